This is an optimization exercise on Yosys and OpenROAD, whose aim is a short achievable clock period and few clock cycles, not a production implementation.
Function was checked by simulation only, so behaviour that the tests miss may differ from the original.
Runs are listed by start time; runs that overlapped did not see each other's results, and the first one shown may already differ from the original design.
Some runs may be left out. An edit can pass the tests and still lose a function that they never use.
No activity file was given, so power comes from the tool's default toggle rates.

<file path="flow/run.sh">
#!/bin/bash
# synth_recipe.tcl (not shown) runs the flow's synth.tcl, then flattens the netlist and writes it again
# the make line also repeats each setting of config.mk as NAME=value (left out here)
make -C /OpenROAD-flow-scripts/flow DESIGN_CONFIG=/design/flow/config.mk WORK_HOME=/design/flow/orfs CLKGATE_MAP_FILE= SYNTH_SCRIPT=/design/flow/synth_recipe.tcl finish
</file>
<file path="flow/design.v">
module register (
    a,
    b,
    clk,
    en,
    reset
);
  parameter n = 5;
  output reg [n-1:0] b;
  input wire [n-1:0] a;
  input wire clk;
  input wire en;
  input wire reset;
  always @(posedge clk, posedge reset) begin
    if (reset) b <= 0;
    else if (en == 1'b1) begin
      b <= a;
    end
  end
endmodule
module registerfile(c10,readselect1,readselect2,writeselect,inp,outp1,outp2,dbg_select,dbg_outp,clk,reset);
	input wire c10,clk,reset;input wire[1:0]readselect1,readselect2,writeselect;
	input wire [7:0]inp;
	output wire [7:0]outp1,outp2;
	input wire [1:0] dbg_select;
	output wire [7:0] dbg_outp;
	reg [7:0] c [0:3];
	integer i;
	always @(posedge clk , posedge reset) begin
		if (reset) begin
			for(i=0 ; i<4 ; i=i+1) begin
				c[i] <= 8'd0;
			end
		end
		else begin
			if (c10==1'b1)
				c[writeselect] <= inp;
		end
	end
	assign outp1 = c[readselect1];
	assign outp2 = c[readselect2];
	assign dbg_outp = c[dbg_select];
endmodule
module flag_calculator (
    output wire negative,
    output wire zero,
    input wire [7:0] ALU_RESULT
);
  assign negative = ALU_RESULT[7];
  assign zero = ~|ALU_RESULT;
endmodule
module full_adder (
    output wire s,
    output wire cout,
    input  wire a,
    input  wire b,
    input  wire c
);
  assign s = a ^ b ^ c;
  assign cout = (a & b) | (b & c) | (a & c);
endmodule
module adder_sub (
    output wire [7:0] result,
    output wire carry,
    output wire overflow,
    input wire [7:0] X,
    input wire [7:0] Y,
    input wire sub
);
  wire [8:0] carrys;
  assign carrys[0] = sub;
  full_adder FA0 (
      .s(result[0]),
      .cout(carrys[1]),
      .a(X[0]),
      .b(Y[0] ^ sub),
      .c(carrys[0])
  );
  full_adder FA1 (
      .s(result[1]),
      .cout(carrys[2]),
      .a(X[1]),
      .b(Y[1] ^ sub),
      .c(carrys[1])
  );
  full_adder FA2 (
      .s(result[2]),
      .cout(carrys[3]),
      .a(X[2]),
      .b(Y[2] ^ sub),
      .c(carrys[2])
  );
  full_adder FA3 (
      .s(result[3]),
      .cout(carrys[4]),
      .a(X[3]),
      .b(Y[3] ^ sub),
      .c(carrys[3])
  );
  full_adder FA4 (
      .s(result[4]),
      .cout(carrys[5]),
      .a(X[4]),
      .b(Y[4] ^ sub),
      .c(carrys[4])
  );
  full_adder FA5 (
      .s(result[5]),
      .cout(carrys[6]),
      .a(X[5]),
      .b(Y[5] ^ sub),
      .c(carrys[5])
  );
  full_adder FA6 (
      .s(result[6]),
      .cout(carrys[7]),
      .a(X[6]),
      .b(Y[6] ^ sub),
      .c(carrys[6])
  );
  full_adder FA7 (
      .s(result[7]),
      .cout(carrys[8]),
      .a(X[7]),
      .b(Y[7] ^ sub),
      .c(carrys[7])
  );
  assign carry = carrys[8];
  assign overflow = carrys[7] ^ carrys[8];
endmodule
module shifter (
    output reg [7:0] result,
    output reg shiftout,
    input wire [7:0] X,
    input wire R
);
  always @(*) begin
    if (R == 1'b0) begin
      result   <= X << 1;
      shiftout <= X[7];
    end else begin
      result   <= X >> 1;
      shiftout <= X[0];
    end
  end
endmodule
module ALU (
    output reg [7:0] ALU_RESULT,
    output reg [3:0] ALU_FLAGS,
    input wire [7:0] X,
    input wire [7:0] Y,
    input wire ALU_SELECT1,
    input wire ALU_SELECT0
);
  wire [7:0] s1, s2;
  wire s3, s4, s5;
  shifter SH (
      .result(s1),
      .shiftout(s3),
      .X(X),
      .R(ALU_SELECT0)
  );
  adder_sub AS (
      .result(s2),
      .carry(s4),
      .overflow(s5),
      .X(X),
      .Y(Y),
      .sub(ALU_SELECT0)
  );
  wire flag_negative, flag_zero;
  flag_calculator FC (
      .negative(flag_negative),
      .zero(flag_zero),
      .ALU_RESULT(ALU_RESULT)
  );
  always @(*) begin
    ALU_RESULT = 8'b0;
    ALU_FLAGS  = 4'b0000;
    case (ALU_SELECT1)
      1'b0: begin
        ALU_RESULT   = s1;   
        ALU_FLAGS[3] = s3;   
        ALU_FLAGS[2] = 1'b0;   
      end
      1'b1: begin
        ALU_RESULT   = s2;   
        ALU_FLAGS[3] = s4;   
        ALU_FLAGS[2] = s5;   
      end
    endcase
    ALU_FLAGS[1] = flag_negative;
    ALU_FLAGS[0] = flag_zero;
  end
endmodule
module opCodeDecoder(
   Y,
   Inp,
   En
);
	output wire [26:0]Y;
   input wire [7:0] Inp;
   wire [15:0]I;
   input wire En;
   reg [26:0]reg_Y;
	assign I[15:0] = {Inp,8'b00000000} ;
   assign Y = reg_Y;
   always @(I or En)
	begin
      reg_Y = 23'b0;  
      if (En == 1'b1)
		begin
			reg_Y[23] = I[11];
			reg_Y[24] = I[10];
			reg_Y[25] = I[9];
			reg_Y[26] = I[8];
         case (I[15:12])
            4'b0000: reg_Y[0] = 1'b1;
				4'b0001: begin
               case (I[9:8])
						2'b00: reg_Y[1] = 1'b1;
                  2'b01: reg_Y[2] = 1'b1;
                  2'b10: reg_Y[3] = 1'b1;
                  2'b11: reg_Y[4] = 1'b1;
               endcase
            end
            4'b0010: reg_Y[5] = 1'b1;
            4'b0011: reg_Y[6] = 1'b1;
            4'b0100: reg_Y[7] = 1'b1;
            4'b0101: reg_Y[8] = 1'b1;
            4'b0110: reg_Y[9] = 1'b1;
            4'b0111: reg_Y[10] = 1'b1;
            4'b1000: reg_Y[11] = 1'b1;
            4'b1001: reg_Y[12] = 1'b1;
            4'b1010: reg_Y[13] = 1'b1;
            4'b1011: reg_Y[14] = 1'b1;
				4'b1100: begin
               case (I[9:8])
                  2'b00: reg_Y[15] = 1'b1;
                  2'b01: reg_Y[16] = 1'b1;
                  default: ;
               endcase
            end
            4'b1101: reg_Y[17] = 1'b1;
            4'b1110: reg_Y[18] = 1'b1;
            4'b1111: begin
               case (I[9:8])
                  2'b00: reg_Y[19] = 1'b1;
                  2'b01: reg_Y[20] = 1'b1;
                  2'b10: reg_Y[21] = 1'b1;
                  2'b11: reg_Y[22] = 1'b1;
               endcase
            end
            default: ;
         endcase
      end
   end
endmodule
module control(
	output reg c1,    
	output reg c2,    
	output reg c3,    
	output reg c4,    
	output reg c5,    
	output reg c6,    
	output reg c7,    
	output reg c8,   
	output reg c9,    
	output reg c10,   
	output reg c11,   
	output reg c12,   
	output reg c13,   
	output reg c14,   
	output reg c15,   
	output reg c16,   
	output reg c17,   
	output reg c18,   
	input wire [26:0]inp,  
	input wire [3:0]flags  
);
	localparam NOOP = 23'b00000000000000000000001;
	localparam INPUTC = 23'b00000000000000000000010;
	localparam INPUTCF = 23'b00000000000000000000100;
	localparam INPUTD = 23'b00000000000000000001000;
	localparam INPUTDF = 23'b00000000000000000010000;
	localparam MOVE = 23'b00000000000000000100000;
	localparam LOADI_LOADP = 23'b00000000000000001000000;
	localparam ADD = 23'b00000000000000010000000;
	localparam ADDI = 23'b00000000000000100000000;
	localparam SUB = 23'b00000000000001000000000;
	localparam SUBI = 23'b00000000000010000000000;
	localparam LOAD = 23'b00000000000100000000000;
	localparam LOADF = 23'b00000000001000000000000;
	localparam STORE = 23'b00000000010000000000000;
	localparam STOREF = 23'b00000000100000000000000;
	localparam SHIFTL = 23'b00000001000000000000000;
	localparam SHIFTR = 23'b00000010000000000000000;
	localparam CMP = 23'b00000100000000000000000;
	localparam JUMP = 23'b00001000000000000000000;
	localparam BRE_BRZ = 23'b00010000000000000000000;
	localparam BRNE_BRNZ = 23'b00100000000000000000000;
	localparam BRG = 23'b01000000000000000000000;
	localparam BRGE = 23'b10000000000000000000000;
	reg B1, B2, B3, B4;
	always@(inp, flags)
	begin
		{c1, c2, c3, c4, c5, c6, c7, c8, c9, c10, c11, c12, c13, c14, c15, c16, c17, c18} = 18'b0;
		B1 = flags[0];
		B2 = ~flags[0];
		B3 = (~flags[0])&(flags[1] ~^ flags[2]);
		B4 = flags[1] ~^ flags[2];
		case(inp[22:0])
			NOOP : c3 = 1'b1;
			INPUTC : begin
				c1 = 1'b1;
				c3 = 1'b1;
				c15 = 1'b1;
			end
			INPUTCF : begin
				c1 = 1'b1;
				c3 = 1'b1;
				c4 = inp[23];
				c5 = inp[24];
				c11 = 1'b1;
				c12 = 1'b1;
			end
			INPUTD : begin
				c3 = 1'b1;
				c15 = 1'b1;
				c16 = 1'b1;
				c17 = 1'b1;
			end
			INPUTDF : begin
				c3 = 1'b1;
				c4 = inp[23];
				c5 = inp[24];
				c11 = 1'b1;
				c12 = 1'b1;
				c16 = 1'b1;
				c17 = 1'b1;
			end
			MOVE : begin
				c3 = 1'b1;
				c4 = inp[25];
				c5 = inp[26];
				c8 = inp[23];
				c9 = inp[24];
				c10 = 1'b1;
				c11 = 1'b1;
				c12 = 1'b1;
			end
			LOADI_LOADP : begin
				c3 = 1'b1;
				c8 = inp[23];
				c9 = inp[24];
				c10 = 1'b1;
				c15 = 1'b1;
			end
			ADD : begin
				c3 = 1'b1;
				c4 = inp[23];
				c5 = inp[24];
				c6 = inp[25];
				c7 = inp[26];
				c8 = inp[23];
				c9 = inp[24];
				c10 = 1'b1;
				c12 = 1'b1;
				c14 = 1'b1;
			end
			ADDI : begin
				c3 = 1'b1;
				c4 = inp[23];
				c5 = inp[24];
				c8 = inp[23];
				c9 = inp[24];
				c10 = 1'b1;
				c11 = 1'b1;
				c12 = 1'b1;
				c14 = 1'b1;
			end
			SUB : begin
				c3 = 1'b1;
				c4 = inp[23];
				c5 = inp[24];
				c6 = inp[25];
				c7 = inp[26];
				c8 = inp[23];
				c9 = inp[24];
				c10 = 1'b1;
				c12 = 1'b1;
				c13 = 1'b1;
				c14 = 1'b1;
			end
			SUBI : begin
				c3 = 1'b1;
				c4 = inp[23];
				c5 = inp[24];
				c8 = inp[23];
				c9 = inp[24];
				c10 = 1'b1;
				c11 = 1'b1;
				c12 = 1'b1;
				c13 = 1'b1;
				c14 = 1'b1;
			end
			LOAD : begin
				c3 = 1'b1;
				c8 = inp[23];
				c9 = inp[24];
				c10 = 1'b1;
				c15 = 1'b1;
				c18 = 1'b1;
			end
			LOADF : begin
				c3 = 1'b1;
				c4 = inp[25];
				c5 = inp[26];
				c8 = inp[23];
				c9 = inp[24];
				c10 = 1'b1;
				c11 = 1'b1;
				c12 = 1'b1;
				c18 = 1'b1;
			end
			STORE : begin
				c3 = 1'b1;
				c6 = inp[23];
				c7 = inp[24];
				c15 = 1'b1;
				c17 = 1'b1;
			end
			STOREF : begin
				c3 = 1'b1;
				c4 = inp[25];
				c5 = inp[26];
				c6 = inp[23];
				c7 = inp[24];
				c11 = 1'b1;
				c12 = 1'b1;
				c17 = 1'b1;
			end
			SHIFTL : begin
				c3 = 1'b1;
				c4 = inp[23];
				c5 = inp[24];
				c8 = inp[23];
				c9 = inp[24];
				c10 = 1'b1;
				c14 = 1'b1;
			end
			SHIFTR : begin
				c3 = 1'b1;
				c4 = inp[23];
				c5 = inp[24];
				c8 = inp[23];
				c9 = inp[24];
				c10 = 1'b1;
				c13 = 1'b1;
				c14 = 1'b1;
			end
			CMP : begin
				c3 = 1'b1;
				c4 = inp[23];
				c5 = inp[24];
				c6 = inp[25];
				c7 = inp[26];
				c12 = 1'b1;
				c13 = 1'b1;
				c14 = 1'b1;
			end
			JUMP : begin
				c2 = 1'b1;
				c3 = 1'b1;
			end
			BRE_BRZ : begin
				c2 = B1;
				c3 = 1'b1;
			end
			BRNE_BRNZ : begin
				c2 = B2;
				c3 = 1'b1;
			end
			BRG : begin
				c2 = B3;
				c3 = 1'b1;
			end
			BRGE : begin
				c2 = B4;
				c3 = 1'b1;
			end
			default : begin
				c1 = 1'b0;
				c2 = 1'b0;
				c3 = 1'b0;
				c4 = 1'b0;
				c5 = 1'b0;
				c6 = 1'b0;
				c7 = 1'b0;
				c8 = 1'b0;
				c9 = 1'b0;
				c10 = 1'b0;
				c11 = 1'b0;
				c12 = 1'b0;
				c13 = 1'b0;
				c14 = 1'b0;
				c15 = 1'b0;
				c16 = 1'b0;
				c17 = 1'b0;
				c18 = 1'b0;
			end
		endcase
	end
endmodule
module PC_updatelogic(currentaddress,offset,outp0,outp1);
	input wire [5:0] currentaddress,offset;
	output wire [5:0] outp0,outp1;
	assign outp0 = currentaddress + 5'b00001 ;
	assign outp1 = currentaddress + 5'b00001 + offset;
endmodule
module codememory_sort(c1,readselect,writeselect,inp,outp,clk,reset,ld_we,ld_addr,ld_data);
	input wire c1,clk,reset;input wire[5:0]readselect,writeselect;
	input wire [15:0]inp;
	output wire [15:0]outp;
	input wire ld_we;
	input wire [5:0] ld_addr;
	input wire [15:0] ld_data;
	reg [15:0] c [0:63];
	always @(posedge clk) begin
		if (reset) begin
			if (ld_we == 1'b1)
				c[ld_addr] <= ld_data;
		end
		else begin
			if(c1==1'b1)
				c[writeselect] <= inp;
		end
	end
	assign outp = c[readselect];
endmodule
module datamemory_sort(c17,readselect,writeselect,inp,outp,clk,reset,ld_we,ld_addr,ld_data,dbg_addr,dbg_outp);
	input wire c17,clk,reset;input wire[3:0]readselect,writeselect;
	input wire [7:0]inp;
	output wire [7:0]outp;
	input wire ld_we;
	input wire [3:0] ld_addr;
	input wire [7:0] ld_data;
	input wire [3:0] dbg_addr;
	output wire [7:0] dbg_outp;
	reg [7:0] c_o [0:15];
	always @(posedge clk) begin
		if (reset) begin
			if (ld_we == 1'b1)
				c_o[ld_addr] <= ld_data;
		end
		else begin
			if (c17==1'b1)
				c_o[writeselect] <= inp;
		end
	end
	assign outp = c_o[readselect];
	assign dbg_outp = c_o[dbg_addr];
endmodule
module CPU (
    input wire clk,
    input wire [15:0] switches,
    input wire reset,
    input wire ld_we,
    input wire ld_code,
    input wire [5:0] ld_addr,
    input wire [15:0] ld_data,
    input wire [4:0] rd_addr,
    output wire [7:0] rd_data,
    output wire halted
);
  wire [7:0] datamem_outp;
  wire [7:0] datamem_dbg;
  wire c1, c2, c3, c4, c5, c6, c7, c8, c9, c10, c11, c12, c13, c14, c15, c16, c17, c18;
  wire [15:0] instruction;
  wire [ 5:0] cm_writeselect;
  wire [ 5:0] pc;
  codememory_sort cm (
      .c1(c1),
      .readselect(pc),
      .writeselect(cm_writeselect),
      .inp(switches),
      .outp(instruction),
      .clk(clk),
      .reset(reset),
      .ld_we(ld_we & ld_code),
      .ld_addr(ld_addr),
      .ld_data(ld_data)
  );
  wire [26:0] control_in;
  opCodeDecoder op (
      .Y (control_in),
      .Inp (instruction[15:8]),
      .En(1'b1)
  );
  wire [3:0] ALU_flags;
  control ctrl (
      .inp(control_in),
      .flags(ALU_flags),
      .c1(c1),
      .c2(c2),
      .c3(c3),
      .c4(c4),
      .c5(c5),
      .c6(c6),
      .c7(c7),
      .c8(c8),
      .c9(c9),
      .c10(c10),
      .c11(c11),
      .c12(c12),
      .c13(c13),
      .c14(c14),
      .c15(c15),
      .c16(c16),
      .c17(c17),
      .c18(c18)
  );
  wire [7:0] regfile_inp;
  wire [7:0] regfile_outp1, regfile_outp2, regfile_dbg;
  registerfile rf (
      .c10(c10),
      .readselect1({c4, c5}),
      .readselect2({c6, c7}),
      .writeselect({c8, c9}),
      .inp(regfile_inp),
      .outp1(regfile_outp1),
      .outp2(regfile_outp2),
      .dbg_select(rd_addr[1:0]),
      .dbg_outp(regfile_dbg),
      .clk(clk),
      .reset(reset)
  );
  wire [7:0] ALU_outp;
  wire [3:0] ALU_f;
  ALU alu (
      .X(regfile_outp1),
      .Y((c11) ? instruction[7:0] : regfile_outp2),
      .ALU_SELECT1(c12),
      .ALU_SELECT0(c13),
      .ALU_RESULT(ALU_outp),
      .ALU_FLAGS(ALU_f)
  );
  register fr (
      .a(ALU_f),
      .b(ALU_flags),
      .clk(clk),
      .en(c14),
      .reset(reset)
  );
  defparam fr.n=4;
  wire [7:0] ALU_res_MUX;
  assign ALU_res_MUX = (c15) ? instruction[7:0] : ALU_outp;
  assign cm_writeselect = ALU_res_MUX[5:0];
  assign regfile_inp = (c18) ? datamem_outp : ALU_res_MUX;
  datamemory_sort dm (
      .c17(c17),
      .readselect(ALU_res_MUX[3:0]),
      .writeselect(ALU_res_MUX[3:0]),
      .inp((c16) ? switches[7:0] : regfile_outp2),
      .outp(datamem_outp),
      .clk(clk),
      .reset(reset),
      .ld_we(ld_we & ~ld_code),
      .ld_addr(ld_addr[3:0]),
      .ld_data(ld_data[7:0]),
      .dbg_addr(rd_addr[3:0]),
      .dbg_outp(datamem_dbg)
  );
  wire [5:0] pc_out1, pc_out2;
  PC_updatelogic pcu (
      .currentaddress(pc),
      .offset(instruction[5:0]),
      .outp0(pc_out1),
      .outp1(pc_out2)
  );
  register pcr (
      .a((c2) ? pc_out2 : pc_out1),
      .b(pc),
      .clk(clk),
      .en(c3),
      .reset(reset)
  );
  defparam pcr.n=6;
  assign halted = c2 & (instruction[5:0] == 6'b111111);
  assign rd_data = (rd_addr[4] == 1'b0) ? datamem_dbg :
                   (rd_addr[3:2] == 2'b00) ? regfile_dbg :
                   (rd_addr[3:0] == 4'b0100) ? {4'b0000, ALU_flags} : 8'b00000000;
endmodule
</file>
<file path="flow/constraint.sdc">
create_clock -name core_clock -period 9.0 [get_ports {clk}]
set_input_delay 1.8000 -clock core_clock [delete_from_list [all_inputs] [get_ports {clk}]]
set_output_delay 1.8000 -clock core_clock [all_outputs]
set_load 0.01 [all_outputs]
</file>
<file path="flow/config.mk">
export PLATFORM = sky130hd
export DESIGN_NAME = CPU
export DESIGN_NICKNAME = CPU
export VERILOG_FILES = /design/flow/design.v
export SDC_FILE = /design/flow/constraint.sdc
export NUM_CORES = 4
export LEC_CHECK = 0
export CAP_MARGIN = 20
export CORE_MARGIN = 2
export CORE_UTILIZATION = 40
export PLACE_DENSITY = 0.6
export SLEW_MARGIN = 20
</file>
==> results of run 1 <==
-- how the worst min path moves through the flow --
stage,start,end,slack (ps),depth (start not counted)
4_1_cts,rf.c[3][3]$_DFFE_PP0P_,rf.c[3][3]$_DFFE_PP0P_,560,1
2_1_floorplan,rf.c[3][7]$_DFFE_PP0P_,rf.c[3][7]$_DFFE_PP0P_,490,1
3_3_place_gp,rf.c[3][5]$_DFFE_PP0P_,rf.c[3][5]$_DFFE_PP0P_,530,1
5_1_grt,rf.c[3][3]$_DFFE_PP0P_,rf.c[3][3]$_DFFE_PP0P_,580,1
3_5_place_dp,rf.c[3][3]$_DFFE_PP0P_,rf.c[3][3]$_DFFE_PP0P_,540,1
6_report,rf.c[1][5]$_DFFE_PP0P_,rf.c[1][5]$_DFFE_PP0P_,560,1
-- cell usage after synthesis, types with 4 or more instances --
cell type     n  area share [%]
edfxtp_1   1152              69
mux4_2      348              16
nor2_1      163             1.2
mux2i_1     106             2.1
nand2_1     105            0.79
mux2_2       67             1.5
a21oi_1      55            0.55
o21ai_0      51            0.51
a22oi_1      44            0.66
clkbuf_1     44            0.33
dfrtp_1      42             2.1
buf_2        38            0.38
nand3_1      27            0.27
buf_4        20            0.30
inv_1        19            0.14
nor3_1       17            0.17
buf_1        16            0.12
xnor2_1      15            0.26
a31oi_1      13            0.16
buf_6        13            0.29
nor2b_1      13            0.16
and2_1       11            0.14
o22ai_1      10            0.12
fa_1          8            0.32
a221oi_1      7            0.12
nand2b_1      7           0.087
o211ai_1      7            0.10
a211o_1       6            0.10
a21o_1        6           0.090
ha_1          6            0.15
a221oi_2      5            0.15
and3_1        5           0.062
nand4_1       5           0.062
o2111ai_1     5           0.087
o21a_1        5           0.075
a211oi_1      4           0.060
nor4_1        4           0.050
o211a_1       4           0.080
-- logic make-up after synthesis --
| family | after synthesis | synth area share, % |
|---|---|---|
| XOR/XNOR | 18 | 0.3148 |
| AND/OR/NAND/NOR | 379 | 3.371 |
| adder cells (fa/ha/maj) | 14 | 0.4697 |
| flip-flops | 1194 | 71.18 |
| buffers and inverters | 154 | 1.619 |
| multiplexers | 526 | 19.41 |
| AO/OA/AOI/OAI | 261 | 3.636 |
-- repair_timing --
item,in CTS,in global routing
gates resized for setup,0,0
endpoints found under the setup margin,0,93
hold endpoints to repair,0,0
setup buffers,0,1
-- placed cells by master, fill, tap and decap left out, drive strengths merged, types with 8 or more instances in the layout --
cell and instances:
a21oi 56, a221oi 12, a22oi 44, a31oi 14
and2 11, buf 215, bufinv 14, clkbuf 137
clkdlybuf4s50 53, clkinv 57, clkinvlp 8, dfrtp 42
edfxtp 1152, fa 8, inv 28, mux2 71
mux2i 107, mux4 348, nand2 106, nand3 27
nor2 164, nor2b 13, nor3 17, o211ai 9
o21ai 54, o22ai 10, xnor2 15
-- through the flow --
step | setup WS [ps] | cell area, sq um | util, %
after floorplan | 1219 | 50080 | -
after global placement | 384.8 | 53770 | 43.38
after detailed placement | 355.2 | 53770 | 43.38
after CTS | 352.1 | 57710 | 46.55
after global routing | 17.05 | 57730 | 46.58
final | 417.4 | 57740 | 46.58
-- layer usage --
| layer | vias to the layer above | GRT usage, % |
|---|---|---|
| li1 | 11090 | - |
| met1 | 14180 | 30.28 |
| met2 | 1232 | 33.58 |
| met3 | 217 | 3.710 |
| met4 | 0 | 6.820 |
| met5 | - | 0 |
-- cell type report --
type	count	area [sq um]	area share [%]
Sequential cell	1194	35660	61.75
Multi-Input combinational cell	1198	13700	23.73
Clock buffer	137	3067	5.311
Timing Repair Buffer	268	2317	4.013
Tap cell	1637	2048	3.547
Clock inverter	86	865.8	1.499
Inverter	21	78.83	0.1365
Antenna cell	3	7.507	0.01300
-- worst register-to-register path, stage by stage, from the launching register on --
cell and delay [ps]:
dfrtp_4 600, buf_12 250, buf_4 410, mux4_2 580, mux4_2 550, o21ai_0 520
o21a_1 360, o22a_1 230, buf_4 230, a211oi_1 110, nor3b_1 270, a21oi_1 150
fa_1 440, inv_1 100, fa_1 170, inv_1 60, fa_1 450, fa_1 420
inv_1 80, fa_1 380, nand2_1 70, o221a_2 210, a21oi_1 90, mux2_2 290
nor2_1 240, nand2_1 310, nor2_1 390, buf_4 310
-- flip-flops by register name (all words and copies together), names as in the netlist --
register and flops:
rf.c 32, fr.b 4, cm.c 1024, pcr.b 6, dm.c_o 128
==> summary.txt, run 1 <==
cts hold-fix bufs=0; routability cong.=0.9647; initial antenna violation count=3; Pre-Repair DR Iteration Count=7; detailed-route DRC error count=0; first-pass GRT wire length=195700 microns; vias in the first global route=26950; Max Slew Vio Count=0; status=no timing/DRC/antenna violations; setup_tns=0 ps; Rel. slew slack=20.42%; Clock Skews=29.77 ps; CP required=9410 ps; Via-to-Cell Ratio=5.881; GRT overflow=0; clock buffer depth=3; WS Path Type=reg -> reg; # IOs=56; Most common cell on crit path=fa_1; Final Instance Count excl. Fillers=4544; slowest CP cell=dfrtp_4; gr usage total=21.30%; CTS tree=built; Period minus WS final=8583 ps; Setup Viol. Count Final=0; R2R cell count=27; Worst R2R End=cm.c[28][6]$_DFFE_PP_; Critical Path Sink=cm.c[28][6]$_DFFE_PP_; period utilization=95.36%; DRT antenna net count=0; Yosys warnings=10; # fillers=10300; met2 WL post-DR=64150 microns; synth unique cells=83; layout cells sized above 1=29.65%; Synth Cell Area=50080 sq um; total CTS buffers=120; CP Depth=27; Least-Margin Pin Slew=1177 ps; port bufs=55; Crit Path Max Fanout=21; achievable frequency=116.5 MHz; die area=128000 sq um; Syn Nets=2607; Arr. time, crit path=8990 ps; hold_ws=564.7 ps; DRT iter0 DRCs=3109; Die X=357.8 microns; Worst setup EP type=flop; Met1 Wirelength=56620 microns; number of synthesized flops with an enable pin=1152; main flop type after synthesis=edfxtp_1; critical path's largest stage delay=600 ps; clock sinks=1194; clock transition at the registers of the reported paths=60 ps; startpoint types=flop; H-tree depth=3; async set-or-reset flop fraction in the synthesized netlist=3.518%; buffers and inverters on the worst path=7; sequential area share after synthesis=71.18%; final WL=136600 microns; max_cap viols=0; flops & latches, synth=1194; nets=2864; Core Region=124000 sq um; Initial Util=40.40%; R2R Path Start=pcr.b[0]$_DFFE_PP0P_; Hold Violations, Final=0; largest net degree at the start of global routing=65; area grow syn2layout=15.31%; HPWL after DPL=89210 microns; synthesized instance count=2546; Clk Latency, worst-skew pair=720 ps; Vias=26720; CTS root buf=clkbuf_16; DR WL met3=11010 microns; num rows=129; Placed Cells=4317; WL/cell=30.05 microns; Synth Area per Inst=19.67 sq um; chip height=357.8 microns; RSZ-0062 raised after global routing=no; internal reg-to-reg setup slack=420 ps; crit path from=pcr.b[0]$_DFFE_PP0P_; Hold Crit Class=reg -> reg; DR top layer=met4; critical path's top delay family=adder cells
Testbench counts, summed over its fixed seeds: cycles 37,776.
Power of run 1 is not shown: default switching activity piles up to over one toggle a cycle in this logic, so the estimate is an artifact.
==> run 2, diff against run 1 <==
==> flow/design.v (replaced) <==
module i281_form (
    input  wire [15:0] c0,   
    input  wire [15:0] c1,   
    input  wire [ 5:0] a1,   
    output wire [62:0] b
);
  wire [5:0] a2 = a1 + 6'd1;
  wire [5:0] a3 = a1 + 6'd2;
  wire [3:0] op0 = c0[15:12];
  wire [3:0] op1 = c1[15:12];
  wire ctl0 = &c0[15:13];
  wire ctl1 = &c1[15:13];
  wire cw0 = (op0 == 4'h1) & ~c0[9];
  wire cw1 = (op1 == 4'h1) & ~c1[9];
  wire wreg0 = ((op0 >= 4'h2) & (op0 <= 4'h9)) | (op0 == 4'hC);
  wire base1_used = (op1 == 4'h9) | (op1 == 4'hB) | ((op1 == 4'h1) & (c1[9:8] == 2'b11));
  wire [1:0] base1 = (op1 == 4'h1) ? c1[11:10] : c1[9:8];
  wire dwr0 = (op0 == 4'hA) | (op0 == 4'hB) | ((op0 == 4'h1) & c0[9]);
  wire drd1 = (op1 == 4'h8) | (op1 == 4'h9);
  wire pair = ~cw1 & ~(wreg0 & base1_used & (c0[11:10] == base1)) & ~(dwr0 & drd1);
  reg v0, v1, hb, bj, bhalt;
  reg [1:0] by;
  reg [5:0] ft, ft1, tg, tg1;
  always @(*) begin
    v0 = 1'b1;
    v1 = 1'b0;
    hb = 1'b0;
    bj = 1'b0;
    by = 2'b00;
    bhalt = 1'b0;
    ft = a1;
    ft1 = a2;
    tg = a2 + c1[5:0];
    tg1 = a3 + c1[5:0];
    if (ctl0) begin
      v0 = 1'b0;
      hb = 1'b1;
      bj = ~c0[12];
      by = c0[9:8];
      bhalt = &c0[5:0];
      tg = a1 + c0[5:0];
      tg1 = a2 + c0[5:0];
    end else if (cw0) begin
    end else if (ctl1) begin
      hb = 1'b1;
      bj = ~c1[12];
      by = c1[9:8];
      bhalt = &c1[5:0];
      ft = a2;
      ft1 = a3;
    end else if (pair) begin
      v1 = 1'b1;
      ft = a2;
      ft1 = a3;
    end
  end
  assign b = {v0, v1, hb, bj, by, bhalt, c0, c1, ft, ft1, tg, tg1};
endmodule
module i281_slot (
    input  wire        v,
    input  wire [15:0] w,
    input  wire [ 7:0] rx,      
    input  wire [ 7:0] ry,      
    input  wire [ 7:0] base,    
    input  wire [ 7:0] mrd,     
    input  wire [ 7:0] sw,
    output wire [ 3:0] daddr,
    output wire        dwe,
    output wire [ 7:0] ddata,
    output wire        cwe,
    output wire [ 5:0] caddr,
    output wire        wen,
    output wire [ 7:0] wdata,
    output wire        sets,
    output wire [ 3:0] flags
);
  wire [3:0] op = w[15:12];
  wire [7:0] imm = w[7:0];
  wire is_sub = (op == 4'h6) | (op == 4'h7) | (op == 4'hD);
  wire [7:0] A = (op == 4'h2) ? ry : rx;
  wire [7:0] B = ((op == 4'h4) | (op == 4'h6) | (op == 4'hD)) ? ry : imm;
  wire [7:0] Bx = B ^ {8{is_sub}};
  wire [7:0] lo = {1'b0, A[6:0]} + {1'b0, Bx[6:0]} + {7'd0, is_sub};
  wire [8:0] sum = {1'b0, A} + {1'b0, Bx} + {8'd0, is_sub};
  wire is_sh = (op == 4'hC);
  wire [7:0] shr = w[8] ? {1'b0, rx[7:1]} : {rx[6:0], 1'b0};
  wire shc = w[8] ? rx[0] : rx[7];
  wire [7:0] res = is_sh ? shr : sum[7:0];
  assign flags = {is_sh ? shc : sum[8], is_sh ? 1'b0 : (lo[7] ^ sum[8]), res[7], ~|res};
  assign sets = v & ((op == 4'h4) | (op == 4'h5) | (op == 4'h6) | (op == 4'h7) | is_sh | (op == 4'hD));
  assign wen = v & (((op >= 4'h2) & (op <= 4'h9)) | is_sh);
  assign wdata = ((op == 4'h8) | (op == 4'h9)) ? mrd : (op == 4'h3) ? imm : res;
  wire dimm = (op == 4'h8) | (op == 4'hA) | ((op == 4'h1) & ~w[8]);
  assign daddr = dimm ? imm[3:0] : (base[3:0] + imm[3:0]);
  assign dwe = v & ((op == 4'hA) | (op == 4'hB) | ((op == 4'h1) & w[9]));
  assign ddata = (op == 4'h1) ? sw[7:0] : rx;
  assign cwe = v & (op == 4'h1) & ~w[9];
  assign caddr = w[8] ? (base[5:0] + imm[5:0]) : imm[5:0];
endmodule
module CPU (
    input wire clk,
    input wire [15:0] switches,
    input wire reset,
    input wire ld_we,
    input wire ld_code,
    input wire [5:0] ld_addr,
    input wire [15:0] ld_data,
    input wire [4:0] rd_addr,
    output wire [7:0] rd_data,
    output wire halted
);
  reg [1023:0] cm;   
  reg [127:0] dm;   
  reg [7:0] R0, R1, R2, R3;
  reg [3:0] FL;   
  reg halt_r;
  reg [62:0] ir;   
  wire run = ~halt_r;
  wire v0 = ir[62], v1 = ir[61], hb = ir[60], bj = ir[59];
  wire [1:0] by = ir[58:57];
  wire bhalt = ir[56];
  wire [15:0] w0 = ir[55:40], w1 = ir[39:24];
  wire [5:0] ft = ir[23:18], ft1 = ir[17:12], tg = ir[11:6], tg1 = ir[5:0];
  function [7:0] rsel(input [1:0] s, input [7:0] a, input [7:0] b, input [7:0] c, input [7:0] d);
    rsel = s[1] ? (s[0] ? d : c) : (s[0] ? b : a);
  endfunction
  wire [7:0] rx0 = rsel(w0[11:10], R0, R1, R2, R3);
  wire [7:0] ry0 = rsel(w0[9:8], R0, R1, R2, R3);
  wire [3:0] daddr0, daddr1;
  wire dwe0, dwe1, cwe0, cwe1, wen0, wen1, sets0, sets1;
  wire [7:0] ddata0, ddata1, wdata0, wdata1;
  wire [5:0] caddr0, caddr1;
  wire [3:0] flags0, flags1;
  wire [7:0] mrd0 = dm[8*daddr0+:8];
  wire [7:0] mrd1 = dm[8*daddr1+:8];
  i281_slot s0 (
      .v(v0),
      .w(w0),
      .rx(rx0),
      .ry(ry0),
      .base((w0[15:12] == 4'h1) ? rx0 : ry0),
      .mrd(mrd0),
      .sw(switches),
      .daddr(daddr0),
      .dwe(dwe0),
      .ddata(ddata0),
      .cwe(cwe0),
      .caddr(caddr0),
      .wen(wen0),
      .wdata(wdata0),
      .sets(sets0),
      .flags(flags0)
  );
  wire [1:0] wr0 = w0[11:10];
  wire [7:0] F0 = (wen0 & (wr0 == 2'd0)) ? wdata0 : R0;
  wire [7:0] F1 = (wen0 & (wr0 == 2'd1)) ? wdata0 : R1;
  wire [7:0] F2 = (wen0 & (wr0 == 2'd2)) ? wdata0 : R2;
  wire [7:0] F3 = (wen0 & (wr0 == 2'd3)) ? wdata0 : R3;
  wire [7:0] rx1 = rsel(w1[11:10], F0, F1, F2, F3);
  wire [7:0] ry1 = rsel(w1[9:8], F0, F1, F2, F3);
  wire [7:0] base1 = rsel((w1[15:12] == 4'h1) ? w1[11:10] : w1[9:8], R0, R1, R2, R3);
  i281_slot s1 (
      .v(v1),
      .w(w1),
      .rx(rx1),
      .ry(ry1),
      .base(base1),
      .mrd(mrd1),
      .sw(switches),
      .daddr(daddr1),
      .dwe(dwe1),
      .ddata(ddata1),
      .cwe(cwe1),
      .caddr(caddr1),
      .wen(wen1),
      .wdata(wdata1),
      .sets(sets1),
      .flags(flags1)
  );
  wire [3:0] flags_br = sets0 ? flags0 : FL;
  wire [3:0] flags_end = sets1 ? flags1 : flags_br;
  function cond(input j, input [1:0] y, input [3:0] f);
    cond = j | (y == 2'd0 ? f[0] : y == 2'd1 ? ~f[0] : y == 2'd2 ? (~f[0] & (f[1] == f[2])) : (f[1] == f[2]));
  endfunction
  wire taken = hb & cond(bj, by, flags_br);
  wire [62:0] bft, btg;
  i281_form fft (
      .c0(cm[16*ft+:16]),
      .c1(cm[16*ft1+:16]),
      .a1(ft1),
      .b (bft)
  );
  i281_form ftg (
      .c0(cm[16*tg+:16]),
      .c1(cm[16*tg1+:16]),
      .a1(tg1),
      .b (btg)
  );
  wire [62:0] bnext = taken ? btg : bft;
  wire nhalt = ~bnext[62] & bnext[60] & bnext[56] & cond(bnext[59], bnext[58:57], flags_end);
  wire [62:0] bempty = {3'b000, 4'b0000, 32'd0, ft, ft1, 12'd0};
  always @(posedge clk or posedge reset) begin
    if (reset) begin
      ir <= {39'd0, 6'd0, 6'd1, 12'd0};
      halt_r <= 1'b0;
    end else if (run) begin
      ir <= cwe0 ? bempty : bnext;
      halt_r <= (taken & bhalt) | (~cwe0 & nhalt);
    end
  end
  always @(posedge clk or posedge reset) begin
    if (reset) begin
      R0 <= 8'd0;
      R1 <= 8'd0;
      R2 <= 8'd0;
      R3 <= 8'd0;
      FL <= 4'd0;
    end else if (run) begin
      if (wen1 & (w1[11:10] == 2'd0)) R0 <= wdata1;
      else if (wen0 & (wr0 == 2'd0)) R0 <= wdata0;
      if (wen1 & (w1[11:10] == 2'd1)) R1 <= wdata1;
      else if (wen0 & (wr0 == 2'd1)) R1 <= wdata0;
      if (wen1 & (w1[11:10] == 2'd2)) R2 <= wdata1;
      else if (wen0 & (wr0 == 2'd2)) R2 <= wdata0;
      if (wen1 & (w1[11:10] == 2'd3)) R3 <= wdata1;
      else if (wen0 & (wr0 == 2'd3)) R3 <= wdata0;
      FL <= flags_end;
    end
  end
  integer k;
  always @(posedge clk) begin
    for (k = 0; k < 16; k = k + 1) begin
      if (reset) begin
        if (ld_we & ~ld_code & (ld_addr[3:0] == k)) dm[8*k+:8] <= ld_data[7:0];
      end else if (run) begin
        if (dwe1 & (daddr1 == k)) dm[8*k+:8] <= ddata1;
        else if (dwe0 & (daddr0 == k)) dm[8*k+:8] <= ddata0;
      end
    end
  end
  always @(posedge clk) begin
    for (k = 0; k < 64; k = k + 1) begin
      if (reset) begin
        if (ld_we & ld_code & (ld_addr == k)) cm[16*k+:16] <= ld_data;
      end else if (run) begin
        if (cwe0 & (caddr0 == k)) cm[16*k+:16] <= switches;
      end
    end
  end
  assign halted = halt_r;
  wire [7:0] rsel_dbg = rsel(rd_addr[1:0], R0, R1, R2, R3);
  assign rd_data = (rd_addr[4] == 1'b0) ? dm[8*rd_addr[3:0]+:8] :
                   (rd_addr[3:2] == 2'b00) ? rsel_dbg :
                   (rd_addr[3:0] == 4'b0100) ? {4'b0000, FL} : 8'b00000000;
endmodule
==> summary.txt, run 2 <==
Yosys top cell area share=39.81% (-29 points); Core Region=216500 sq um (+75%); gr usage total=30.56% (+9.3 points); clock buffer depth=3 (unchanged); Setup Viol. Count Final=0 (unchanged); RSZ-0062 raised after global routing=no; R2R cell count=29 (+7.4%); flops & latches, synth=1252 (+4.9%); synth unique cells=106 (+28%); Worst Hold End=ir[56]$_DFFE_PP0N_; CTS tree=built; critical path's largest stage delay=680 ps (+80 ps); DRT antenna net count=0 (unchanged); Arr. time, crit path=9150 ps (+160 ps); synth top area cells=edfxtp_1 40%, mux4_2 31%, mux2i_1 4.2%; nets=6165 (+120%); Top Registers=cm (1024), dm (128), ir (62); num rows=171 (+33%); period utilization=93.16% (-2.2 points); # fillers=19000 (+84%); achievable frequency=119.3 MHz (+2.4%); startpoint types=flop; CP required=9760 ps (+350 ps); Initial Util=40.14% (-0.26 points); final WL=344500 microns (+150%); Synth area leader=edfxtp_1; Least-Margin Pin Slew=1166 ps (-11.29 ps); vias in the first global route=62320 (+130%); routability cong.=0.9665 (+0.19%); async set-or-reset flop fraction in the synthesized netlist=7.987% (+4.5 points); cts hold-fix bufs=0 (unchanged); H-tree depth=4 (+1); Post-CTS Setup Inserts=0 (unchanged); R2R Path Start=ir[52]$_DFFE_PP0N_; most common cell after layout, fill and taps aside=mux4_2; GRT overflow=0 (unchanged); main flop type after synthesis=edfxtp_1; synthesized instance count=6181 (+140%); max_cap viols=0 (unchanged); port bufs=55 (unchanged); WL/cell=38.21 microns (+27%); crit path from=ir[52]$_DFFE_PP0N_; Synth Cell Area=86900 sq um (+74%); hold_ws=491.6 ps (-73.06 ps); setup_tns=0 ps (unchanged); most frequent cell after synthesis=mux4_2; Resized Gates After CTS=0 (unchanged); max reg flops=1024 (unchanged); Clock Skews=71.77 ps (+42.01 ps); Pre-Repair DR Iteration Count=7 (unchanged); Top reg by flops=cm; # IOs=56 (unchanged); Hold Startpoint=ir[56]$_DFFE_PP0N_; total CTS buffers=150 (+25%); largest net degree at the start of global routing=121 (+86%); Worst R2R End=halt_r$_DFF_PP0_; first-pass GRT wire length=482000 microns (+150%); commonest cells in the netlist=1180 x mux4_2, 1152 x edfxtp_1, 473 x o21ai_0, 378 x clkbuf_1, 370 x nand2_1; WS Path Type=reg -> reg; detailed-route DRC error count=0 (unchanged); Hold Violations, Final=0 (unchanged); DRT iter0 DRCs=10090 (+220%); Rel. slew slack=21.29% (+0.87 points); highest-count cells in the layout ignoring fill and taps=1180 x mux4_2, 1152 x edfxtp_1, 464 x o21ai_0, 370 x nand2_1, 363 x mux2i_1; Period minus WS final=8385 ps (-198.0 ps); Crit Path Max Fanout=15 (-29%); status=no timing/DRC/antenna violations; Die X=470.1 microns (+31%); Hold Crit Class=reg -> reg; Via-to-Cell Ratio=7.224 (+23%); Syn Nets=6308 (+140%); die area=221000 sq um (+73%); Hold Path Stages=2 (+1); internal reg-to-reg setup slack=620 ps (+200 ps); initial antenna violation count=14 (+11); CTS root buf=clkbuf_16; Synth Area per Inst=14.06 sq um (-29%); Yosys warnings=4 (-6); clock sinks=1252 (+4.9%); chip height=470.1 microns (+31%); Clk Latency, worst-skew pair=860 ps (+140 ps); layout cells sized above 1=31.20% (+1.6 points); Worst setup EP type=flop; clock transition at the registers of the reported paths=70 ps (about the same); slowest CP cell=fa_1; Max Slew Vio Count=0 (unchanged); sequential area share after synthesis=42.69% (-28 points); Vias=65140 (+140%); HPWL after DPL=216800 microns (+140%); number of synthesized flops with an enable pin=1152 (unchanged); area grow syn2layout=10.74%
-- run 2: area by class of cell --
cell class                 instances  area [sq um]  share of cell area [%]
clock inverter                    83         899.6                  0.9348
tap                             2854          3571                   3.711
sequential                      1252         37180                   38.63
inverter                          68         257.7                  0.2678
multi-input combinational       4260         47690                   49.55
clock buffer                     188          3926                   4.080
timing repair buffer             306          2704                   2.810
antenna                            6         15.01                 0.01560
-- run 2: worst max-delay path by stage --
stage	slack, ps	end
after CTS	770	halt_r$_DFF_PP0_
final	620	halt_r$_DFF_PP0_
after global routing	20	halt_r$_DFF_PP0_
after detailed placement	750	halt_r$_DFF_PP0_
after global placement	790	halt_r$_DFF_PP0_
after floorplan	810	halt_r$_DFF_PP0_
-- run 2: layer usage --
metal | vias up | share of wire (%) | track usage (%)
li1 | 25520 | - | -
met1 | 33520 | 36 | 39.78
met2 | 5098 | 44 | 45.16
met3 | 989 | 14 | 11.23
met4 | 14 | 5.7 | 14.76
met5 | - | 0.032 | 0
-- run 2: metrics by stage --
step / worst slack, ps / cells / util [%] / area, sq um
after floorplan: 814.2 / 6181 / - / 86900
after global placement: 792.9 / 8737 / 42.17 / 91310
after detailed placement: 753.7 / 8739 / 42.18 / 91330
after CTS: 767.4 / 9010 / 44.41 / 96150
after global routing: 18.67 / 9012 / 44.44 / 96220
final: 615.3 / 9017 / 44.45 / 96240
-- run 2: logic make-up (layout without fill, tap and decap cells) --
| group | Yosys count | in the layout | share of synthesized area (%) |
|---|---|---|---|
| adders and majority gates | 80 | 80 | 1.255 |
| AOI/OAI and AO/OA | 1443 | 1443 | 10.42 |
| and+or+nand+nor | 978 | 978 | 5.209 |
| xor gates and xnor gates | 110 | 110 | 1.109 |
| muxes | 1649 | 1649 | 36.13 |
| DFF | 1252 | 1252 | 42.69 |
| other | 0 | 6 | 0 |
| buffers and inverters | 669 | 645 | 3.188 |
-- run 2: critical path: cells and delay by family, from the launching register on --
family / cells / cell delay [ps]
mux: 2 / 910
compound gates: 13 / 2700
fa+ha+maj: 2 / 1120
xor+xnor: 3 / 480
flops: 1 / 640
buf+inv: 1 / 290
simple gates: 8 / 2220
Testbench counts for the RTL of run 2, summed over its fixed seeds: cycles 19,464.
Power of run 2 is not shown: the default activity estimate is doubtful for this run.
==> run 3, diff against run 2 <==
--- a/flow/design.v
+++ b/flow/design.v
@@ -200,12 +200,19 @@
   wire nhalt = ~bnext[62] & bnext[60] & bnext[56] & cond(bnext[59], bnext[58:57], flags_end);
   wire [62:0] bempty = {3'b000, 4'b0000, 32'd0, ft, ft1, 12'd0};
+  wire [62:0] b0;
+  i281_form f0 (
+      .c0(cm[15:0]),
+      .c1(cm[31:16]),
+      .a1(6'd1),
+      .b (b0)
+  );
+  wire ld01 = ld_we & ld_code & (ld_addr[5:1] == 5'd0);
+  always @(posedge clk) begin
+    if (reset) ir <= ld01 ? {39'd0, 6'd0, 6'd1, 12'd0} : b0;
+    else if (run) ir <= cwe0 ? bempty : bnext;
+  end
   always @(posedge clk or posedge reset) begin
-    if (reset) begin
-      ir <= {39'd0, 6'd0, 6'd1, 12'd0};
-      halt_r <= 1'b0;
-    end else if (run) begin
-      ir <= cwe0 ? bempty : bnext;
-      halt_r <= (taken & bhalt) | (~cwe0 & nhalt);
-    end
+    if (reset) halt_r <= 1'b0;
+    else if (run) halt_r <= (taken & bhalt) | (~cwe0 & nhalt);
   end
   always @(posedge clk or posedge reset) begin
--- a/flow/config.mk
+++ b/flow/config.mk
@@ -6,7 +6,10 @@
 export NUM_CORES = 4
 export LEC_CHECK = 0
+export ABC_CLOCK_PERIOD_IN_PS = 5000
 export CAP_MARGIN = 20
 export CORE_MARGIN = 2
-export CORE_UTILIZATION = 40
-export PLACE_DENSITY = 0.6
+export CORE_UTILIZATION = 35
+export PLACE_DENSITY = 0.55
+export SETUP_SLACK_MARGIN = 3.8
 export SLEW_MARGIN = 20
+export TNS_END_PERCENT = 100
==> summary.txt, run 3 <==
status=no timing/DRC/antenna violations; Clock Skews=76.08 ps (+4.305 ps); commonest cells in the netlist=1215 x edfxtp_1, 1179 x mux4_2, 483 x o21ai_0, 389 x nand2_1, 350 x mux2i_1; synth top area cells=edfxtp_1 42%, mux4_2 30%, mux2i_1 4.0%; clock sinks=1252 (unchanged); Final Instance Count excl. Fillers=9770 (+8.4%); most frequent cell after synthesis=edfxtp_1; Storage cell area=37420 sq um (+0.65%); Hold Crit Class=reg -> reg; clock buffer depth=3 (unchanged); Worst setup EP type=flop; clock transition at the registers of the reported paths=70 ps (about the same); met2 WL post-DR=160500 microns (+6.0%); Yosys top cell area share=41.55% (+1.7 points); CP required=9680 ps (-80 ps); Synth area leader=edfxtp_1; Via-to-Cell Ratio=6.925 (-4.1%); synth unique cells=111 (+4.7%); vias in the first global route=64630 (+3.7%); synthesized instance count=6195 (+0.23%); GRT overflow=0 (unchanged); first-pass GRT wire length=509600 microns (+5.7%); num rows=183 (+7.0%); detailed-route DRC error count=0 (unchanged); async set-or-reset flop fraction in the synthesized netlist=2.955% (-5.0 points); # IOs=56 (unchanged); RSZ-0062 raised after global routing=yes; WS Path Type=reg -> reg; Core Region=249100 sq um (+15%); Hold Path Stages=2 (unchanged); gr usage total=28.07% (-2.5 points); DRT antenna net count=0 (unchanged); most common cell after layout, fill and taps aside=edfxtp_1; Synth Area per Inst=14.17 sq um (+0.82%); Synth Cell Area=87810 sq um (+1.0%); Vias=67660 (+3.9%); sequential area share after synthesis=42.60% (-0.084 points); Max Slew Vio Count=0 (unchanged); main flop type after synthesis=edfxtp_1; Clk Latency, worst-skew pair=870 ps (about the same); startpoint types=flop; achievable frequency=152.1 MHz (+27%); DRT iter0 DRCs=10480 (+3.8%); Initial Util=35.25% (-4.9 points); number of synthesized flops with an enable pin=1215 (+5.5%); highest-count cells in the layout ignoring fill and taps=1215 x edfxtp_1, 1179 x mux4_2, 364 x nand2_1, 361 x buf_4, 349 x o21ai_0; # fillers=22670 (+19%); flops & latches, synth=1252 (unchanged); DR WL met3=51750 microns (+4.9%); CTS root buf=clkbuf_16; largest net degree at the start of global routing=101 (-17%); Arr. time, crit path=7260 ps (-1890 ps); max reg flops=1024 (unchanged); HPWL after DPL=231300 microns (+6.7%); period utilization=73.07% (-20 points); port bufs=55 (unchanged); total CTS buffers=145 (-3.3%); R2R cell count=29 (unchanged); Most common cell on crit path=buf_6; slowest CP cell=mux4_2; final WL=368800 microns (+7.1%); Yosys warnings=4 (unchanged); Top reg by flops=cm; Rel. slew slack=10.79% (-11 points); Pre-Repair DR Iteration Count=8 (+1); Die X=504.9 microns (+7.4%); Top Registers=cm (1024), dm (128), ir (63); CTS tree=built; layout cells sized above 1=38.64% (+7.4 points); initial antenna violation count=13 (-1); routability cong.=0.9718 (+0.55%); Crit Path Max Fanout=8 (-7); DR top layer=met5; Setup Viol. Count Final=0 (unchanged); H-tree depth=4 (unchanged); nets=6463 (+4.8%); Period minus WS final=6576 ps (-1808 ps); multi-input gate area in the final layout=50290 sq um (+5.5%); WL/cell=37.75 microns (-1.2%); area grow syn2layout=17.05%; Hold Violations, Final=0 (unchanged); Placed Cells=9232 (+5.6%); max_cap viols=0 (unchanged); Least-Margin Pin Slew=1324 ps (+158.4 ps); critical path's largest stage delay=610 ps (-70 ps); cts hold-fix bufs=0 (unchanged); chip height=504.9 microns (+7.4%); Met1 Wirelength=136400 microns (+10%); die area=254900 sq um (+15%); setup_tns=0 ps (unchanged); Syn Nets=6329 (+0.33%)
[run 3: cell types whose count changed in the layout (fill, tap and decap cells not counted), moves of 28 or more]
| cell | previous run | this run |
|---|---|---|
| o21ai_1 | 12 | 103 |
| buf_4 | 229 | 361 |
| edfxtp_1 | 1152 | 1215 |
| buf_6 | 0 | 59 |
| o21ai_0 | 464 | 349 |
| o21ai_2 | 2 | 51 |
| a22oi_1 | 70 | 125 |
| buf_12 | 22 | 59 |
| o22ai_1 | 63 | 111 |
| mux2i_1 | 363 | 320 |
| dfrtp_1 | 75 | 33 |
| nor2_1 | 210 | 182 |
| a21oi_1 | 344 | 111 |
[run 3: worst paths after layout]
path | slack, ps | from | end
min | 620 | R0[2]$_DFFE_PP0N_ | R0[2]$_DFFE_PP0N_
max in group asynchronous | 6880 | reset | R3[0]$_DFFE_PP0N_
min in group asynchronous | 1620 | reset | FL[1]$_DFFE_PP0N_
min reg2reg | 620 | R0[2]$_DFFE_PP0N_ | R0[2]$_DFFE_PP0N_
max reg2reg | 2420 | ir[50]$_DFFE_PP_ | R0[7]$_DFFE_PP0N_
max | 2420 | ir[50]$_DFFE_PP_ | R0[7]$_DFFE_PP0N_
[run 3: repair_timing]
action / 4_1_cts / 5_1_grt
pin swaps: 95 / 98
gates resized for setup: 459 / 264
cloned: 19 / 12
buffers inserted: 174 / 74
endpoints found under the setup margin: 1212 / 483
[run 3: cells by family (layout without fill, tap and decap cells)]
kind of cell / after synthesis / after routing / share of synthesized area [%]
other cells: 0 / 4 / 0
flops: 1252 / 1252 / 42.60
mux: 1645 / 1647 / 35.72
fa+ha+maj: 87 / 87 / 1.342
buf+inv: 676 / 908 / 3.286
compound gates: 1401 / 1401 / 10.46
simple gates: 1012 / 1019 / 5.368
xor+xnor: 122 / 122 / 1.217
[run 3: per-stage QoR]
step	hold slack, ps	cell area (sq um)	utilization, %	worst slack [ps]
2_1_floorplan	460.9	88050	-	2463
3_3_place_gp	566.6	92660	37.20	1321
6_report	622.7	102800	41.26	2424
4_1_cts	604.4	101000	40.55	2563
5_1_grt	633.9	102800	41.26	2247
3_5_place_dp	591.5	92690	37.21	1208
[run 3: routing by layer]
| layer | track usage (%) | vias to the layer above |
|---|---|---|
| met5 | 0 | - |
| met4 | 12.41 | 6 |
| met3 | 9.663 | 1062 |
| met2 | 41.33 | 5197 |
| met1 | 37.42 | 35100 |
| li1 | - | 26300 |
[run 3: final cells by class]
| class | count | share of cell area (%) |
|---|---|---|
| clock inverters | 69 | 0.7644 |
| flip-flops and latches | 1252 | 36.40 |
| multi-input cells | 4276 | 48.92 |
| inverters | 85 | 0.3141 |
| repair buffers | 569 | 5.816 |
| diodes | 4 | 0.009738 |
| well taps | 3330 | 4.054 |
| clock buffers | 185 | 3.716 |
[run 3: critical path, delay by kind of cell, from the launching register on]
family          cells  cell delay (ps)
mux                 5             1870
flops               1              420
simple gates        4              780
fa+ha+maj           3              890
buf+inv             7              880
compound gates     10             1580
Testbench counts for the RTL of run 3, summed over its fixed seeds: cycles 19,368.
Power of run 3 is not shown: the default activity estimate is doubtful for this run.
==> run 4, diff against run 3 <==
==> flow/design.v (replaced) <==
module i281_dec (
    input  wire [15:0] c,
    output wire        ctl,     
    output wire        cw,      
    output wire        plain,   
    output wire        wreg,    
    output wire        rdx,     
    output wire        rdy,     
    output wire        bu,      
    output wire [1:0]  bs,      
    output wire        drd,     
    output wire        dwr,     
    output wire        sets     
);
  wire [3:0] op = c[15:12];
  assign ctl = &c[15:13];
  assign cw = (op == 4'h1) & ~c[9];
  assign plain = ~ctl & ~cw;
  assign wreg = ((op >= 4'h2) & (op <= 4'h9)) | (op == 4'hC);
  assign rdx = (op >= 4'h4) & (op <= 4'hD) & (op != 4'h8) & (op != 4'h9);
  assign rdy = (op == 4'h2) | (op == 4'h4) | (op == 4'h6) | (op == 4'hD);
  assign bu = (op == 4'h9) | (op == 4'hB) | ((op == 4'h1) & (c[9:8] == 2'b11));
  assign bs = (op == 4'h1) ? c[11:10] : c[9:8];
  assign drd = (op == 4'h8) | (op == 4'h9);
  assign dwr = (op == 4'hA) | (op == 4'hB) | ((op == 4'h1) & c[9]);
  assign sets = ((op >= 4'h4) & (op <= 4'h7)) | (op == 4'hC) | (op == 4'hD);
endmodule
module i281_form (
    input  wire [ 95:0] cwin,   
    input  wire [  5:0] a,
    output wire [ 37:0] b
);
  wire [15:0] c0 = cwin[15:0];
  wire ctl0, cw0, plain0, wreg0, rdx0, rdy0, bu0, drd0, dwr0, sets0;
  wire [1:0] bs0;
  i281_dec d0 (c0, ctl0, cw0, plain0, wreg0, rdx0, rdy0, bu0, bs0, drd0, dwr0, sets0);
  wire isj0 = ctl0 & ~c0[12];   
  wire bc0 = ctl0 & c0[12];   
  wire simple0 = (c0[15:12] == 4'h8) | (c0[15:12] == 4'h3);   
  wire [15:0] c1 = cwin[31:16];
  wire ctl1, cw1, plain1, wreg1, rdx1, rdy1, bu1, drd1, dwr1, sets1;
  wire [1:0] bs1;
  i281_dec d1 (c1, ctl1, cw1, plain1, wreg1, rdx1, rdy1, bu1, bs1, drd1, dwr1, sets1);
  wire isj1 = ctl1 & ~c1[12];   
  wire bc1 = ctl1 & c1[12];   
  wire simple1 = (c1[15:12] == 4'h8) | (c1[15:12] == 4'h3);   
  wire [15:0] c2 = cwin[47:32];
  wire ctl2, cw2, plain2, wreg2, rdx2, rdy2, bu2, drd2, dwr2, sets2;
  wire [1:0] bs2;
  i281_dec d2 (c2, ctl2, cw2, plain2, wreg2, rdx2, rdy2, bu2, bs2, drd2, dwr2, sets2);
  wire isj2 = ctl2 & ~c2[12];   
  wire bc2 = ctl2 & c2[12];   
  wire simple2 = (c2[15:12] == 4'h8) | (c2[15:12] == 4'h3);   
  wire [15:0] c3 = cwin[63:48];
  wire ctl3, cw3, plain3, wreg3, rdx3, rdy3, bu3, drd3, dwr3, sets3;
  wire [1:0] bs3;
  i281_dec d3 (c3, ctl3, cw3, plain3, wreg3, rdx3, rdy3, bu3, bs3, drd3, dwr3, sets3);
  wire isj3 = ctl3 & ~c3[12];   
  wire bc3 = ctl3 & c3[12];   
  wire simple3 = (c3[15:12] == 4'h8) | (c3[15:12] == 4'h3);   
  wire [15:0] c4 = cwin[79:64];
  wire ctl4, cw4, plain4, wreg4, rdx4, rdy4, bu4, drd4, dwr4, sets4;
  wire [1:0] bs4;
  i281_dec d4 (c4, ctl4, cw4, plain4, wreg4, rdx4, rdy4, bu4, bs4, drd4, dwr4, sets4);
  wire isj4 = ctl4 & ~c4[12];   
  wire bc4 = ctl4 & c4[12];   
  wire simple4 = (c4[15:12] == 4'h8) | (c4[15:12] == 4'h3);   
  wire [15:0] c5 = cwin[95:80];
  wire ctl5, cw5, plain5, wreg5, rdx5, rdy5, bu5, drd5, dwr5, sets5;
  wire [1:0] bs5;
  i281_dec d5 (c5, ctl5, cw5, plain5, wreg5, rdx5, rdy5, bu5, bs5, drd5, dwr5, sets5);
  wire isj5 = ctl5 & ~c5[12];   
  wire bc5 = ctl5 & c5[12];   
  wire simple5 = (c5[15:12] == 4'h8) | (c5[15:12] == 4'h3);   
  wire raw01 = wreg0 & ((rdx1 & (c1[11:10] == c0[11:10])) | (rdy1 & (c1[9:8] == c0[11:10])));
  wire d1_01 = (wreg0 & bu1 & (bs1 == c0[11:10])) | (dwr0 & drd1);
  wire d2_01 = raw01 | d1_01;
  wire raw02 = wreg0 & ((rdx2 & (c2[11:10] == c0[11:10])) | (rdy2 & (c2[9:8] == c0[11:10])));
  wire d1_02 = (wreg0 & bu2 & (bs2 == c0[11:10])) | (dwr0 & drd2);
  wire d2_02 = raw02 | d1_02;
  wire raw03 = wreg0 & ((rdx3 & (c3[11:10] == c0[11:10])) | (rdy3 & (c3[9:8] == c0[11:10])));
  wire d1_03 = (wreg0 & bu3 & (bs3 == c0[11:10])) | (dwr0 & drd3);
  wire d2_03 = raw03 | d1_03;
  wire raw04 = wreg0 & ((rdx4 & (c4[11:10] == c0[11:10])) | (rdy4 & (c4[9:8] == c0[11:10])));
  wire d1_04 = (wreg0 & bu4 & (bs4 == c0[11:10])) | (dwr0 & drd4);
  wire d2_04 = raw04 | d1_04;
  wire raw05 = wreg0 & ((rdx5 & (c5[11:10] == c0[11:10])) | (rdy5 & (c5[9:8] == c0[11:10])));
  wire d1_05 = (wreg0 & bu5 & (bs5 == c0[11:10])) | (dwr0 & drd5);
  wire d2_05 = raw05 | d1_05;
  wire raw12 = wreg1 & ((rdx2 & (c2[11:10] == c1[11:10])) | (rdy2 & (c2[9:8] == c1[11:10])));
  wire d1_12 = (wreg1 & bu2 & (bs2 == c1[11:10])) | (dwr1 & drd2);
  wire d2_12 = raw12 | d1_12;
  wire raw13 = wreg1 & ((rdx3 & (c3[11:10] == c1[11:10])) | (rdy3 & (c3[9:8] == c1[11:10])));
  wire d1_13 = (wreg1 & bu3 & (bs3 == c1[11:10])) | (dwr1 & drd3);
  wire d2_13 = raw13 | d1_13;
  wire raw14 = wreg1 & ((rdx4 & (c4[11:10] == c1[11:10])) | (rdy4 & (c4[9:8] == c1[11:10])));
  wire d1_14 = (wreg1 & bu4 & (bs4 == c1[11:10])) | (dwr1 & drd4);
  wire d2_14 = raw14 | d1_14;
  wire raw15 = wreg1 & ((rdx5 & (c5[11:10] == c1[11:10])) | (rdy5 & (c5[9:8] == c1[11:10])));
  wire d1_15 = (wreg1 & bu5 & (bs5 == c1[11:10])) | (dwr1 & drd5);
  wire d2_15 = raw15 | d1_15;
  wire raw23 = wreg2 & ((rdx3 & (c3[11:10] == c2[11:10])) | (rdy3 & (c3[9:8] == c2[11:10])));
  wire d1_23 = (wreg2 & bu3 & (bs3 == c2[11:10])) | (dwr2 & drd3);
  wire d2_23 = raw23 | d1_23;
  wire raw24 = wreg2 & ((rdx4 & (c4[11:10] == c2[11:10])) | (rdy4 & (c4[9:8] == c2[11:10])));
  wire d1_24 = (wreg2 & bu4 & (bs4 == c2[11:10])) | (dwr2 & drd4);
  wire d2_24 = raw24 | d1_24;
  wire raw25 = wreg2 & ((rdx5 & (c5[11:10] == c2[11:10])) | (rdy5 & (c5[9:8] == c2[11:10])));
  wire d1_25 = (wreg2 & bu5 & (bs5 == c2[11:10])) | (dwr2 & drd5);
  wire d2_25 = raw25 | d1_25;
  wire raw34 = wreg3 & ((rdx4 & (c4[11:10] == c3[11:10])) | (rdy4 & (c4[9:8] == c3[11:10])));
  wire d1_34 = (wreg3 & bu4 & (bs4 == c3[11:10])) | (dwr3 & drd4);
  wire d2_34 = raw34 | d1_34;
  wire raw35 = wreg3 & ((rdx5 & (c5[11:10] == c3[11:10])) | (rdy5 & (c5[9:8] == c3[11:10])));
  wire d1_35 = (wreg3 & bu5 & (bs5 == c3[11:10])) | (dwr3 & drd5);
  wire d2_35 = raw35 | d1_35;
  wire raw45 = wreg4 & ((rdx5 & (c5[11:10] == c4[11:10])) | (rdy5 & (c5[9:8] == c4[11:10])));
  wire d1_45 = (wreg4 & bu5 & (bs5 == c4[11:10])) | (dwr4 & drd5);
  wire d2_45 = raw45 | d1_45;
  wire hs0 = bc0 & 1'b1;
  wire hs1 = bc1 & ~bc0;
  wire hs2 = bc2 & ~bc0 & ~bc1;
  wire hs3 = bc3 & ~bc0 & ~bc1 & ~bc2;
  wire hs4 = bc4 & ~bc0 & ~bc1 & ~bc2 & ~bc3;
  wire hs5 = ~bc0 & ~bc1 & ~bc2 & ~bc3 & ~bc4;
  wire pnone0 = 1'b1;
  wire fok0 = pnone0;
  wire [3:0] pxy0 = 4'd0;
  wire g0_0 = bc0 & fok0;
  wire g0_1 = plain1 & 1'b1;
  wire g0_2 = plain2 & ~d1_12 & ~(raw12 & (1'b1 | ~simple1));
  wire g0_3 = plain3 & ~d2_13 & ~d2_23;
  wire g0_4 = plain4 & ~d2_14 & ~d2_24 & ~d2_34;
  wire g0_5 = 1'b0;
  wire in0_0 = 1'b1;
  wire in0_1 = in0_0 & g0_0;
  wire in0_2 = in0_1 & g0_1;
  wire in0_3 = in0_2 & g0_2;
  wire in0_4 = in0_3 & g0_3;
  wire in0_5 = in0_4 & g0_4;
  wire in0_6 = in0_5 & g0_5;
  wire nw0_1 = (in0_0 & isj0) | (in0_1 & ~g0_1 & ~isj1);
  wire nw0_2 = (in0_1 & isj1) | (in0_2 & ~g0_2 & ~isj2);
  wire nw0_3 = (in0_2 & isj2) | (in0_3 & ~g0_3 & ~isj3);
  wire nw0_4 = (in0_3 & isj3) | (in0_4 & ~g0_4 & ~isj4);
  wire nw0_5 = (in0_4 & isj4) | (in0_5 & ~g0_5 & ~isj5);
  wire nw0_6 = (in0_5 & isj5) | in0_6;
  wire jend0 = (in0_0 & isj0) | (in0_1 & isj1) | (in0_2 & isj2) | (in0_3 & isj3) | (in0_4 & isj4) | (in0_5 & isj5);
  wire prov1_0 = sets0;
  wire pnone1 = ~sets0;
  wire fok1 = pnone1 | (prov1_0 & (c0[15:12] == 4'hD));
  wire [3:0] pxy1 = ({4{prov1_0}} & c0[11:8]);
  wire g1_0 = plain0 & 1'b1;
  wire g1_1 = bc1 & fok1;
  wire g1_2 = plain2 & ~d1_02 & ~(raw02 & (1'b0 | ~simple0));
  wire g1_3 = plain3 & ~d2_03 & ~d2_23;
  wire g1_4 = plain4 & ~d2_04 & ~d2_24 & ~d2_34;
  wire g1_5 = 1'b0;
  wire in1_0 = 1'b1;
  wire in1_1 = in1_0 & g1_0;
  wire in1_2 = in1_1 & g1_1;
  wire in1_3 = in1_2 & g1_2;
  wire in1_4 = in1_3 & g1_3;
  wire in1_5 = in1_4 & g1_4;
  wire in1_6 = in1_5 & g1_5;
  wire nw1_1 = (in1_0 & isj0) | (in1_1 & ~g1_1 & ~isj1);
  wire nw1_2 = (in1_1 & isj1) | (in1_2 & ~g1_2 & ~isj2);
  wire nw1_3 = (in1_2 & isj2) | (in1_3 & ~g1_3 & ~isj3);
  wire nw1_4 = (in1_3 & isj3) | (in1_4 & ~g1_4 & ~isj4);
  wire nw1_5 = (in1_4 & isj4) | (in1_5 & ~g1_5 & ~isj5);
  wire nw1_6 = (in1_5 & isj5) | in1_6;
  wire jend1 = (in1_0 & isj0) | (in1_1 & isj1) | (in1_2 & isj2) | (in1_3 & isj3) | (in1_4 & isj4) | (in1_5 & isj5);
  wire prov2_0 = sets0 & ~sets1;
  wire prov2_1 = sets1;
  wire pnone2 = ~sets0 & ~sets1;
  wire fok2 = pnone2 | (prov2_0 & (c0[15:12] == 4'hD)) | (prov2_1 & (c1[15:12] == 4'hD) & ~raw01);
  wire [3:0] pxy2 = ({4{prov2_0}} & c0[11:8]) | ({4{prov2_1}} & c1[11:8]);
  wire g2_0 = plain0 & 1'b1;
  wire g2_1 = plain1 & ~d1_01 & ~(raw01 & (1'b0 | ~simple0));
  wire g2_2 = bc2 & fok2;
  wire g2_3 = plain3 & ~d2_03 & ~d2_13;
  wire g2_4 = plain4 & ~d2_04 & ~d2_14 & ~d2_34;
  wire g2_5 = 1'b0;
  wire in2_0 = 1'b1;
  wire in2_1 = in2_0 & g2_0;
  wire in2_2 = in2_1 & g2_1;
  wire in2_3 = in2_2 & g2_2;
  wire in2_4 = in2_3 & g2_3;
  wire in2_5 = in2_4 & g2_4;
  wire in2_6 = in2_5 & g2_5;
  wire nw2_1 = (in2_0 & isj0) | (in2_1 & ~g2_1 & ~isj1);
  wire nw2_2 = (in2_1 & isj1) | (in2_2 & ~g2_2 & ~isj2);
  wire nw2_3 = (in2_2 & isj2) | (in2_3 & ~g2_3 & ~isj3);
  wire nw2_4 = (in2_3 & isj3) | (in2_4 & ~g2_4 & ~isj4);
  wire nw2_5 = (in2_4 & isj4) | (in2_5 & ~g2_5 & ~isj5);
  wire nw2_6 = (in2_5 & isj5) | in2_6;
  wire jend2 = (in2_0 & isj0) | (in2_1 & isj1) | (in2_2 & isj2) | (in2_3 & isj3) | (in2_4 & isj4) | (in2_5 & isj5);
  wire prov3_0 = sets0 & ~sets1 & ~sets2;
  wire prov3_1 = sets1 & ~sets2;
  wire prov3_2 = sets2;
  wire pnone3 = ~sets0 & ~sets1 & ~sets2;
  wire fok3 = pnone3 | (prov3_0 & (c0[15:12] == 4'hD)) | (prov3_1 & (c1[15:12] == 4'hD) & ~raw01) | (prov3_2 & (c2[15:12] == 4'hD));
  wire [3:0] pxy3 = ({4{prov3_0}} & c0[11:8]) | ({4{prov3_1}} & c1[11:8]) | ({4{prov3_2}} & c2[11:8]);
  wire g3_0 = plain0 & 1'b1;
  wire g3_1 = plain1 & ~d1_01 & ~(raw01 & (1'b0 | ~simple0));
  wire g3_2 = plain2 & ~d2_02 & ~d2_12;
  wire g3_3 = bc3 & fok3;
  wire g3_4 = plain4 & ~d2_04 & ~d2_14 & ~d2_24;
  wire g3_5 = 1'b0;
  wire in3_0 = 1'b1;
  wire in3_1 = in3_0 & g3_0;
  wire in3_2 = in3_1 & g3_1;
  wire in3_3 = in3_2 & g3_2;
  wire in3_4 = in3_3 & g3_3;
  wire in3_5 = in3_4 & g3_4;
  wire in3_6 = in3_5 & g3_5;
  wire nw3_1 = (in3_0 & isj0) | (in3_1 & ~g3_1 & ~isj1);
  wire nw3_2 = (in3_1 & isj1) | (in3_2 & ~g3_2 & ~isj2);
  wire nw3_3 = (in3_2 & isj2) | (in3_3 & ~g3_3 & ~isj3);
  wire nw3_4 = (in3_3 & isj3) | (in3_4 & ~g3_4 & ~isj4);
  wire nw3_5 = (in3_4 & isj4) | (in3_5 & ~g3_5 & ~isj5);
  wire nw3_6 = (in3_5 & isj5) | in3_6;
  wire jend3 = (in3_0 & isj0) | (in3_1 & isj1) | (in3_2 & isj2) | (in3_3 & isj3) | (in3_4 & isj4) | (in3_5 & isj5);
  wire prov4_0 = sets0 & ~sets1 & ~sets2 & ~sets3;
  wire prov4_1 = sets1 & ~sets2 & ~sets3;
  wire prov4_2 = sets2 & ~sets3;
  wire prov4_3 = sets3;
  wire pnone4 = ~sets0 & ~sets1 & ~sets2 & ~sets3;
  wire fok4 = pnone4 | (prov4_0 & (c0[15:12] == 4'hD)) | (prov4_1 & (c1[15:12] == 4'hD) & ~raw01) | (prov4_2 & (c2[15:12] == 4'hD)) | (prov4_3 & (c3[15:12] == 4'hD));
  wire [3:0] pxy4 = ({4{prov4_0}} & c0[11:8]) | ({4{prov4_1}} & c1[11:8]) | ({4{prov4_2}} & c2[11:8]) | ({4{prov4_3}} & c3[11:8]);
  wire g4_0 = plain0 & 1'b1;
  wire g4_1 = plain1 & ~d1_01 & ~(raw01 & (1'b0 | ~simple0));
  wire g4_2 = plain2 & ~d2_02 & ~d2_12;
  wire g4_3 = plain3 & ~d2_03 & ~d2_13 & ~d2_23;
  wire g4_4 = bc4 & fok4;
  wire g4_5 = 1'b0;
  wire in4_0 = 1'b1;
  wire in4_1 = in4_0 & g4_0;
  wire in4_2 = in4_1 & g4_1;
  wire in4_3 = in4_2 & g4_2;
  wire in4_4 = in4_3 & g4_3;
  wire in4_5 = in4_4 & g4_4;
  wire in4_6 = in4_5 & g4_5;
  wire nw4_1 = (in4_0 & isj0) | (in4_1 & ~g4_1 & ~isj1);
  wire nw4_2 = (in4_1 & isj1) | (in4_2 & ~g4_2 & ~isj2);
  wire nw4_3 = (in4_2 & isj2) | (in4_3 & ~g4_3 & ~isj3);
  wire nw4_4 = (in4_3 & isj3) | (in4_4 & ~g4_4 & ~isj4);
  wire nw4_5 = (in4_4 & isj4) | (in4_5 & ~g4_5 & ~isj5);
  wire nw4_6 = (in4_5 & isj5) | in4_6;
  wire jend4 = (in4_0 & isj0) | (in4_1 & isj1) | (in4_2 & isj2) | (in4_3 & isj3) | (in4_4 & isj4) | (in4_5 & isj5);
  wire g5_0 = plain0 & 1'b1;
  wire g5_1 = plain1 & ~d1_01 & ~(raw01 & (1'b0 | ~simple0));
  wire g5_2 = plain2 & ~d2_02 & ~d2_12;
  wire g5_3 = plain3 & ~d2_03 & ~d2_13 & ~d2_23;
  wire g5_4 = 1'b0;
  wire g5_5 = 1'b0;
  wire in5_0 = 1'b1;
  wire in5_1 = in5_0 & g5_0;
  wire in5_2 = in5_1 & g5_1;
  wire in5_3 = in5_2 & g5_2;
  wire in5_4 = in5_3 & g5_3;
  wire in5_5 = in5_4 & g5_4;
  wire in5_6 = in5_5 & g5_5;
  wire nw5_1 = (in5_0 & isj0) | (in5_1 & ~g5_1 & ~isj1);
  wire nw5_2 = (in5_1 & isj1) | (in5_2 & ~g5_2 & ~isj2);
  wire nw5_3 = (in5_2 & isj2) | (in5_3 & ~g5_3 & ~isj3);
  wire nw5_4 = (in5_3 & isj3) | (in5_4 & ~g5_4 & ~isj4);
  wire nw5_5 = (in5_4 & isj4) | (in5_5 & ~g5_5 & ~isj5);
  wire nw5_6 = (in5_5 & isj5) | in5_6;
  wire jend5 = (in5_0 & isj0) | (in5_1 & isj1) | (in5_2 & isj2) | (in5_3 & isj3) | (in5_4 & isj4) | (in5_5 & isj5);
  wire nw_1 = (hs0 & nw0_1) | (hs1 & nw1_1) | (hs2 & nw2_1) | (hs3 & nw3_1) | (hs4 & nw4_1) | (hs5 & nw5_1);
  wire nw_2 = (hs0 & nw0_2) | (hs1 & nw1_2) | (hs2 & nw2_2) | (hs3 & nw3_2) | (hs4 & nw4_2) | (hs5 & nw5_2);
  wire nw_3 = (hs0 & nw0_3) | (hs1 & nw1_3) | (hs2 & nw2_3) | (hs3 & nw3_3) | (hs4 & nw4_3) | (hs5 & nw5_3);
  wire nw_4 = (hs0 & nw0_4) | (hs1 & nw1_4) | (hs2 & nw2_4) | (hs3 & nw3_4) | (hs4 & nw4_4) | (hs5 & nw5_4);
  wire nw_5 = (hs0 & nw0_5) | (hs1 & nw1_5) | (hs2 & nw2_5) | (hs3 & nw3_5) | (hs4 & nw4_5) | (hs5 & nw5_5);
  wire nw_6 = (hs0 & nw0_6) | (hs1 & nw1_6) | (hs2 & nw2_6) | (hs3 & nw3_6) | (hs4 & nw4_6) | (hs5 & nw5_6);
  wire jp_0 = isj0 & ((hs0 & in0_0) | (hs1 & in1_0) | (hs2 & in2_0) | (hs3 & in3_0) | (hs4 & in4_0) | (hs5 & in5_0));
  wire jp_1 = isj1 & ((hs0 & in0_1) | (hs1 & in1_1) | (hs2 & in2_1) | (hs3 & in3_1) | (hs4 & in4_1) | (hs5 & in5_1));
  wire jp_2 = isj2 & ((hs0 & in0_2) | (hs1 & in1_2) | (hs2 & in2_2) | (hs3 & in3_2) | (hs4 & in4_2) | (hs5 & in5_2));
  wire jp_3 = isj3 & ((hs0 & in0_3) | (hs1 & in1_3) | (hs2 & in2_3) | (hs3 & in3_3) | (hs4 & in4_3) | (hs5 & in5_3));
  wire jp_4 = isj4 & ((hs0 & in0_4) | (hs1 & in1_4) | (hs2 & in2_4) | (hs3 & in3_4) | (hs4 & in4_4) | (hs5 & in5_4));
  wire jp_5 = isj5 & ((hs0 & in0_5) | (hs1 & in1_5) | (hs2 & in2_5) | (hs3 & in3_5) | (hs4 & in4_5) | (hs5 & in5_5));
  wire jend = (hs0 & jend0) | (hs1 & jend1) | (hs2 & jend2) | (hs3 & jend3) | (hs4 & jend4) | (hs5 & jend5);
  wire in_0 = (hs0 & in0_0) | (hs1 & in1_0) | (hs2 & in2_0) | (hs3 & in3_0) | (hs4 & in4_0) | (hs5 & in5_0);
  wire in_1 = (hs0 & in0_1) | (hs1 & in1_1) | (hs2 & in2_1) | (hs3 & in3_1) | (hs4 & in4_1) | (hs5 & in5_1);
  wire in_2 = (hs0 & in0_2) | (hs1 & in1_2) | (hs2 & in2_2) | (hs3 & in3_2) | (hs4 & in4_2) | (hs5 & in5_2);
  wire in_3 = (hs0 & in0_3) | (hs1 & in1_3) | (hs2 & in2_3) | (hs3 & in3_3) | (hs4 & in4_3) | (hs5 & in5_3);
  wire in_4 = (hs0 & in0_4) | (hs1 & in1_4) | (hs2 & in2_4) | (hs3 & in3_4) | (hs4 & in4_4) | (hs5 & in5_4);
  wire in_5 = (hs0 & in0_5) | (hs1 & in1_5) | (hs2 & in2_5) | (hs3 & in3_5) | (hs4 & in4_5) | (hs5 & in5_5);
  wire in_6 = (hs0 & in0_6) | (hs1 & in1_6) | (hs2 & in2_6) | (hs3 & in3_6) | (hs4 & in4_6) | (hs5 & in5_6);
  wire hb = (hs0 & in0_1) | (hs1 & in1_2) | (hs2 & in2_3) | (hs3 & in3_4) | (hs4 & in4_5);
  wire [15:0] cb = ({16{hs0}} & c0) | ({16{hs1}} & c1) | ({16{hs2}} & c2) | ({16{hs3}} & c3) | ({16{hs4}} & c4);
  wire fcmp = (hs0 & ~pnone0) | (hs1 & ~pnone1) | (hs2 & ~pnone2) | (hs3 & ~pnone3) | (hs4 & ~pnone4);
  wire [3:0] pxy = ({4{hs0}} & pxy0) | ({4{hs1}} & pxy1) | ({4{hs2}} & pxy2) | ({4{hs3}} & pxy3) | ({4{hs4}} & pxy4);
  wire tin = hb & ((hs0 & nw_2 & (c0[5:0] < 6'd1)) | (hs0 & nw_3 & (c0[5:0] < 6'd2)) | (hs0 & nw_4 & (c0[5:0] < 6'd3)) | (hs0 & nw_5 & (c0[5:0] < 6'd4)) | (hs0 & nw_6 & (c0[5:0] < 6'd5)) | (hs1 & nw_3 & (c1[5:0] < 6'd1)) | (hs1 & nw_4 & (c1[5:0] < 6'd2)) | (hs1 & nw_5 & (c1[5:0] < 6'd3)) | (hs1 & nw_6 & (c1[5:0] < 6'd4)) | (hs2 & nw_4 & (c2[5:0] < 6'd1)) | (hs2 & nw_5 & (c2[5:0] < 6'd2)) | (hs2 & nw_6 & (c2[5:0] < 6'd3)) | (hs3 & nw_5 & (c3[5:0] < 6'd1)) | (hs3 & nw_6 & (c3[5:0] < 6'd2)) | (hs4 & nw_6 & (c4[5:0] < 6'd1)));
  wire pre0 = hs1 | hs2 | hs3 | hs4 | hs5;
  wire [15:0] w0 = pre0 ? c0 : c1;
  wire v0 = cw0 | (pre0 ? in_1 : in_2);
  wire s0 = ~cw0 & hb & ((hs0 & (~tin | (c0[5:0] > 6'd0))));
  wire pre1 = hs2 | hs3 | hs4 | hs5;
  wire [15:0] w1 = pre1 ? c1 : c2;
  wire v1 = ~cw0 & (pre1 ? in_2 : in_3);
  wire s1 = ~cw0 & hb & ((hs0 & (~tin | (c0[5:0] > 6'd1))) | (hs1 & (~tin | (c1[5:0] > 6'd0))));
  wire pre2 = hs3 | hs4 | hs5;
  wire [15:0] w2 = pre2 ? c2 : c3;
  wire v2 = ~cw0 & (pre2 ? in_3 : in_4);
  wire s2 = ~cw0 & hb & ((hs0 & (~tin | (c0[5:0] > 6'd2))) | (hs1 & (~tin | (c1[5:0] > 6'd1))) | (hs2 & (~tin | (c2[5:0] > 6'd0))));
  wire pre3 = hs4 | hs5;
  wire [15:0] w3 = pre3 ? c3 : c4;
  wire v3 = ~cw0 & (pre3 ? in_4 : in_5);
  wire s3 = ~cw0 & hb & ((hs0 & (~tin | (c0[5:0] > 6'd3))) | (hs1 & (~tin | (c1[5:0] > 6'd2))) | (hs2 & (~tin | (c2[5:0] > 6'd1))) | (hs3 & (~tin | (c3[5:0] > 6'd0))));
  wire [5:0] an1 = a + 6'd1;
  wire [5:0] an2 = a + 6'd2;
  wire [5:0] an3 = a + 6'd3;
  wire [5:0] an4 = a + 6'd4;
  wire [5:0] an5 = a + 6'd5;
  wire [5:0] an6 = a + 6'd6;
  wire [5:0] tp0 = an1 + c0[5:0];
  wire [5:0] tp1 = an2 + c1[5:0];
  wire [5:0] tp2 = an3 + c2[5:0];
  wire [5:0] tp3 = an4 + c3[5:0];
  wire [5:0] tp4 = an5 + c4[5:0];
  wire [5:0] tp5 = an6 + c5[5:0];
  wire [5:0] ft = cw0 ? an1 : jend ? (({6{jp_0}} & tp0) | ({6{jp_1}} & tp1) | ({6{jp_2}} & tp2) | ({6{jp_3}} & tp3) | ({6{jp_4}} & tp4) | ({6{jp_5}} & tp5)) : (({6{nw_1}} & an1) | ({6{nw_2}} & an2) | ({6{nw_3}} & an3) | ({6{nw_4}} & an4) | ({6{nw_5}} & an5) | ({6{nw_6}} & an6));
  wire [5:0] tg = ({6{hs0}} & tp0) | ({6{hs1}} & tp1) | ({6{hs2}} & tp2) | ({6{hs3}} & tp3) | ({6{hs4}} & tp4);
  assign b = {
    v0, s0, pre0, v1, s1, pre1, v2, s2, pre2, v3, s3, pre3,
    hb & ~cw0, cb[9:8], &cb[5:0], tin & ~cw0, fcmp, pxy,
    ctl0 & (&c0[5:0]), isj0, c0[9:8],
    ft, tg
  };
endmodule
module i281_slot (
    input  wire        v,
    input  wire [15:0] w,
    input  wire [ 7:0] rx,      
    input  wire [ 7:0] ry,      
    input  wire [ 7:0] base,    
    input  wire [ 7:0] mrd,     
    input  wire [ 7:0] sw,
    output wire [ 3:0] daddr,
    output wire        dwe,
    output wire [ 7:0] ddata,
    output wire        cwe,
    output wire [ 5:0] caddr,
    output wire        wen,
    output wire [ 7:0] wdata,
    output wire        sets,
    output wire [ 3:0] flags
);
  wire [3:0] op = w[15:12];
  wire [7:0] imm = w[7:0];
  wire is_sub = (op == 4'h6) | (op == 4'h7) | (op == 4'hD);
  wire [7:0] A = (op == 4'h2) ? ry : rx;
  wire [7:0] B = ((op == 4'h4) | (op == 4'h6) | (op == 4'hD)) ? ry : imm;
  wire [7:0] Bx = B ^ {8{is_sub}};
  wire [7:0] pp = A ^ Bx;
  wire [7:0] g0 = {A[7:1] & Bx[7:1], (A[0] & Bx[0]) | (pp[0] & is_sub)};
  wire [7:0] g1 = g0 | ({pp[7:1], 1'b0} & {g0[6:0], 1'b0});
  wire [7:0] p1 = pp & {pp[6:0], 1'b0};
  wire [7:0] g2 = g1 | ({p1[7:2], 2'b0} & {g1[5:0], 2'b0});
  wire [7:0] p2 = p1 & {p1[5:0], 2'b0};
  wire [7:0] g3 = g2 | ({p2[7:4], 4'b0} & {g2[3:0], 4'b0});
  wire [8:0] cy = {g3, is_sub};   
  wire [7:0] sum = pp ^ cy[7:0];
  wire zadd = ~|(pp ^ {A[6:0] | Bx[6:0], is_sub});
  wire is_sh = (op == 4'hC);
  wire [7:0] shr = w[8] ? {1'b0, rx[7:1]} : {rx[6:0], 1'b0};
  wire shc = w[8] ? rx[0] : rx[7];
  wire [7:0] res = is_sh ? shr : sum;
  assign flags = {is_sh ? shc : cy[8], is_sh ? 1'b0 : (cy[7] ^ cy[8]), res[7], is_sh ? ~|shr : zadd};
  assign sets = v & ((op == 4'h4) | (op == 4'h5) | (op == 4'h6) | (op == 4'h7) | is_sh | (op == 4'hD));
  assign wen = v & (((op >= 4'h2) & (op <= 4'h9)) | is_sh);
  assign wdata = ((op == 4'h8) | (op == 4'h9)) ? mrd : (op == 4'h3) ? imm : res;
  wire dimm = (op == 4'h8) | (op == 4'hA) | ((op == 4'h1) & ~w[8]);
  assign daddr = dimm ? imm[3:0] : (base[3:0] + imm[3:0]);
  assign dwe = v & ((op == 4'hA) | (op == 4'hB) | ((op == 4'h1) & w[9]));
  assign ddata = (op == 4'h1) ? sw[7:0] : rx;
  assign cwe = v & (op == 4'h1) & ~w[9];
  assign caddr = w[8] ? (base[5:0] + imm[5:0]) : imm[5:0];
endmodule
module CPU (
    input wire clk,
    input wire [15:0] switches,
    input wire reset,
    input wire ld_we,
    input wire ld_code,
    input wire [5:0] ld_addr,
    input wire [15:0] ld_data,
    input wire [4:0] rd_addr,
    output wire [7:0] rd_data,
    output wire halted
);
  reg [1023:0] cm;   
  reg [2431:0] bt;   
  reg [127:0] dm;   
  reg [7:0] R0, R1, R2, R3;
  reg [3:0] FL;   
  reg halt_r;
  reg [3:0] iv, is;   
  reg [15:0] w0, w1, w2, w3;
  reg hb, bhalt, tin, fcmp;
  reg [1:0] by;
  reg [3:0] pxy;
  reg [29:0] ftv, tgv;   
  wire run = ~halt_r;
  wire v0 = iv[0], v1 = iv[1], v2 = iv[2], v3 = iv[3];
  wire s0 = is[0], s1 = is[1], s2 = is[2], s3 = is[3];
  function [7:0] rsel(input [1:0] s, input [7:0] a, input [7:0] b, input [7:0] c, input [7:0] d);
    rsel = s[1] ? (s[0] ? d : c) : (s[0] ? b : a);
  endfunction
  wire [3:0] daddr0, daddr1, daddr2, daddr3, daddr1n;
  wire dwe0, dwe1, dwe2, dwe3, cwe0, cwe1, cwe2, cwe3;
  wire wen0, wen1, wen2, wen3, sets0, sets1, sets2, sets3;
  wire [7:0] ddata0, ddata1, ddata2, ddata3, wdata0, wdata1, wdata2, wdata3;
  wire [5:0] caddr0, caddr1, caddr2, caddr3;
  wire [3:0] flags0, flags1, flags2, flags3, flags1n;
  wire [7:0] mrd0 = dm[8*daddr0+:8];
  wire [7:0] mrd1 = dm[8*daddr1+:8];
  wire [7:0] mrd2 = dm[8*daddr2+:8];
  wire [7:0] mrd3 = dm[8*daddr3+:8];
  wire [7:0] rx0 = rsel(w0[11:10], R0, R1, R2, R3);
  wire [7:0] ry0 = rsel(w0[9:8], R0, R1, R2, R3);
  i281_slot u_s0 (
      .v(v0),
      .w(w0),
      .rx(rx0),
      .ry(ry0),
      .base((w0[15:12] == 4'h1) ? rx0 : ry0),
      .mrd(mrd0),
      .sw(switches),
      .daddr(daddr0),
      .dwe(dwe0),
      .ddata(ddata0),
      .cwe(cwe0),
      .caddr(caddr0),
      .wen(wen0),
      .wdata(wdata0),
      .sets(sets0),
      .flags(flags0)
  );
  wire [1:0] wr0 = w0[11:10], wr1 = w1[11:10], wr2 = w2[11:10], wr3 = w3[11:10];
  wire fwd0 = v0 & ((w0[15:12] == 4'h8) | (w0[15:12] == 4'h3));
  wire [7:0] fwdv = w0[15] ? dm[8*w0[3:0]+:8] : w0[7:0];
  wire [7:0] rx1n = rsel(w1[11:10], R0, R1, R2, R3);
  wire [7:0] ry1n = rsel(w1[9:8], R0, R1, R2, R3);
  wire [7:0] rx1 = (fwd0 & (wr0 == w1[11:10])) ? fwdv : rx1n;
  wire [7:0] ry1 = (fwd0 & (wr0 == w1[9:8])) ? fwdv : ry1n;
  wire [7:0] base1 = (w1[15:12] == 4'h1) ? rx1n : ry1n;
  i281_slot u_s1 (
      .v(v1),
      .w(w1),
      .rx(rx1),
      .ry(ry1),
      .base(base1),
      .mrd(mrd1),
      .sw(switches),
      .daddr(daddr1),
      .dwe(dwe1),
      .ddata(ddata1),
      .cwe(cwe1),
      .caddr(caddr1),
      .wen(wen1),
      .wdata(wdata1),
      .sets(sets1),
      .flags(flags1)
  );
  i281_slot u_s1n (
      .v(v1),
      .w(w1),
      .rx(rx1n),
      .ry(ry1n),
      .base(base1),
      .mrd(mrd1),
      .sw(switches),
      .daddr(daddr1n),
      .dwe(),
      .ddata(),
      .cwe(),
      .caddr(),
      .wen(),
      .wdata(),
      .sets(),
      .flags(flags1n)
  );
  wire [7:0] rx2 = rsel(w2[11:10], R0, R1, R2, R3);
  wire [7:0] ry2 = rsel(w2[9:8], R0, R1, R2, R3);
  i281_slot u_s2 (
      .v(v2),
      .w(w2),
      .rx(rx2),
      .ry(ry2),
      .base((w2[15:12] == 4'h1) ? rx2 : ry2),
      .mrd(mrd2),
      .sw(switches),
      .daddr(daddr2),
      .dwe(dwe2),
      .ddata(ddata2),
      .cwe(cwe2),
      .caddr(caddr2),
      .wen(wen2),
      .wdata(wdata2),
      .sets(sets2),
      .flags(flags2)
  );
  wire [7:0] rx3 = rsel(w3[11:10], R0, R1, R2, R3);
  wire [7:0] ry3 = rsel(w3[9:8], R0, R1, R2, R3);
  i281_slot u_s3 (
      .v(v3),
      .w(w3),
      .rx(rx3),
      .ry(ry3),
      .base((w3[15:12] == 4'h1) ? rx3 : ry3),
      .mrd(mrd3),
      .sw(switches),
      .daddr(daddr3),
      .dwe(dwe3),
      .ddata(ddata3),
      .cwe(cwe3),
      .caddr(caddr3),
      .wen(wen3),
      .wdata(wdata3),
      .sets(sets3),
      .flags(flags3)
  );
  function cond(input j, input [1:0] y, input [3:0] f);
    cond = j | (y == 2'd0 ? f[0] : y == 2'd1 ? ~f[0] : y == 2'd2 ? (~f[0] & (f[1] == f[2])) : (f[1] == f[2]));
  endfunction
  function sge(input [7:0] a, input [7:0] b);   
    reg [7:0] gt, eq;
    reg g1, g2, g3, g4, e1, e2, e3, e4, gh, eh, gl, el;
    begin
      gt = {~a[7] & b[7], a[6:0] & ~b[6:0]};
      eq = ~(a ^ b);
      g1 = gt[7] | (eq[7] & gt[6]);
      e1 = eq[7] & eq[6];
      g2 = gt[5] | (eq[5] & gt[4]);
      e2 = eq[5] & eq[4];
      g3 = gt[3] | (eq[3] & gt[2]);
      e3 = eq[3] & eq[2];
      g4 = gt[1] | (eq[1] & gt[0]);
      e4 = eq[1] & eq[0];
      gh = g1 | (e1 & g2);
      eh = e1 & e2;
      gl = g3 | (e3 & g4);
      el = e3 & e4;
      sge = gh | (eh & (gl | el));
    end
  endfunction
  reg [15:0] cz, cge;   
  integer ci;
  always @(*) begin
    for (ci = 0; ci < 16; ci = ci + 1) begin
      cz[ci] = rsel(ci[3:2], R0, R1, R2, R3) == rsel(ci[1:0], R0, R1, R2, R3);
      cge[ci] = sge(rsel(ci[3:2], R0, R1, R2, R3), rsel(ci[1:0], R0, R1, R2, R3));
    end
  end
  wire bz = fcmp ? cz[pxy] : FL[0];
  wire bnv = fcmp ? cge[pxy] : (FL[1] == FL[2]);
  wire [3:0] flags_br = {1'b0, ~bnv, 1'b0, bz};
  wire taken = hb & cond(1'b0, by, flags_br);
  wire [3:0] flags_nt = sets3 ? flags3 : sets2 ? flags2 : sets1 ? flags1 : sets0 ? flags0 : FL;
  wire [3:0] flags_tk = (~s3 & sets3) ? flags3 : (~s2 & sets2) ? flags2 :
                        (~s1 & sets1) ? flags1 : (~s0 & sets0) ? flags0 : FL;
  function [141:0] cand(input [37:0] e, input [79:0] c);   
    reg [5:0] f, t;
    begin
      f = e[11:6];
      t = e[5:0];
      cand = {e[28], e[31], e[34], e[37], e[27], e[30], e[33], e[36],
              e[26] ? c[63:48] : c[79:64], e[29] ? c[47:32] : c[63:48],
              e[32] ? c[31:16] : c[47:32], e[35] ? c[15:0] : c[31:16],
              e[25:16],
              f, f + 6'd1, f + 6'd2, f + 6'd3, f + 6'd4,
              t, t + 6'd1, t + 6'd2, t + 6'd3, t + 6'd4};
    end
  endfunction
  function [141:0] empty(input [29:0] av);
    empty = {82'd0, av, 30'd0};
  endfunction
  function [79:0] win(input [1023:0] m, input [29:0] av);
    integer q;
    for (q = 0; q < 5; q = q + 1) win[16*q+:16] = m[16*av[24-6*q+:6]+:16];
  endfunction
  wire [37:0] eft = bt[38*ftv[29:24]+:38];
  wire [37:0] etg = bt[38*tgv[29:24]+:38];
  wire [5:0] se1 = sb_e + 6'd1, se2 = sb_e + 6'd2, se3 = sb_e + 6'd3, se4 = sb_e + 6'd4, se5 = sb_e + 6'd5;
  wire [29:0] fa = sb_v ? {sb_e, se1, se2, se3, se4} : ftv;
  wire [29:0] ta = sb_v ? {se5, tgv[23:0]} : tgv;
  wire [79:0] wft = win(cm, fa);
  wire [79:0] wtg = win(cm, ta);
  wire [141:0] cft = cand(eft, wft);
  wire [141:0] ctg = cand(etg, wtg);
  wire busy;
  reg sb_v, sc_v, sd_v;
  reg [5:0] sb_e, sc_e, sd_e;
  wire ldc = ld_we & ld_code;
  wire [141:0] ir_nt = (busy | cwe0) ? empty(ftv) : cft;
  wire [141:0] ir_tk = busy ? empty(tin ? ftv : tgv) : tin ? cft : ctg;
  wire halt_nt = ~busy & ~cwe0 & eft[15] & eft[14];
  wire halt_tk = bhalt | (~busy & (tin ? (eft[15] & eft[14]) : (etg[15] & etg[14])));
  wire [141:0] ir_rst = (busy | ldc) ? empty({6'd0, 6'd1, 6'd2, 6'd3, 6'd4}) : cand(bt[37:0], cm[79:0]);
  always @(posedge clk) begin
    if (reset) {iv, is, w3, w2, w1, w0, hb, by, bhalt, tin, fcmp, pxy, ftv, tgv} <= ir_rst;
    else if (run) {iv, is, w3, w2, w1, w0, hb, by, bhalt, tin, fcmp, pxy, ftv, tgv} <= taken ? ir_tk : ir_nt;
  end
  always @(posedge clk or posedge reset) begin
    if (reset) halt_r <= 1'b0;
    else if (run) halt_r <= taken ? halt_tk : halt_nt;
  end
  function [7:0] rnext(input [1:0] r, input [7:0] cur, input t);
    rnext = (wen3 & ~(t & s3) & (wr3 == r)) ? wdata3 : (wen2 & ~(t & s2) & (wr2 == r)) ? wdata2 :
            (wen1 & ~(t & s1) & (wr1 == r)) ? wdata1 : (wen0 & ~(t & s0) & (wr0 == r)) ? wdata0 : cur;
  endfunction
  always @(posedge clk or posedge reset) begin
    if (reset) begin
      R0 <= 8'd0;
      R1 <= 8'd0;
      R2 <= 8'd0;
      R3 <= 8'd0;
      FL <= 4'd0;
    end else if (run) begin
      R0 <= taken ? rnext(2'd0, R0, 1'b1) : rnext(2'd0, R0, 1'b0);
      R1 <= taken ? rnext(2'd1, R1, 1'b1) : rnext(2'd1, R1, 1'b0);
      R2 <= taken ? rnext(2'd2, R2, 1'b1) : rnext(2'd2, R2, 1'b0);
      R3 <= taken ? rnext(2'd3, R3, 1'b1) : rnext(2'd3, R3, 1'b0);
      FL <= taken ? flags_tk : flags_nt;
    end
  end
  function [8:0] dnext(input [3:0] k, input t);   
    dnext = (dwe3 & ~(t & s3) & (daddr3 == k)) ? {1'b1, ddata3} :
            (dwe2 & ~(t & s2) & (daddr2 == k)) ? {1'b1, ddata2} :
            (dwe1 & ~(t & s1) & (daddr1 == k)) ? {1'b1, ddata1} :
            (dwe0 & ~(t & s0) & (daddr0 == k)) ? {1'b1, ddata0} : 9'd0;
  endfunction
  reg [8:0] dn;
  integer kd;
  always @(posedge clk) begin
    for (kd = 0; kd < 16; kd = kd + 1) begin
      if (reset) begin
        if (ld_we & ~ld_code & (ld_addr[3:0] == kd)) dm[8*kd+:8] <= ld_data[7:0];
      end else if (run) begin
        dn = taken ? dnext(kd, 1'b1) : dnext(kd, 1'b0);
        if (dn[8]) dm[8*kd+:8] <= dn[7:0];
      end
    end
  end
  wire cwr = reset ? ldc : (run & cwe0);
  wire [5:0] cwa = reset ? ld_addr : caddr0;
  assign busy = any_dirty | sb_v | sc_v | sd_v;
  integer kc;
  always @(posedge clk) begin
    for (kc = 0; kc < 64; kc = kc + 1) begin
      if (cwr & (cwa == kc)) cm[16*kc+:16] <= reset ? ld_data : switches;
    end
  end
  reg [63:0] dirty;
  reg [95:0] sc_c;
  reg [37:0] sd_b;
  function [2:0] ffs8(input [7:0] d);
    casez (d)
      8'b???????1: ffs8 = 3'd0;
      8'b??????10: ffs8 = 3'd1;
      8'b?????100: ffs8 = 3'd2;
      8'b????1000: ffs8 = 3'd3;
      8'b???10000: ffs8 = 3'd4;
      8'b??100000: ffs8 = 3'd5;
      8'b?1000000: ffs8 = 3'd6;
      default: ffs8 = 3'd7;
    endcase
  endfunction
  reg [7:0] dgrp;
  integer gi;
  always @(*) for (gi = 0; gi < 8; gi = gi + 1) dgrp[gi] = |dirty[8*gi+:8];
  wire [2:0] pg = ffs8(dgrp);
  wire [5:0] pick = {pg, ffs8(dirty[8*pg+:8])};
  wire any_dirty = |dgrp;
  reg [63:0] mark;
  reg [5:0] md;
  integer km;
  always @(*) begin
    for (km = 0; km < 64; km = km + 1) begin
      md = cwa - km;
      mark[km] = cwr & (md < 6);
    end
  end
  integer ks;
  always @(posedge clk) begin
    for (ks = 0; ks < 64; ks = ks + 1) dirty[ks] <= mark[ks] | (dirty[ks] & ~(any_dirty & (pick == ks)));
    sb_v <= any_dirty;
    sb_e <= pick;
    sc_v <= sb_v;
    sc_e <= sb_e;
    sc_c <= {wtg[15:0], wft};
    sd_v <= sc_v;
    sd_e <= sc_e;
    sd_b <= fe;
    for (ks = 0; ks < 64; ks = ks + 1) if (sd_v & (sd_e == ks)) bt[38*ks+:38] <= sd_b;
  end
  wire [37:0] fe;
  i281_form f_upd (
      .cwin(sc_c),
      .a(sc_e),
      .b(fe)
  );
  assign halted = halt_r;
  wire [7:0] rsel_dbg = rsel(rd_addr[1:0], R0, R1, R2, R3);
  assign rd_data = (rd_addr[4] == 1'b0) ? dm[8*rd_addr[3:0]+:8] :
                   (rd_addr[3:2] == 2'b00) ? rsel_dbg :
                   (rd_addr[3:0] == 4'b0100) ? {4'b0000, FL} : 8'b00000000;
endmodule
--- a/flow/config.mk
+++ b/flow/config.mk
@@ -6,10 +6,12 @@
 export NUM_CORES = 4
 export LEC_CHECK = 0
-export ABC_CLOCK_PERIOD_IN_PS = 5000
+export ABC_CLOCK_PERIOD_IN_PS = 4500
 export CAP_MARGIN = 20
+export CELL_PAD_IN_SITES_DETAIL_PLACEMENT = 1
+export CELL_PAD_IN_SITES_GLOBAL_PLACEMENT = 2
 export CORE_MARGIN = 2
 export CORE_UTILIZATION = 35
 export PLACE_DENSITY = 0.55
-export SETUP_SLACK_MARGIN = 3.8
+export SETUP_SLACK_MARGIN = 4.0
 export SLEW_MARGIN = 20
 export TNS_END_PERCENT = 100
==> summary.txt, run 4 <==
Least-Margin Pin Slew=1321 ps (-3.513 ps); Period minus WS final=5375 ps (-1202 ps); Initial Util=35.08% (-0.17 points); Hold Crit Class=reg -> reg; sequential area share after synthesis=41.11% (-1.5 points); die area=790700 sq um (+210%); RSZ-0062 raised after global routing=yes; Synth area leader=edfxtp_1; Clk Latency, worst-skew pair=1140 ps (+270 ps); total power=110.8 mW; Worst setup EP type=output pin; most common cell after layout, fill and taps aside=mux4_2; Max Slew Vio Count=0 (unchanged); clock transition at the registers of the reported paths=60 ps (about the same); largest net degree at the start of global routing=111 (+9.9%); Vias=230500 (+240%); max_cap viols=0 (unchanged); vias in the first global route=222700 (+240%); Syn Nets=21510 (+240%); Yosys warnings=6 (+2); HPWL after DPL=1030000 microns (+350%); setup_tns=0 ps (unchanged); GRT overflow=0 (unchanged); DRT antenna net count=0 (unchanged); max reg flops=2304 (+130%); CTS root buf=clkbuf_16; routability cong.=0.9722 (about the same); Pre-Repair DR Iteration Count=7 (-1); WL/cell=50.00 microns (+32%); nets=21360 (+230%); port bufs=55 (unchanged); Peak VDD IR=0.3787 mV; main flop type after synthesis=edfxtp_1; Setup Viol. Count Final=0 (unchanged); first-pass GRT wire length=2113000 microns (+310%); number of synthesized flops with an enable pin=3590 (+200%); Arr. time, crit path=3570 ps (-3690 ps); CP required=7200 ps (-2480 ps); Clock Skews=162.4 ps (+86.29 ps); period utilization=59.72% (-13 points); Yosys top cell area share=39.30% (-2.2 points); CTS tree=built; Core Region=782000 sq um (+210%); Top reg by flops=bt; PwrDens=349.7 nW/um^2; Rel. slew slack=11.96% (+1.2 points); clock buffer depth=4 (+1); initial antenna violation count=166 (+153); layout cells sized above 1=33.12% (-5.5 points); synth unique cells=118 (+6.3%); startpoint types=primary input; Hold Violations, Final=0 (unchanged); gr usage total=39.08% (+11 points); most frequent cell after synthesis=mux4_2; chip height=889.2 microns (+76%); Die X=889.2 microns (+76%); synth top area cells=edfxtp_1 39%, mux4_2 31%, nand2_1 4.4%; DRT iter0 DRCs=32930 (+210%); P_leak=101.0 nW; # IOs=56 (unchanged); flops & latches, synth=3828 (+210%); Synth Cell Area=274300 sq um (+210%); highest-count cells in the layout ignoring fill and taps=3772 x mux4_2, 3590 x edfxtp_1, 3136 x nand2_1, 1078 x buf_4, 785 x nand3_1; H-tree depth=5 (+1); cts hold-fix bufs=0 (unchanged); achievable frequency=186.1 MHz (+22%); clock sinks=3828 (+210%); final WL=1600000 microns (+330%); internal reg-to-reg setup slack=3800 ps (+1380 ps); async set-or-reset flop fraction in the synthesized netlist=0.9666% (-2.0 points); total CTS buffers=449 (+210%); status=no timing/DRC/antenna violations; detailed-route DRC error count=0 (unchanged); synthesized instance count=21180 (+240%); Top Registers=bt (2304), cm (1024), dm (128); commonest cells in the netlist=3779 x mux4_2, 3590 x edfxtp_1, 3190 x nand2_1, 1579 x clkbuf_1; Crit Path Max Fanout=8 (unchanged); area grow syn2layout=15.54%; WS Path Type=in -> out; Synth Area per Inst=12.95 sq um (-8.7%); Via-to-Cell Ratio=7.204 (+4.0%); num rows=325 (+78%)
## run 4: cell types whose count changed after synthesis, sizes merged, moves of 201 or more
cell and change:
nor2 +367, nor3 +256, a211oi +594, mux4 +2600, nand2 +2799, a311oi +466, nand3 +763, buf +381
edfxtp +2375, a21oi +654, and3 +257, clkbuf +1232, dfxtp +201
## run 4: report_power, final
group | switching, mW | total, mW | leakage (nW) | internal (mW)
clock network | 8.53 | 18.9 | 7.10 | 10.4
registers | 2.16 | 23.8 | 35.2 | 21.7
logic | 46.1 | 68.1 | 58.7 | 22.0
total | 56.8 | 111 | 101 | 54.0
## run 4: repair_timing
action                     4_1_cts  5_1_grt
buffers inserted               342      162
setup endpoints to repair     1573      844
cloned                          36       24
pin swaps                      136       95
gates resized for setup        712      358
## run 4: final cells by class
class                   count  area [sq um]
multi-input cells       14900        157500
well taps               10460         13090
flip-flops and latches   3828        112900
clock inverters           273          2770
repair buffers           1588         17370
diodes                    100         250.2
fillers                 79400        465100
inverters                 276          1065
clock buffers             562         11930
## run 4: kinds of logic (layout without fill, tap and decap cells)
logic type	after synthesis	after routing	share of synthesized area (%)
adders and majority gates	276	276	1.297
DFF	3828	3828	41.11
xor gates and xnor gates	353	353	1.127
other	0	100	0
buffers and inverters	2480	2699	3.571
and+or+nand+nor	5986	5989	9.823
muxes	4460	4475	33.59
AOI/OAI and AO/OA	3800	3805	9.480
## run 4: through the flow
step	setup slack, ps	util [%]	cells	instance area, sq um	hold WS [ps]
5_1_grt	3649	40.50	31910	316700	356.3
4_1_cts	3672	40.02	31700	313000	353.0
6_report	3625	40.53	31990	316900	351.5
3_5_place_dp	2304	37.25	30490	291300	339.5
3_3_place_gp	2148	37.07	30420	289800	339.5
2_1_floorplan	3391	-	21180	274800	329.0
## run 4: layer usage
metal / vias to the layer above / track usage, % / share of wire, %
li1: 86450 / - / -
met1: 124200 / 49.94 / 37
met2: 15710 / 59.39 / 44
met3: 3965 / 10.67 / 11
met4: 114 / 23.55 / 7.6
met5: - / 0.5710 / 0.11
## run 4: final timing paths
| check | start | end | cells past startpoint |
|---|---|---|---|
| max | rd_addr[0] | rd_data[7] | 7 |
| min | sc_v$_DFF_P_ | sd_v$_DFF_P_ | 0 |
| max reg2reg | sb_e[2]$_DFF_P_ | w3[11]$_DFFE_PP_ | 15 |
| min reg2reg | sc_v$_DFF_P_ | sd_v$_DFF_P_ | 0 |
| max in group asynchronous | reset | R2[6]$_DFFE_PP0P_ | 3 |
| min in group asynchronous | reset | halt_r$_DFF_PP0_ | 2 |
## run 4: worst max-delay path, stage by stage
cell and delay (ps):
buf_16 140, buf_16 170, mux4_2 570, mux4_2 520, inv_2 90, o21ai_4 80
buf_6 150
Testbench counts for the RTL of run 4, summed over its fixed seeds: cycles 12,576.

-- static timing again, ports no longer ideal --
How much do the figures lean on ideal ports? The routed layouts below were timed once more, with nothing changed but the port constraints. Step 1: set_driving_cell puts a clkbuf_16 on clk and a buf_2 on each other input, an assumption about the parent block. Step 2 also shifts input and output timing later by t, the mid clock arrival at the registers, as if the neighbouring blocks saw the same clock. Slacks: no drivers / after step 1 / after step 2; pairs: no drivers / after step 1.
| run | t, ns | setup slack, ns | worst setup path at the end | clock arrival spread, ns |
|---|---|---|---|---|
| run 1 | 0.782 | 0.417 / 0.417 / 0.417 | register to register | 0.030 / 0.030 |
| run 2 | 0.912 | 0.615 / 0.615 / 0.615 | register to register | 0.072 / 0.072 |
| run 3 | 0.921 | 2.424 / 2.424 / 2.424 | register to register | 0.077 / 0.078 |
| run 4 | 1.224 | 3.625 / 3.514 / 3.141 | input to register | 0.183 / 0.183 |
After both steps setup and hold are still met in every run listed. For run 4, which loses most, drivers alone change the setup slack by -0.111 ns; drivers and shift together by -0.484 ns.
